Background: an optimization exercise with open tools, aiming at small area, a short achievable clock period and few clock cycles. Do not read the settings as production practice.
The RTL was checked by simulation tests, not by an equivalence proof against the original design.
Order is by start time. A run may have started before the one above it ended, and the first run may already hold edits.
The series may have gaps, and a smaller design here may also do less where the tests do not look.
Power is estimated from default activity; no workload was simulated.

--- design/flow/design.v ---
/*verilator lint_off UNUSED*/
module alu(
in1, in2, control, out, zero, neg
);
input wire [31:0] in1;
input wire [31:0] in2;
input wire [3:0] control;  
output wire [31:0] out;
output wire zero;  
output wire neg;  
reg [31:0] acc;
reg reg_zero;
reg reg_neg;
always @*
begin
   if (control == 4'b0000) begin  
      acc = in1 + in2;
   end else if (control == 4'b1000) begin  
      acc = in1 - in2;
   end else if (control == 4'b1001) begin  
      acc = ($signed(in1) - $signed(in2));
   end else if (control == 4'b0001) begin  
      acc = in1 << in2[4:0];
   end else if (control == 4'b0010) begin  
      acc[0] = ($signed(in1) < $signed(in2));
      acc[31:1] = 31'h0;
   end else if (control == 4'b0011) begin  
      acc[0] = (in1 < in2);
      acc[31:1] = 31'h0;
   end else if (control == 4'b0100) begin  
      acc = in1 ^ in2;
   end else if (control == 4'b101) begin  
      acc = in1 >> in2[4:0];
   end else if (control == 4'b1101) begin  
      acc = $signed(in1) >>> in2[4:0];
   end else if (control == 4'b110) begin  
      acc = in1 | in2;
   end else if (control == 4'b111) begin  
      acc = in1 & in2;
   end else begin
      acc = 32'h0;
   end
   reg_neg = (acc[31] == 1'b1);
   reg_zero = (acc == 32'h0);
end
assign out  = acc;
assign neg  = reg_neg;
assign zero = reg_zero;
endmodule
/*verilator lint_off UNUSED*/
module register_file(
clk, reset, rd_1_en, rd_2_en, read_reg_1, read_reg_2, write_reg, write_data, write_en, data_out_1, data_out_2
);
input wire clk;
input wire reset;
input wire rd_1_en;
input wire rd_2_en;
input wire [4:0] read_reg_1;
input wire [4:0] read_reg_2;
input wire [4:0] write_reg;
input wire [31:0] write_data;
input wire write_en;
output reg [31:0] data_out_1;
output reg [31:0] data_out_2;
reg [31:0] registers_1 [0:31];
reg [31:0] registers_2 [0:31];
always @(posedge clk)
begin
   if(write_en == 1 && write_reg != 0) begin
      registers_1[write_reg] <= write_data;
      registers_2[write_reg] <= write_data;
   end
   if (rd_1_en == 1) begin
      data_out_1 <= (read_reg_1 == 5'd0) ? 32'h0 : registers_1[read_reg_1];
   end
   if (rd_2_en == 1) begin
      data_out_2 <= (read_reg_2 == 5'd0) ? 32'h0 : registers_2[read_reg_2];
   end
end
endmodule
/*verilator lint_off UNUSED*/
module simple_cpu(
clk, reset, read_req, read_addr, read_data, read_data_valid, write_req, write_addr, write_data, memory_mask, error_instruction, debug
);
input wire clk;
input wire reset;
output reg read_req;
output reg [31:0] read_addr;
input wire [31:0] read_data;
input wire read_data_valid;
output reg write_req;
output reg [31:0] write_addr;
output reg [31:0] write_data;
output reg [3:0] memory_mask;
output reg error_instruction;
output reg [31:0] debug;
reg read_1_en;
reg read_2_en;
reg [4:0] read_reg_1;
reg [4:0] read_reg_2;
reg [4:0] write_reg;
reg [31:0] reg_write_data;
reg write_en;
wire [31:0] data_out_1;
wire [31:0] data_out_2;
reg [31:0] pc;
reg misaligned_load;
register_file register_file_inst(
.clk(clk), .reset(reset), .rd_1_en(read_1_en), .rd_2_en(read_2_en), .read_reg_1(read_reg_1), .read_reg_2(read_reg_2), .write_reg(write_reg), .write_data(reg_write_data), .write_en(write_en), .data_out_1(data_out_1), .data_out_2(data_out_2)
);
reg [7:0] state;  
reg [7:0] future_state;  
reg [31:0] instruction_sav;
reg [31:0] jump_add_reg;
parameter IDLE = 0, IF_MEM = IDLE+1, ID = IF_MEM+1, ID_BUF = ID+1,
          EX_LD = ID_BUF+1, MEM_LD = EX_LD+1, WB_LD = MEM_LD+1,
          EX_R = WB_LD+1, MEM_R=EX_R+1, WB_R = MEM_R+1,
          EX_S=WB_R+1, MEM_S=EX_S+1, WB_S = MEM_S+1,
          EX_IR=WB_S+1, MEM_IR=EX_IR+1, WB_IR=MEM_IR+1,
          EX_J=WB_IR+1, MEM_J=EX_J+1, WB_J=MEM_J+1,
          EX_UPC=WB_J+1, MEM_UPC=EX_UPC+1, WB_UPC=MEM_UPC+1,
          EX_LUI=WB_UPC+1, MEM_LUI=EX_LUI+1, WB_LUI=MEM_LUI+1,
          EX_JALR=WB_LUI+1, MEM_JALR=EX_JALR+1, WB_JALR=MEM_JALR+1,
          EX_BR=WB_JALR+1, MEM_BR=EX_BR+1, WB_BR=MEM_BR+1,
          EX_SYS=WB_BR+1, MEM_SYS=EX_SYS+1, WB_SYS=MEM_SYS+1;
reg [31:0] alu_in1;
reg [31:0] alu_in2;
reg [3:0] alu_control;
wire [31:0] alu_out;
wire alu_zero;
wire alu_neg;
parameter mscratch = 0, mtvec = mscratch+1, mepc = mtvec+1, mcause = mepc+1, mtval = mcause+1;
reg [31:0] CSRegs [0:mtval];
alu alu_inst(
.in1(alu_in1), .in2(alu_in2), .control(alu_control), .out(alu_out), .zero(alu_zero), .neg(alu_neg)
);
always @(posedge clk)
begin : main
   reg[31:0] offset;
   reg[31:0] src;
   reg[31:0] csr_idx;
   if(reset == 1) begin
      read_req <= 1'b0;
      read_addr <= 32'b0;
      write_req <= 1'b0;
      write_addr <= 32'b0;
      write_data <= 32'b0;
      read_1_en <= 1'b0;
      read_2_en <= 1'b0;
      read_reg_1 <= 5'b0;
      read_reg_2 <= 5'b0;
      write_reg <= 5'b0;
      write_data <= 32'b0;
      write_en <= 1'b0;
      pc <= 32'b0;
      memory_mask <= 4'b0;
      error_instruction <= 1'b0;
      debug <= 32'b1;
      state <= IF_MEM;
   end else begin
      read_1_en <= 1'b0;
      read_2_en <= 1'b0;
      read_req <= 1'b0;
      write_req <= 1'b0;
      write_en <= 1'b0;
      read_addr <= pc[31:0];
      memory_mask <= 4'b1111;
      misaligned_load <= 1'b0;
      case (state)
      IF_MEM: begin
         if(pc[1:0] == 2'b00) begin
            pc <= pc+4;
            read_req <= 1'b1;
            state <= ID;
         end else begin  
            pc <= CSRegs[mtvec];
            CSRegs[mepc] <= pc;
            CSRegs[mtval] <= pc;
            state <= IF_MEM;
         end
      end
      ID: begin
         if( read_data_valid == 1'b1) begin
            instruction_sav <= read_data;
            state <= ID_BUF;
            if ( read_data[6:0] == 7'b0000011) begin  
               read_1_en <= 1'b1;
               read_reg_1 <= read_data[19:15];
               future_state <= EX_LD;
            end else if ( read_data[6:0] == 7'b0110011 ) begin  
               read_1_en <= 1'b1;
               read_2_en <= 1'b1;
               read_reg_1 <= read_data[19:15];
               read_reg_2 <= read_data[24:20];
               future_state <= EX_R;
            end else if ( read_data[6:0] == 7'b0100011 ) begin  
               read_1_en <= 1'b1;
               read_reg_1 <= read_data[19:15];
               future_state <= EX_S;
            end else if ( read_data[6:0] == 7'b0010011 ) begin  
               read_1_en <= 1'b1;
               read_reg_1 <= read_data[19:15];
               future_state <= EX_IR;
            end else if ( read_data[6:0] == 7'b1101111 ) begin  
               future_state <= EX_J;
            end else if ( read_data[6:0] == 7'b0010111 ) begin  
               future_state <= EX_UPC;
            end else if ( read_data[6:0] == 7'b0110111 ) begin  
               read_1_en <= 1'b1;
               read_reg_1 <= read_data[11:7];
               future_state <= EX_LUI;
            end else if ( read_data[6:0] == 7'b1100111 ) begin  
               read_1_en <= 1'b1;
               read_reg_1 <= read_data[19:15];
               future_state <= EX_JALR;
            end else if ( read_data[6:0] == 7'b1100011 ) begin  
               read_1_en <= 1'b1;
               read_2_en <= 1'b1;
               read_reg_1 <= read_data[19:15];
               read_reg_2 <= read_data[24:20];
               future_state <= EX_BR;
            end else if ( read_data[6:0] == 7'b1110011 ) begin  
               read_1_en <= 1'b1;
               read_reg_1 <= read_data[19:15];
               future_state <= EX_SYS;
            end else begin  
               error_instruction <= 1'b1;
               future_state <= IF_MEM;
            end
         end else begin
            read_req <= 1'b1;
            read_addr <= pc[31:0]-4;  
         end
      end
      ID_BUF: begin  
         state <= future_state;
         if(future_state == EX_S) begin
            read_1_en <= 1'b1;
            read_reg_1 <= instruction_sav[24:20];  
         end
      end
      EX_LD: begin
         alu_in1 <= data_out_1;
         alu_in2 <= {{20{instruction_sav[31]}}, instruction_sav[31:20]};
         alu_control <= 4'b0;  
         state <= MEM_LD;
      end
      MEM_LD: begin
         read_addr <= alu_out[31:0];
         if(instruction_sav[14:12] == 3'b000 || instruction_sav[14:12] == 3'b100) begin  
            memory_mask <= 4'b0001;
            read_req <= 1'b1;
         end else if (instruction_sav[14:12] == 3'b001 || instruction_sav[14:12] == 3'b101) begin  
            memory_mask <= 4'b0011;
            if (alu_out[0] == 1'b0) begin  
               read_req <= 1'b1;
            end else begin
               misaligned_load <= 1'b1;
               pc <= CSRegs[mtvec];
               CSRegs[mepc] <= pc-4;
               CSRegs[mtval] <= alu_out;
               CSRegs[mcause] <= 32'd4;  
            end
         end else if (instruction_sav[14:12] == 3'b010) begin  
            memory_mask <= 4'b1111;
            if (alu_out[1:0] == 2'b0) begin  
               read_req <= 1'b1;
            end else begin
               misaligned_load <= 1'b1;
               pc <= CSRegs[mtvec];
               CSRegs[mepc] <= pc-4;
               CSRegs[mtval] <= alu_out;
               CSRegs[mcause] <= 32'd4;  
            end
         end
         state <= WB_LD;
      end
      WB_LD: begin
         if( read_data_valid == 1'b1) begin
            if(instruction_sav[14:12] == 3'b000) begin  
               reg_write_data <= { {24{read_data[7]}}, read_data[7:0] };
            end else if (instruction_sav[14:12] == 3'b001) begin  
               reg_write_data <= { {16{read_data[15]}}, read_data[15:0] };
            end else if (instruction_sav[14:12] == 3'b010) begin  
               reg_write_data <= read_data[31:0];
            end else if (instruction_sav[14:12] == 3'b100) begin  
               reg_write_data <= {24'b0, read_data[7:0]};
            end else if (instruction_sav[14:12] == 3'b101) begin  
               reg_write_data <= {16'b0, read_data[15:0]};
            end
            write_reg <= instruction_sav[11:7];
            write_en <= 1'b1;
            state <= IF_MEM;
         end else if ( misaligned_load == 1'b1 ) begin  
            state <= IF_MEM;
         end else begin
            read_req <= 1'b1;
            read_addr <= read_addr;
         end
      end
      EX_R: begin
         alu_in1 <= data_out_1;
         alu_in2 <= data_out_2;
         alu_control <= {instruction_sav[30], instruction_sav[14:12]};
         state <= MEM_R;
      end
      MEM_R: begin  
         state <= WB_R;
      end
      WB_R: begin
         reg_write_data <= alu_out;
         write_reg <= instruction_sav[11:7];
         write_en <= 1'b1;
         state <= IF_MEM;
      end
      EX_S: begin
         alu_in1 <= data_out_1;
         alu_in2 <= { {20{instruction_sav[31]}}, instruction_sav[31:25], instruction_sav[11:7]};  
         alu_control <= 4'b0;  
         state <= MEM_S;
      end
      MEM_S: begin
         if(instruction_sav[14:12] == 3'b000) begin  
            memory_mask <= 4'b0001;
            write_req <= 1'b1;
         end else if (instruction_sav[14:12] == 3'b001) begin  
            memory_mask <= 4'b0011;
            if (alu_out[0] == 1'b0) begin  
               write_req <= 1'b1;
            end else begin
               pc <= CSRegs[mtvec];
               CSRegs[mepc] <= pc-4;
               CSRegs[mtval] <= alu_out;
               CSRegs[mcause] <= 32'd6;  
            end
         end else if (instruction_sav[14:12] == 3'b010) begin  
            memory_mask <= 4'b1111;
            if (alu_out[1:0] == 2'b00) begin  
               write_req <= 1'b1;
            end else begin
               pc <= CSRegs[mtvec];
               CSRegs[mepc] <= pc-4;
               CSRegs[mtval] <= alu_out;
               CSRegs[mcause] <= 32'd6;  
            end
         end
         write_addr <= alu_out[31:0];
         write_data <= data_out_1;
         state <= WB_S;
      end
      WB_S : begin
         state <= IF_MEM;
      end
      EX_IR: begin
         alu_control <= {1'b0, instruction_sav[14:12]};
         alu_in1 <= data_out_1;
         if(instruction_sav[14:12] == 3'b000 || instruction_sav[14:12] == 3'b100 || instruction_sav[14:12] == 3'b110|| instruction_sav[14:12] == 3'b111
         || instruction_sav[14:12] == 3'b010 || instruction_sav[14:12] == 3'b011) begin  
            alu_in2 <= { {20{instruction_sav[31]}}, instruction_sav[31:20]};
         end else if(instruction_sav[14:12] == 3'b001 || instruction_sav[14:12] == 3'b101) begin  
            alu_in2 <= {27'b0, instruction_sav[24:20]};
            alu_control <= {instruction_sav[30], instruction_sav[14:12]};
         end else begin
            alu_in2 <= {20'b0, instruction_sav[31:20]};
         end
         state <= MEM_IR;
      end
      MEM_IR: begin
         state <= WB_IR;
      end
      WB_IR: begin
         reg_write_data <= alu_out;
         write_reg <= instruction_sav[11:7];
         write_en <= 1'b1;
         state <= IF_MEM;
      end
      EX_J: begin
         jump_add_reg <= pc + {{11{instruction_sav[31]}}, instruction_sav[31], instruction_sav[19:12], instruction_sav[20], instruction_sav[30:21], 1'b0};
         state <= MEM_J;
      end
      MEM_J: begin
         state <= WB_J;
      end
      WB_J: begin  
         reg_write_data <= pc;  
         pc <= jump_add_reg-4;
         write_reg <= instruction_sav[11:7];
         write_en <= 1'b1;
         state <= IF_MEM;
      end
      EX_UPC: begin
         alu_in1 <= (pc-4);
         alu_in2 <= {instruction_sav[31:12], 12'b0};
         alu_control <= 4'b0;  
         state <= MEM_UPC;
      end
      MEM_UPC: begin
         state <= WB_UPC;
      end
      WB_UPC: begin
         reg_write_data <= alu_out;
         write_reg <= instruction_sav[11:7];
         write_en <= 1'b1;
         state <= IF_MEM;
      end
      EX_LUI: begin
         state <= MEM_LUI;
      end
      MEM_LUI: begin
         state <= WB_LUI;
      end
      WB_LUI: begin
         reg_write_data <= {instruction_sav[31:12], 12'b0};  
         write_reg <= instruction_sav[11:7];
         write_en <= 1'b1;
         state <= IF_MEM;
      end
      EX_JALR : begin
         alu_in1 <= data_out_1;
         alu_in2 <= {{20{instruction_sav[31]}}, instruction_sav[31:20]};
         alu_control <= 4'b0;  
         state <= MEM_JALR;
      end
      MEM_JALR : begin
         state <= WB_JALR;
      end
      WB_JALR : begin
         reg_write_data <= pc;
         pc <= {alu_out[31:1], 1'b0};
         write_reg <= instruction_sav[11:7];
         write_en <= 1'b1;
         state <= IF_MEM;
      end
      EX_BR : begin
         alu_in1 <= data_out_1;
         alu_in2 <= data_out_2;
         if(instruction_sav[14:12] == 3'b000 || instruction_sav[14:12] == 3'b001) begin  
            alu_control <= 4'b1000;  
         end else if(instruction_sav[14:12] == 3'b110 || instruction_sav[14:12] == 3'b111) begin  
            alu_control <= 4'b0011;  
         end else begin
            alu_control <= 4'b0010;  
         end
         state <= MEM_BR;
      end
      MEM_BR: begin
         state <= WB_BR;
      end
      WB_BR: begin
         offset = { {19{instruction_sav[31]}}, instruction_sav[31], instruction_sav[7], instruction_sav[30:25], instruction_sav[11:8], 1'b0};
         if(instruction_sav[14:12] == 3'b000 && alu_zero == 1'b1) begin  
            pc <= pc-4+offset;
         end else if (instruction_sav[14:12] == 3'b001 && alu_zero == 1'b0) begin  
            pc <= pc-4+offset;
         end else if (instruction_sav[14:12] == 3'b101 && alu_out == 32'b0 ) begin  
            pc <= pc-4+offset;
         end else if (instruction_sav[14:12] == 3'b111 && alu_out == 32'b0 ) begin  
            pc <= pc-4+offset;
         end else if (instruction_sav[14:12] == 3'b100 && alu_out == 32'b1 ) begin  
            pc <= pc-4+offset;
         end else if (instruction_sav[14:12] == 3'b110 && alu_out == 32'b1 ) begin  
            pc <= pc-4+offset;
         end
         state <= IF_MEM;
      end
      EX_SYS: begin
         state <= MEM_SYS;
      end
      MEM_SYS: begin
         state <= WB_SYS;
      end
      WB_SYS: begin
         if(instruction_sav[14] == 1'b0) begin
            src = data_out_1;
         end else begin
            src = {27'b0, instruction_sav[19:15]};
         end
         if(instruction_sav[31:20] == 12'h340) begin  
            csr_idx = mscratch;
         end else if (instruction_sav[31:20] == 12'h305) begin  
            csr_idx = mtvec;
         end else if (instruction_sav[31:20] == 12'h341) begin  
            csr_idx = mepc;
         end else if (instruction_sav[31:20] == 12'h342) begin  
            csr_idx = mcause;
         end else if (instruction_sav[31:20] == 12'h343) begin  
            csr_idx = mtval;
         end
         if(instruction_sav[14:12] == 3'b000) begin  
            if(instruction_sav[31:20] == 12'b000000000000) begin  
               pc <= CSRegs[mtvec];
               CSRegs[mepc] <= pc-4;
               CSRegs[mcause] <= 32'd11;  
            end else if(instruction_sav[31:20] == 12'b000000000001) begin  
               pc <= CSRegs[mtvec];
               CSRegs[mepc] <= pc-4;
               CSRegs[mcause] <= 32'd3;  
            end else if(instruction_sav[31:20] == 12'b001100000010) begin  
               pc <= CSRegs[mepc];
            end
         end else if(instruction_sav[13:12] == 2'b01) begin  
            CSRegs[csr_idx] <= src;
            reg_write_data <= CSRegs[csr_idx];
            write_reg <= instruction_sav[11:7];
            write_en <= 1'b1;
         end else if(instruction_sav[13:12] == 2'b10) begin  
            CSRegs[csr_idx] <= (CSRegs[csr_idx] | src);
            reg_write_data <= CSRegs[csr_idx];
            write_reg <= instruction_sav[11:7];
            write_en <= 1'b1;
         end else if(instruction_sav[13:12] == 2'b11) begin  
            CSRegs[csr_idx] <= (CSRegs[csr_idx] & ~src);
            reg_write_data <= CSRegs[csr_idx];
            write_reg <= instruction_sav[11:7];
            write_en <= 1'b1;
         end
         state <= IF_MEM;
      end
      default: begin
      end
      endcase
   end
end
endmodule
--- design/flow/run.sh ---
#!/bin/bash
# synth_recipe.tcl (not shown) runs the flow's synth.tcl, then flattens the netlist and writes it again
# the make line also repeats each setting of config.mk as NAME=value (left out here)
make -C /OpenROAD-flow-scripts/flow DESIGN_CONFIG=/design/flow/config.mk WORK_HOME=/design/flow/orfs CLKGATE_MAP_FILE= SYNTH_SCRIPT=/design/flow/synth_recipe.tcl finish
--- design/flow/config.mk ---
export PLATFORM = sky130hd
export DESIGN_NAME = simple_cpu
export DESIGN_NICKNAME = simple_cpu
export VERILOG_FILES = /design/flow/design.v
export SDC_FILE = /design/flow/constraint.sdc
export NUM_CORES = 4
export LEC_CHECK = 0
export CAP_MARGIN = 20
export CORE_MARGIN = 2
export CORE_UTILIZATION = 40
export SLEW_MARGIN = 20
--- design/flow/constraint.sdc ---
create_clock -name core_clock -period 8.0 [get_ports {clk}]
set_input_delay 1.6000 -clock core_clock [delete_from_list [all_inputs] [get_ports {clk}]]
set_output_delay 1.6000 -clock core_clock [all_outputs]
set_load 0.01 [all_outputs]
==> results.toml, run 1 <==
[grt]
antenna_found_initial = 38
grt_first_pass_wirelength_microns = 525000
global_route.usage.total_pct = 32.5
grt_start_max_net_pins = 151
first_global_vias = 65150
grt_remaining_overflow = 0

[clocking]
cts_root_buf = "sky130_fd_sc_hd__clkbuf_16"
cts_resized = 0
cts.hold.buffers_added = 0
cts.sinks = 1604
cts.htree.levels = 4
worst_setup_hold_path_clk_slew_ns = 0.07
worst_skew_pair.late_latency_ns = 0.87
post_cts.repair.setup_buffers = 0
cts-buffers-inserted = 172
tritoncts = "yes"
cts-root-to-sink-buffers = 3

[synthesis]
largest_family_of_logic_cells_by_synthesized_area = "multiplexers"
synth_compound_area_share_pct = 11.4
yosys.area.top_type = "sky130_fd_sc_hd__edfxtp_1"
asyncSetResetFlopFracSynth_pct = 0
synth.avg_cell_area_sq_um = 12.9
synth_top_area_share_pct = 48.2
yosys_most_used_dff = "sky130_fd_sc_hd__edfxtp_1"
ys_warn_count = 3
synth_enable_flop_cells = 1446
ys_seq_area_share_pct = 51.7
synthesis.area_sq_um = 90100
synthSimpleGateAreaFrac_pct = 9.11
synth-xor-area-share_pct = 1.57
synth.ff_latch_count = 1604
synth_cells = 6969
synth.mux.area_fraction_pct = 20.3
synth_fa_ha_area_share_pct = 2.39
ys_types = 103
synth_top_cells_by_area = "sky130_fd_sc_hd__edfxtp_1, sky130_fd_sc_hd__mux4_2, sky130_fd_sc_hd__dfxtp_1"

[worst_hold_path]
worst_hold_path_type = "reg -> reg"

[drt]
first_iter_violations = 10286
firstDrtPassIters = 9
drc = 0
detail-route-antenna-nets = 0
route.vias.total = 68096
drt-total-wl_microns = 381000
avgRoutedWirePerCell_microns = 37.4
via_per_inst = 6.69

[floorplan]
fp.dieW_microns = 479
starting_density_of_the_core_pct = 40.1
floorplan.die_area_sq_um = 229000
rows = 174
num_io_pins = 170
die_h_microns = 479
floorplan.core_area_sq_um = 224000

[critical_path]
worst-path-max-fanout = 14
critical_path_class = "reg -> reg"
worst_setup_path_end_kind = "flop"
critical_path_data_required_time_ns = 8.75
startpoint_type = "flop"
endpoint_arrival_time_on_the_critical_path_ns = 8.50

[timing]
worst_clock_skew_ns = 0.0832
maxSlewViolCount = 0
final.hold.worst_slack_ns = 0.451
tightestPinTransition_ns = 1.20
relSlewSlack_pct = 18.9
hold_violations = 0
final_setup_violation_count = 0
min_period_over_period_pct = 96.9
setup_repair_after_global_routing_missed_its_margin = "no"
fin_setup_tns_ns = 0
finalWorstPathRequiredPeriod_ns = 7.75
fmax_ghz = 0.129

[pwr]
report.power.total_mw = 27.3
power_per_cell_area_nw_per_um2 = 269
p_leak_nw = 32.7
peakVddDrop_mv = 0.236

[run_status]
outcome = "complete, no violations"

[layout]
top_register = "register_file_inst.registers_1"
final_cell_area_sq_um = 102000
filler_cell_count = 19949
max_reg_flops = 640
largestRegisters = "register_file_inst.registers_1 (640), register_file_inst.registers_2 (384), CSRegs (192)"
highest_count_cells_in_the_layout_ignoring_fill_and_taps = "sky130_fd_sc_hd__edfxtp_1, sky130_fd_sc_hd__mux4_2, sky130_fd_sc_hd__nand2_1"
layout_commonest_cell = "sky130_fd_sc_hd__edfxtp_1"
drive_above_1_share_pct = 20.2
syn2layout_area_growth_pct = 12.7
number_of_nets_at_the_end_of_the_flow = 7232
post_route_core_utilization_pct = 45.2

[placement]
numPortBuffers = 137
place_hpwl_microns = 261000
gp_congestion = 1.06
detailed_place.area_sq_um = 95700

[job]
drv_cap = 0
## final timing paths
check / startpoint / end / slack (ns) / cells after the start
worst max-delay path: pc[2] / pc[28] / 0.25 / 21
worst min-delay path: write_addr[0] / write_addr[0] / 0.45 / 2
worst max register to register: pc[2] / pc[28] / 0.25 / 21
worst min register to register: write_addr[0] / write_addr[0] / 0.45 / 2
## power breakdown
group / switching (mW) / internal [mW]
clock: 3.59 / 4.61
combinational: 6.26 / 2.84
sequential: 0.440 / 9.58
## cells in the mapped netlist, types with 96 or more instances
cell type,number
sky130_fd_sc_hd__mux4_2,698
sky130_fd_sc_hd__nand2_1,587
sky130_fd_sc_hd__a21oi_1,373
sky130_fd_sc_hd__dfxtp_1,158
sky130_fd_sc_hd__ha_1,166
sky130_fd_sc_hd__o21ai_0,343
sky130_fd_sc_hd__buf_1,96
sky130_fd_sc_hd__nor2_1,516
sky130_fd_sc_hd__mux2i_1,182
sky130_fd_sc_hd__inv_1,191
sky130_fd_sc_hd__edfxtp_1,1446
sky130_fd_sc_hd__xnor2_1,123
sky130_fd_sc_hd__nor3_1,141
sky130_fd_sc_hd__nand3_1,112
sky130_fd_sc_hd__clkbuf_1,415
## worst max-delay path, stage by stage, from the launching register on
cell and delay, ns:
sky130_fd_sc_hd__dfxtp_1 0.30, sky130_fd_sc_hd__buf_4 0.22, sky130_fd_sc_hd__inv_1 0.31, sky130_fd_sc_hd__ha_1 0.42, sky130_fd_sc_hd__nand4_1 0.39, sky130_fd_sc_hd__or4_1 0.71, sky130_fd_sc_hd__or3_1 0.52, sky130_fd_sc_hd__or3_1 0.48
sky130_fd_sc_hd__nor2_1 0.13, sky130_fd_sc_hd__nand4_1 0.54, sky130_fd_sc_hd__nor3_1 0.39, sky130_fd_sc_hd__xor2_1 0.40, sky130_fd_sc_hd__ha_1 0.37, sky130_fd_sc_hd__nand2b_1 0.12, sky130_fd_sc_hd__o21ai_0 0.18, sky130_fd_sc_hd__a222oi_1 0.35
sky130_fd_sc_hd__o221ai_1 0.37, sky130_fd_sc_hd__a21oi_1 0.54, sky130_fd_sc_hd__o221ai_1 0.27, sky130_fd_sc_hd__a21oi_1 0.32, sky130_fd_sc_hd__nor4_1 0.08, sky130_fd_sc_hd__a31o_1 0.21
## metal layers
metal  GRT usage [%]  share of wire (%)  vias up
met5               0              0.044        -
li1                -                  -    27609
met4            18.6                6.8       22
met2            49.8                 45     4585
met3            6.97                 10     1073
met1            42.9                 38    34807
## kinds of logic (layout without fill, tap and decap cells)
kind of cell / Yosys count / after routing
flops: 1604 / 1604
mux: 943 / 943
compound gates: 1521 / 1521
buf+inv: 788 / 928
other cells: 2 / 79
xor+xnor: 162 / 162
fa+ha+maj: 170 / 170
simple gates: 1779 / 1779
## final cells by class
type	instances	area, sq um	share of cell area, %
clock buffer	210	4510	4.44
clock inverter	108	1220	1.20
antenna	15	37.5	0.0370
multi-input combinational	4639	41000	40.4
tap	2992	3740	3.69
sequential	1604	46600	45.9
timing repair buffer	413	3640	3.59
inverter	197	739	0.728
## metrics by stage
step	instances	setup slack [ns]
floorplan	7031	1.39
global placement	9842	0.546
detailed placement	9843	0.653
CTS	10161	0.643
global route	10171	0.0991
finish	10178	0.251
Testbench counts, summed over its fixed seeds: cycles 192,018.
==> run 2: changes to the inputs <==
==> design/flow/design.v (replaced) <==
module alu(
in1, in2, sub, sel_add, sel_sll, sel_slt, sel_sltu, sel_xor, sel_sr, sel_or, sel_and, arith,
out, sum, lt, ltu, eq
);
input wire [31:0] in1;
input wire [31:0] in2;
input wire sub;
input wire sel_add, sel_sll, sel_slt, sel_sltu, sel_xor, sel_sr, sel_or, sel_and;
input wire arith;  
output wire [31:0] out;
output wire [31:0] sum;
output wire lt;
output wire ltu;
output wire eq;
wire [32:0] s = {1'b0, in1} + {1'b0, sub ? ~in2 : in2} + {32'b0, sub};
assign sum = s[31:0];
assign ltu = ~s[32];
assign lt = (in1[31] ^ in2[31]) ? in1[31] : s[31];
assign eq = (in1 == in2);
wire [31:0] sh_in;
wire [31:0] sh_out;
wire [31:0] sh_rev;
genvar k;
generate for (k = 0; k < 32; k = k + 1) begin : rev
   assign sh_in[k] = sel_sll ? in1[31-k] : in1[k];
   assign sh_rev[k] = sh_out[31-k];
end endgenerate
wire sh_fill = arith & in1[31];
assign sh_out = $signed({sh_fill, sh_in}) >>> in2[4:0];
assign out = ({32{sel_add}} & sum)
           | ({32{sel_sll}} & sh_rev)
           | ({32{sel_sr}} & sh_out)
           | {31'b0, (sel_slt & lt) | (sel_sltu & ltu)}
           | ({32{sel_xor}} & (in1 ^ in2))
           | ({32{sel_or}} & (in1 | in2))
           | ({32{sel_and}} & (in1 & in2));
endmodule
module register_file(
clk, read_reg_1, read_reg_2, write_reg, write_data, write_en, data_out_1, data_out_2
);
input wire clk;
input wire [4:0] read_reg_1;
input wire [4:0] read_reg_2;
input wire [4:0] write_reg;
input wire [31:0] write_data;
input wire write_en;
output wire [31:0] data_out_1;
output wire [31:0] data_out_2;
reg [31:0] registers [1:31];
integer i;
always @(posedge clk) begin
   for (i = 1; i < 32; i = i + 1)
      if (write_en && write_reg == i) registers[i] <= write_data;
end
reg [31:0] o1, o2;
always @* begin
   o1 = 32'h0;
   o2 = 32'h0;
   for (i = 1; i < 32; i = i + 1) begin
      o1 = o1 | ({32{read_reg_1 == i}} & registers[i]);
      o2 = o2 | ({32{read_reg_2 == i}} & registers[i]);
   end
end
assign data_out_1 = o1;
assign data_out_2 = o2;
endmodule
/*verilator lint_off UNUSED*/
module simple_cpu(
clk, reset, read_req, read_addr, read_data, read_data_valid, write_req, write_addr, write_data, memory_mask, error_instruction, debug
);
input wire clk;
input wire reset;
output reg read_req;
output wire [31:0] read_addr;
input wire [31:0] read_data;
input wire read_data_valid;
output wire write_req;
output wire [31:0] write_addr;
output reg [31:0] write_data;
output reg [3:0] memory_mask;
output reg error_instruction;
output wire [31:0] debug;
assign debug = 32'h00000001;
reg [31:0] pc_f;        
reg [31:0] baddr;       
reg        dph_ld;      
reg        dph_st;      
reg [2:0]  ld_f3;
reg [4:0]  ld_rd;
assign read_addr = baddr;
assign write_addr = baddr;
assign write_req = dph_st;
reg        v_e;
reg [31:0] op_a, op_b;
reg [31:0] x_e;         
reg [4:0]  rd_e, rs1_e, rs2_e;
reg [2:0]  f3_e;
reg        a_rs1_e, b_rs2_e;   
reg        wen_e;
reg        e_load, e_store, e_branch, e_jal, e_jalr, e_csr, e_ecall, e_ebreak, e_mret, e_illegal;
reg        e_sub, e_add, e_sll, e_slt, e_sltu, e_xor, e_sr, e_or, e_and, e_arith, e_link;
reg        c_scratch, c_tvec, c_epc, c_cause, c_tval;
reg [31:0] mscratch, mtvec, mepc, mcause, mtval;
wire dph = dph_ld | dph_st;
wire ex = v_e & ~dph;
wire [31:0] alu_out, alu_sum;
wire alu_lt, alu_ltu, alu_eq;
alu alu_inst(
.in1(op_a), .in2(op_b), .sub(e_sub), .sel_add(e_add), .sel_sll(e_sll), .sel_slt(e_slt), .sel_sltu(e_sltu),
.sel_xor(e_xor), .sel_sr(e_sr), .sel_or(e_or), .sel_and(e_and), .arith(e_arith),
.out(alu_out), .sum(alu_sum), .lt(alu_lt), .ltu(alu_ltu), .eq(alu_eq)
);
wire br_cond = f3_e[2] ? (f3_e[1] ? alu_ltu : alu_lt) : alu_eq;
wire taken = e_branch & (br_cond ^ f3_e[0]);
wire mis = (f3_e[1:0] == 2'b01 & alu_sum[0]) | (f3_e[1:0] == 2'b10 & alu_sum[1:0] != 2'b00);
wire trap_mem = ex & (e_load | e_store) & mis;
wire mem_go = ex & (e_load | e_store) & ~mis;
wire trap = ex & (e_ecall | e_ebreak) | trap_mem;
wire redirect = ex & (taken | e_jal | e_jalr | e_mret | e_ecall | e_ebreak) | trap_mem;
wire [31:0] csr_old = ({32{c_scratch}} & mscratch) | ({32{c_tvec}} & mtvec) | ({32{c_epc}} & mepc)
                    | ({32{c_cause}} & mcause) | ({32{c_tval}} & mtval);
wire [31:0] csr_new = (f3_e[1:0] == 2'b01) ? op_a : (f3_e[1:0] == 2'b10) ? (csr_old | op_a) : (csr_old & ~op_a);
wire [31:0] result_e = e_link ? pc_f : e_csr ? csr_old : alu_out;
wire [31:0] tgt_add = pc_f + x_e;
wire [31:0] iw = read_data;
wire [6:0] opc = iw[6:0];
wire [2:0] f3 = iw[14:12];
wire [4:0] rs1 = iw[19:15];
wire [4:0] rs2 = iw[24:20];
wire [4:0] rd = iw[11:7];
wire d_load   = (opc == 7'b0000011);
wire d_store  = (opc == 7'b0100011);
wire d_op     = (opc == 7'b0110011);
wire d_opimm  = (opc == 7'b0010011);
wire d_lui    = (opc == 7'b0110111);
wire d_auipc  = (opc == 7'b0010111);
wire d_jal    = (opc == 7'b1101111);
wire d_jalr   = (opc == 7'b1100111);
wire d_branch = (opc == 7'b1100011);
wire d_sys    = (opc == 7'b1110011);
wire d_illegal = ~(d_load | d_store | d_op | d_opimm | d_lui | d_auipc | d_jal | d_jalr | d_branch | d_sys);
wire d_csr    = d_sys & (f3[1:0] != 2'b00);
wire d_alu    = d_op | d_opimm;
wire [31:0] imm_i = {{20{iw[31]}}, iw[31:20]};
wire [31:0] imm_s = {{20{iw[31]}}, iw[31:25], iw[11:7]};
wire [31:0] imm_b = {{19{iw[31]}}, iw[31], iw[7], iw[30:25], iw[11:8], 1'b0};
wire [31:0] imm_u = {iw[31:12], 12'b0};
wire [31:0] imm_j = {{11{iw[31]}}, iw[31], iw[19:12], iw[20], iw[30:21], 1'b0};
wire [31:0] rf_1, rf_2;
wire [31:0] ld_val = (ld_f3[1:0] == 2'b00) ? {{24{~ld_f3[2] & read_data[7]}}, read_data[7:0]}
                   : (ld_f3[1:0] == 2'b01) ? {{16{~ld_f3[2] & read_data[15]}}, read_data[15:0]}
                   : read_data;
wire ld_done = dph_ld & read_data_valid;
wire [4:0]  rf_wreg = dph ? ld_rd : rd_e;
wire [31:0] rf_wdata = dph ? ld_val : result_e;
wire        rf_wen = dph ? ld_done : ex & wen_e;
register_file register_file_inst(
.clk(clk), .read_reg_1(rs1), .read_reg_2(rs2), .write_reg(rf_wreg), .write_data(rf_wdata), .write_en(rf_wen), .data_out_1(rf_1), .data_out_2(rf_2)
);
wire fw1 = ex & wen_e & (rd_e == rs1);
wire fw2 = ex & wen_e & (rd_e == rs2);
wire fix_a = ld_done & a_rs1_e & (rs1_e == ld_rd) & (ld_rd != 5'd0);
wire fix_b = ld_done & b_rs2_e & (rs2_e == ld_rd) & (ld_rd != 5'd0);
wire fix_x = ld_done & e_store & (rs2_e == ld_rd) & (ld_rd != 5'd0);
wire a_rs1 = ~(d_auipc | d_lui | (d_sys & f3[2]));
wire b_rs2 = d_op | d_branch;
wire ftrap = ~dph & ~v_e & (pc_f[1:0] != 2'b00);
wire fetch_ok = ~dph & read_req & read_data_valid;
wire jump = ex & (taken | e_jal);
reg [31:0] pc_s, pc_n, baddr_n;
always @* begin
   if (ex & e_jalr) pc_s = {alu_sum[31:1], 1'b0};
   else if (ex & e_mret) pc_s = mepc;
   else if (trap | ftrap) pc_s = mtvec;
   else if (fetch_ok) pc_s = pc_f + 32'd4;
   else pc_s = pc_f;
   pc_n = jump ? tgt_add : pc_s;
   baddr_n = jump ? tgt_add : mem_go ? alu_sum : pc_s;
end
always @(posedge clk) begin
   if (reset) begin
      pc_f <= 32'b0;
      baddr <= 32'b0;
      read_req <= 1'b1;
      v_e <= 1'b0;
      dph_ld <= 1'b0;
      dph_st <= 1'b0;
      error_instruction <= 1'b0;
   end else if (dph) begin
      if (dph_st | read_data_valid) begin
         dph_ld <= 1'b0;
         dph_st <= 1'b0;
         baddr <= pc_f;
         read_req <= (pc_f[1:0] == 2'b00);
      end
   end else begin
      if (ex & e_illegal) error_instruction <= 1'b1;
      pc_f <= pc_n;
      v_e <= fetch_ok & ~redirect & ~ftrap;
      baddr <= baddr_n;
      if (mem_go) begin
         dph_ld <= e_load;
         dph_st <= e_store;
         read_req <= e_load;
      end else begin
         read_req <= (pc_n[1:0] == 2'b00);
      end
   end
end
always @(posedge clk) begin
   if (mem_go) begin
      write_data <= x_e;
      memory_mask <= {f3_e[1], f3_e[1], f3_e[1] | f3_e[0], 1'b1};
      ld_f3 <= f3_e;
      ld_rd <= rd_e;
   end
end
always @(posedge clk) begin
   if (~dph | fix_a)
      op_a <= dph ? ld_val : (fw1 & a_rs1) ? result_e : d_auipc ? pc_f : d_lui ? 32'b0 : (d_sys & f3[2]) ? {27'b0, rs1} : rf_1;
   if (~dph | fix_b)
      op_b <= dph ? ld_val : (fw2 & b_rs2) ? result_e : (d_op | d_branch) ? rf_2 : d_store ? imm_s : (d_lui | d_auipc) ? imm_u : imm_i;
   if (~dph | fix_x)
      x_e <= dph ? ld_val : (fw2 & d_store) ? result_e : d_store ? rf_2 : (d_jal ? imm_j : imm_b) - 32'd4;
   if (~dph) begin
      rd_e <= rd;
      rs1_e <= rs1;
      rs2_e <= rs2;
      f3_e <= f3;
      a_rs1_e <= a_rs1;
      b_rs2_e <= b_rs2;
      wen_e <= (d_alu | d_lui | d_auipc | d_jal | d_jalr | d_csr) & (rd != 5'd0);
      e_load <= d_load;
      e_store <= d_store;
      e_branch <= d_branch;
      e_jal <= d_jal;
      e_jalr <= d_jalr;
      e_csr <= d_csr;
      e_ecall <= d_sys & (f3 == 3'b000) & (iw[31:20] == 12'h000);
      e_ebreak <= d_sys & (f3 == 3'b000) & (iw[31:20] == 12'h001);
      e_mret <= d_sys & (f3 == 3'b000) & (iw[31:20] == 12'h302);
      e_illegal <= d_illegal;
      e_sub <= d_branch | (d_op & iw[30] & f3 == 3'b000) | (d_alu & f3[2:1] == 2'b01);
      e_add <= (d_alu & f3 == 3'b000) | d_lui | d_auipc;
      e_sll <= d_alu & f3 == 3'b001;
      e_slt <= d_alu & f3 == 3'b010;
      e_sltu <= d_alu & f3 == 3'b011;
      e_xor <= d_alu & f3 == 3'b100;
      e_sr <= d_alu & f3 == 3'b101;
      e_or <= d_alu & f3 == 3'b110;
      e_and <= d_alu & f3 == 3'b111;
      e_arith <= iw[30];
      e_link <= d_jal | d_jalr;
      c_scratch <= iw[31:20] == 12'h340;
      c_tvec <= iw[31:20] == 12'h305;
      c_epc <= iw[31:20] == 12'h341;
      c_cause <= iw[31:20] == 12'h342;
      c_tval <= iw[31:20] == 12'h343;
   end
end
wire [31:0] pc_e = pc_f - 32'd4;
always @(posedge clk) begin
   if (~reset) begin
      if (ftrap) begin
         mepc <= pc_f;
         mtval <= pc_f;
      end else if (trap) begin
         mepc <= pc_e;
         if (e_ecall) mcause <= 32'd11;
         else if (e_ebreak) mcause <= 32'd3;
         else begin
            mcause <= e_load ? 32'd4 : 32'd6;
            mtval <= alu_sum;
         end
      end else if (ex & e_csr) begin
         if (c_scratch) mscratch <= csr_new;
         if (c_tvec) mtvec <= csr_new;
         if (c_epc) mepc <= csr_new;
         if (c_cause) mcause <= csr_new;
         if (c_tval) mtval <= csr_new;
      end
   end
end
endmodule
--- a/design/flow/config.mk
+++ b/design/flow/config.mk
@@ -7,2 +7,3 @@
 export LEC_CHECK = 0
+export ABC_CLOCK_PERIOD_IN_PS = 3500
 export CAP_MARGIN = 20
@@ -10,2 +11,3 @@
 export CORE_UTILIZATION = 40
+export SETUP_SLACK_MARGIN = 4.5
 export SLEW_MARGIN = 20
==> results.toml, run 2 <==
[synthesis]
synth_enable_flop_cells = 1336
synth_cells = 6191
ys_warn_count = 3
synthesis.area_sq_um = 72300
yosys.area.top_type = "sky130_fd_sc_hd__edfxtp_1"
synth.cells.most_frequent = "sky130_fd_sc_hd__edfxtp_1, sky130_fd_sc_hd__nand2_1, sky130_fd_sc_hd__a22oi_1, sky130_fd_sc_hd__clkbuf_1, sky130_fd_sc_hd__nor2_1"
asyncSetResetFlopFracSynth_pct = 0
synth_top_area_share_pct = 55.5
synth.avg_cell_area_sq_um = 11.7
synth.ff_latch_count = 1405
yosys_most_used_dff = "sky130_fd_sc_hd__edfxtp_1"
synth_top_cells_by_area = "sky130_fd_sc_hd__edfxtp_1, sky130_fd_sc_hd__a22oi_1, sky130_fd_sc_hd__a221oi_1"
ys_types = 95
yosysMostFrequentCell = "sky130_fd_sc_hd__edfxtp_1"
ys_seq_area_share_pct = 57.4

[drt]
drt-total-wl_microns = 434000
via_per_inst = 7.63
first_iter_violations = 18032
route.vias.total = 72358
firstDrtPassIters = 19
avgRoutedWirePerCell_microns = 45.8
drc = 0
detail-route-antenna-nets = 0

[floorplan]
fp.dieW_microns = 429
starting_density_of_the_core_pct = 40.1
floorplan.die_area_sq_um = 184000
rows = 156
num_io_pins = 170
die_h_microns = 429
floorplan.core_area_sq_um = 180000

[timing]
min_period_over_period_pct = 53.7
worst_clock_skew_ns = 0.0773
finalWorstPathRequiredPeriod_ns = 4.30
setup_repair_after_global_routing_missed_its_margin = "yes"
relSlewSlack_pct = 13.3
fmax_ghz = 0.233
tightestPinTransition_ns = 1.29
hold_violations = 0
final_setup_violation_count = 0
worst_slack_ns = 3.70
maxSlewViolCount = 0
fin_setup_tns_ns = 0

[critical_path]
worst-path-max-fanout = 13
cp_cell_sequence = "buf_12, buf_12, xor2_1, ha_1, nand4_1, o211ai_1, a21oi_2, buf_4, o31a_1, o2111ai_4, o2111a_2, o21a_4, buf_12, nand3_2, a311oi_1"
startpoint_type = "flop"
worst_setup_path_end_kind = "flop"
critical_path_buf_inv_count = 4
worstReg2RegStart = "e_sub"
endpoint_arrival_time_on_the_critical_path_ns = 5.05
critical_path_data_required_time_ns = 8.75
critical_path_class = "reg -> reg"
critical-path-top-delay-family = "compound AO/OA/AOI/OAI gates"
max_stage_delay_ns = 0.49
highest_delay_cell_along_the_critical_path = "sky130_fd_sc_hd__ha_1"
critPathMostFrequentCell = "sky130_fd_sc_hd__buf_12"
critPathLaunch = "e_sub"

[pwr]
peakVddDrop_mv = 0.193
p_leak_nw = 34.0
power_per_cell_area_nw_per_um2 = 204
report.power.total_mw = 19.8

[placement]
place_hpwl_microns = 253000
dp_worst_setup_slack_ns = 1.82
numPortBuffers = 136
gp_congestion = 1.03

[layout]
top_register = "register_file_inst.registers"
post_route_core_utilization_pct = 53.9
drive_above_1_share_pct = 30.1
layout_commonest_cell = "sky130_fd_sc_hd__edfxtp_1"
syn2layout_area_growth_pct = 34.3
max_reg_flops = 992
number_of_nets_at_the_end_of_the_flow = 7113
highest_count_cells_in_the_layout_ignoring_fill_and_taps = "sky130_fd_sc_hd__edfxtp_1, sky130_fd_sc_hd__buf_4, sky130_fd_sc_hd__a22oi_1"

[clocking]
tritoncts = "yes"
cts.htree.levels = 4
cts-root-to-sink-buffers = 3
cts_root_buf = "sky130_fd_sc_hd__clkbuf_16"
worst_setup_hold_path_clk_slew_ns = 0.06
cts.hold.buffers_added = 0
cts.sinks = 1405
cts-buffers-inserted = 154
worst_skew_pair.late_latency_ns = 0.88

[grt]
global_route.usage.total_pct = 45.4
antenna_found_initial = 37
first_global_vias = 65848
grt_remaining_overflow = 0
grt_first_pass_wirelength_microns = 571000
grt_start_max_net_pins = 114

[worst_hold_path]
worst_hold_startpoint = "baddr[3]"
worst_hold_path_type = "reg -> reg"

[job]
drv_cap = 0

[run_status]
outcome = "complete, no violations"
[run 2: cell types whose count changed after synthesis, sizes merged, moves of 51 or more]
cell and change:
a221oi +228, a222oi +68, a22o +234, a22oi +435
dfxtp -89, edfxtp -110, inv -51, mux2i -134
mux4 -653, nand2 -97, nand3 +73, nand4 +85
nor2 -116, o21ai -118
[run 2: worst register-to-register path: cells and delay by family (launching register included)]
kind,cells,cell delay (ns)
buf+inv,4,0.70
simple gates,2,0.44
fa+ha+maj,1,0.49
flops,1,0.42
compound gates,7,1.99
xor+xnor,1,0.19
[run 2: final cells by class]
cell class | count | area (sq um)
Antenna cell | 42 | 105
Clock buffer | 185 | 4040
Clock inverter | 96 | 1010
Fill cell | 14907 | 83100
Inverter | 145 | 592
Multi-Input combinational cell | 4159 | 34600
Sequential cell | 1405 | 41500
Tap cell | 2370 | 2970
Timing Repair Buffer | 1082 | 12200
[run 2: routing by layer]
metal / global-route usage [%] / share of wire (%) / wire length (microns) / vias up
met2: 61.7 / 39 / 169000 / 8282
met5: 6.32 / 0.41 / 1800 / -
met1: 49.6 / 31 / 134000 / 34637
met3: 25.0 / 17 / 74900 / 2947
li1: - / - / - / 26438
met4: 41.7 / 13 / 54500 / 54
[run 2: where the power goes]
part / internal, mW / total [mW] / switching, mW
clock: 4.04 / 7.30 / 3.26
combinational: 1.62 / 4.17 / 2.56
sequential: 8.15 / 8.35 / 0.207
total: 13.8 / 19.8 / 6.03
[run 2: cell families (layout without fill, tap and decap cells)]
kind of cell,after synthesis,in the layout,synth area share [%]
mux,125,125,2.58
other cells,2,75,0.0104
xor+xnor,168,168,2.04
buf+inv,701,1508,4.12
flops,1405,1405,57.4
compound gates,2138,2158,21.8
fa+ha+maj,131,131,2.29
simple gates,1521,1544,9.76
[run 2: per-stage QoR]
step	area, sq um	std cells	hold WS (ns)
5_1_grt	97000	9452	0.503
3_5_place_dp	79000	8472	0.480
6_report	97100	9484	0.483
4_1_cts	94500	9342	0.488
3_3_place_gp	78900	8469	0.467
2_1_floorplan	75100	6222	0.424
[run 2: path summary, 6_finish.rpt]
path | to | slack (ns) | depth (start not counted)
worst max-delay path | baddr[29] | 3.70 | 15
worst min register to register | baddr[3] | 0.48 | 2
worst max register to register | baddr[29] | 3.70 | 15
worst min-delay path | baddr[3] | 0.48 | 2
[run 2: timing repair]
| action | 4_1_cts | 5_1_grt |
|---|---|---|
| buffers inserted | 523 | 88 |
| resized for setup | 938 | 304 |
| setup endpoints to repair | 2502 | 1815 |
| cloned | 66 | 11 |
| pin swaps | 312 | 174 |
Testbench counts for the RTL of run 2, summed over its fixed seeds: cycles 44,586.
==> run 3: changes to the inputs <==
--- a/design/flow/config.mk
+++ b/design/flow/config.mk
@@ -11,3 +11,2 @@
 export CORE_UTILIZATION = 40
-export SETUP_SLACK_MARGIN = 4.5
 export SLEW_MARGIN = 20
==> results.toml, run 3 <==
[critical_path]
worstReg2RegStart = "e_sub"
worst-path-max-fanout = 41
r2r_setup_slack_ns = 1.86
worst_setup_path_end_kind = "flop"
worst_r2r_path_depth = 14
critical_path_data_required_time_ns = 8.73
critical_path_class = "reg -> reg"
worstReg2RegEnd = "pc_f[19]"
startpoint_type = "flop"
endpoint_arrival_time_on_the_critical_path_ns = 6.87

[timing]
min_period_over_period_pct = 76.8
fin_setup_tns_ns = 0
final_setup_violation_count = 0
relSlewSlack_pct = 13.0
fmax_ghz = 0.163
maxSlewViolCount = 0
setup_repair_after_global_routing_missed_its_margin = "no"
tightestPinTransition_ns = 1.30
worst_clock_skew_ns = 0.0734
worst_slack_ns = 1.86
hold_violations = 0
finalWorstPathRequiredPeriod_ns = 6.14

[floorplan]
die_h_microns = 429
starting_density_of_the_core_pct = 40.1
fp.dieW_microns = 429
floorplan.die_area_sq_um = 184000
num_io_pins = 170
floorplan.core_area_sq_um = 180000
rows = 156

[grt]
grt_remaining_overflow = 0
global_route.usage.total_pct = 39.9
grt_start_max_net_pins = 103
antenna_found_initial = 26
first_global_vias = 60044
grt_first_pass_wirelength_microns = 509000

[pwr]
p_leak_nw = 28.2
power_per_cell_area_nw_per_um2 = 223
peakVddDrop_mv = 0.198

[layout]
drive_above_1_share_pct = 12.1
number_of_nets_at_the_end_of_the_flow = 6422
syn2layout_area_growth_pct = 14.6
layout_commonest_cell = "sky130_fd_sc_hd__edfxtp_1"
top_register = "register_file_inst.registers"
filler_cell_count = 16271
highest_count_cells_in_the_layout_ignoring_fill_and_taps = "sky130_fd_sc_hd__edfxtp_1, sky130_fd_sc_hd__nand2_1, sky130_fd_sc_hd__a22oi_1"
max_reg_flops = 992

[worst_hold_path]
min_to = "baddr[2]"
worst_hold_path_type = "reg -> reg"
worst_hold_startpoint = "baddr[2]"
whs_path_depth = 2

[clocking]
cts_resized = 0
tritoncts = "yes"
cts-buffers-inserted = 151
cts.hold.buffers_added = 0
post_cts.repair.setup_buffers = 0
worst_setup_hold_path_clk_slew_ns = 0.07
worst_skew_pair.late_latency_ns = 0.86
cts_root_buf = "sky130_fd_sc_hd__clkbuf_16"
cts-root-to-sink-buffers = 3
cts.htree.levels = 4
cts.sinks = 1405

[placement]
place_hpwl_microns = 247000
gp_congestion = 1.06
dp_worst_setup_slack_ns = 1.68
numPortBuffers = 136

[drt]
firstDrtPassIters = 10
first_iter_violations = 15941
via_per_inst = 7.48
avgRoutedWirePerCell_microns = 43.3
drt-total-wl_microns = 380000
route.vias.total = 65621
detail-route-antenna-nets = 0
drc = 0

[synthesis]
synth_cells = 6191
yosys_most_used_dff = "sky130_fd_sc_hd__edfxtp_1"
ys_types = 95
asyncSetResetFlopFracSynth_pct = 0
synth_enable_flop_cells = 1336
synth_top_area_share_pct = 55.5
synth.avg_cell_area_sq_um = 11.7
yosysMostFrequentCell = "sky130_fd_sc_hd__edfxtp_1"
synth_top_cells_by_area = "sky130_fd_sc_hd__edfxtp_1, sky130_fd_sc_hd__a22oi_1, sky130_fd_sc_hd__a221oi_1"
synth.ff_latch_count = 1405
yosys.area.top_type = "sky130_fd_sc_hd__edfxtp_1"
ys_seq_area_share_pct = 57.4
ys_warn_count = 3
synth.cells.most_frequent = "sky130_fd_sc_hd__edfxtp_1, sky130_fd_sc_hd__nand2_1, sky130_fd_sc_hd__a22oi_1, sky130_fd_sc_hd__clkbuf_1, sky130_fd_sc_hd__nor2_1"
synthesis.area_sq_um = 72300

[run_status]
outcome = "complete, no violations"

[job]
drv_cap = 0
[run 3: report_power, final]
part / internal (mW) / switching (mW)
sequential: 8.15 / 0.259
clock: 4.04 / 3.13
combinational: 0.889 / 1.98
[run 3: area by class of cell]
class | count | area (sq um) | area share [%]
diodes | 18 | 45.0 | 0.0544
flip-flops and latches | 1405 | 41500 | 50.1
repair buffers | 437 | 3900 | 4.71
multi-input cells | 4116 | 28900 | 34.8
inverters | 145 | 547 | 0.660
well taps | 2370 | 2970 | 3.58
clock buffers | 190 | 4000 | 4.83
clock inverters | 87 | 1010 | 1.21
[run 3: per-stage QoR]
step	utilization, %	std cells	area, sq um	power [mW]	hold slack, ns
floorplan	-	6222	72400	9.93	0.424
global placement	43.0	8462	77400	11.2	0.466
detailed placement	43.1	8471	77700	11.2	0.470
CTS	45.9	8748	82700	18.2	0.482
global route	46.0	8756	82800	18.8	0.503
finish	46.0	8768	82800	18.4	0.481
[run 3: worst max-delay path, cell delays in order (launching register included)]
cell and delay [ns]:
sky130_fd_sc_hd__edfxtp_1 1.03, sky130_fd_sc_hd__buf_4 0.28, sky130_fd_sc_hd__xor2_1 0.20, sky130_fd_sc_hd__ha_1 0.36, sky130_fd_sc_hd__a21oi_1 0.29, sky130_fd_sc_hd__o21ai_0 0.18
sky130_fd_sc_hd__or3_1 0.39, sky130_fd_sc_hd__a211oi_2 0.28, sky130_fd_sc_hd__mux2i_1 0.28, sky130_fd_sc_hd__o2111ai_2 0.32, sky130_fd_sc_hd__o31ai_1 0.77, sky130_fd_sc_hd__o21a_2 0.78
sky130_fd_sc_hd__nor2_1 0.25, sky130_fd_sc_hd__o21a_1 0.26, sky130_fd_sc_hd__a2111oi_2 0.31
[run 3: metal layers]
metal  vias to the layer above  wire length (microns)  GRT usage, %
met5                         -                    187             0
met4                        22                  39500          31.8
met3                      2115                  58800          15.8
met2                      7008                 156000          57.1
met1                     31616                 125000          47.4
li1                      24860                      -             -
[run 3: cell families (layout without fill, tap and decap cells)]
family / count (synthesis) / in the layout / synth area share [%]
multiplexers: 125 / 125 / 2.58
AND/OR/NAND/NOR: 1521 / 1521 / 9.76
other: 2 / 51 / 0.0104
AO/OA/AOI/OAI: 2138 / 2138 / 21.8
flip-flops: 1405 / 1405 / 57.4
XOR/XNOR: 168 / 168 / 2.04
buffers and inverters: 701 / 859 / 4.12
adder cells (fa/ha/maj): 131 / 131 / 2.29
[run 3: worst max path at each step]
stage | start | to | slack (ns) | cells after the start
3_3_place_gp | read_data[5] | x_e[23] | 1.77 | 14
3_5_place_dp | read_data[5] | x_e[23] | 1.68 | 14
2_1_floorplan | op_b[1] | mcause[0] | 2.58 | 12
4_1_cts | e_sub | pc_f[19] | 2.00 | 14
5_1_grt | e_sub | pc_f[19] | 1.62 | 14
6_report | e_sub | pc_f[19] | 1.86 | 14
==> run 4: changes to the inputs <==
--- a/design/flow/design.v
+++ b/design/flow/design.v
@@ -16,4 +16,4 @@
 assign sum = s[31:0];
-assign ltu = ~s[32];
-assign lt = (in1[31] ^ in2[31]) ? in1[31] : s[31];
+assign ltu = in1 < in2;
+assign lt = (in1[31] ^ in2[31]) ? in1[31] : ltu;
 assign eq = (in1 == in2);
@@ -99,2 +99,3 @@
 reg        wen_e;
+reg        b_eq_e, b_lt_e, b_ltu_e;
 reg        e_load, e_store, e_branch, e_jal, e_jalr, e_csr, e_ecall, e_ebreak, e_mret, e_illegal;
@@ -112,4 +113,5 @@
 );
-wire br_cond = f3_e[2] ? (f3_e[1] ? alu_ltu : alu_lt) : alu_eq;
-wire taken = e_branch & (br_cond ^ f3_e[0]);
+wire cond_p = (b_eq_e & alu_eq) | (b_lt_e & alu_lt) | (b_ltu_e & alu_ltu);
+wire cond_n = (b_eq_e & ~alu_eq) | (b_lt_e & ~alu_lt) | (b_ltu_e & ~alu_ltu);
+wire taken = f3_e[0] ? cond_n : cond_p;
 wire mis = (f3_e[1:0] == 2'b01 & alu_sum[0]) | (f3_e[1:0] == 2'b10 & alu_sum[1:0] != 2'b00);
@@ -235,2 +237,5 @@
       e_branch <= d_branch;
+      b_eq_e <= d_branch & ~f3[2];
+      b_lt_e <= d_branch & f3[2] & ~f3[1];
+      b_ltu_e <= d_branch & f3[2] & f3[1];
       e_jal <= d_jal;
@@ -242,3 +247,3 @@
       e_illegal <= d_illegal;
-      e_sub <= d_branch | (d_op & iw[30] & f3 == 3'b000) | (d_alu & f3[2:1] == 2'b01);
+      e_sub <= d_op & iw[30] & f3 == 3'b000;
       e_add <= (d_alu & f3 == 3'b000) | d_lui | d_auipc;
--- a/design/flow/config.mk
+++ b/design/flow/config.mk
@@ -10,3 +10,6 @@
 export CORE_MARGIN = 2
-export CORE_UTILIZATION = 40
+export CORE_UTILIZATION = 35
+export CTS_CLUSTER_DIAMETER = 80
+export CTS_CLUSTER_SIZE = 20
+export SETUP_SLACK_MARGIN = 4.0
 export SLEW_MARGIN = 20
==> results.toml, run 4 <==
[critical_path]
worst-path-max-fanout = 12
startpoint_type = "input pin"
r2r_setup_slack_ns = 3.83
worst_setup_path_end_kind = "flop"
critical_path_class = "in -> reg"
endpoint_arrival_time_on_the_critical_path_ns = 4.81
worst_r2r_path_depth = 17
critical_path_data_required_time_ns = 8.60

[timing]
maxSlewViolCount = 0
min_period_over_period_pct = 52.7
fmax_ghz = 0.237
setup_repair_after_global_routing_missed_its_margin = "yes"
worst_clock_skew_ns = 0.0644
hold_violations = 0
final_setup_violation_count = 0
fin_setup_tns_ns = 0
finalWorstPathRequiredPeriod_ns = 4.21
tightestPinTransition_ns = 1.21
relSlewSlack_pct = 19.6
worst_slack_ns = 3.79

[floorplan]
floorplan.core_area_sq_um = 209000
fp.dieW_microns = 463
rows = 168
num_io_pins = 170
starting_density_of_the_core_pct = 35.1
die_h_microns = 463
floorplan.die_area_sq_um = 214000

[drt]
via_per_inst = 7.17
firstDrtPassIters = 13
first_iter_violations = 16945
route.vias.total = 70111
drc = 0
detail-route-antenna-nets = 0
drt-total-wl_microns = 405000
avgRoutedWirePerCell_microns = 41.4

[synthesis]
ys_warn_count = 3
ys_seq_area_share_pct = 56.5
ys_types = 113
synth.avg_cell_area_sq_um = 11.4
synth_top_cells_by_area = "sky130_fd_sc_hd__edfxtp_1, sky130_fd_sc_hd__a22oi_1, sky130_fd_sc_hd__nand2_1"
synth.ff_latch_count = 1407
yosysMostFrequentCell = "sky130_fd_sc_hd__edfxtp_1"
synth_cells = 6466
yosys.area.top_type = "sky130_fd_sc_hd__edfxtp_1"
synth_top_area_share_pct = 54.6
synth_enable_flop_cells = 1338
asyncSetResetFlopFracSynth_pct = 0
yosys_most_used_dff = "sky130_fd_sc_hd__edfxtp_1"
synthesis.area_sq_um = 73600
synth.cells.most_frequent = "sky130_fd_sc_hd__edfxtp_1, sky130_fd_sc_hd__a22oi_1, sky130_fd_sc_hd__nand2_1, sky130_fd_sc_hd__nor2_1, sky130_fd_sc_hd__clkbuf_1"

[job]
drv_cap = 0

[run_status]
outcome = "complete, no violations"

[pwr]
peakVddDrop_mv = 0.199
p_leak_nw = 31.5
power_per_cell_area_nw_per_um2 = 188

[grt]
first_global_vias = 63998
global_route.usage.total_pct = 35.8
grt_start_max_net_pins = 104
grt_first_pass_wirelength_microns = 536000
antenna_found_initial = 26
grt_remaining_overflow = 0

[layout]
syn2layout_area_growth_pct = 21.6
highest_count_cells_in_the_layout_ignoring_fill_and_taps = "sky130_fd_sc_hd__edfxtp_1, sky130_fd_sc_hd__a22oi_1, sky130_fd_sc_hd__nand2_1"
drive_above_1_share_pct = 20.8
number_of_nets_at_the_end_of_the_flow = 7112
top_register = "register_file_inst.registers"
layout_commonest_cell = "sky130_fd_sc_hd__edfxtp_1"
max_reg_flops = 992
final_cell_area_sq_um = 89500

[clocking]
cts-buffers-inserted = 92
tritoncts = "yes"
cts.htree.levels = 3
cts_root_buf = "sky130_fd_sc_hd__clkbuf_16"
worst_setup_hold_path_clk_slew_ns = 0.09
cts.hold.buffers_added = 0
cts.sinks = 1407
worst_skew_pair.late_latency_ns = 0.81
cts-root-to-sink-buffers = 3

[worst_hold_path]
worst_hold_path_type = "reg -> reg"
whs_path_depth = 0

[placement]
place_hpwl_microns = 246000
dp_worst_setup_slack_ns = 1.85
numPortBuffers = 136
gp_congestion = 1.02
detailed_place.area_sq_um = 79300
-- run 4: cell count changes after synthesis, moves of 29 or more --
cell	delta
sky130_fd_sc_hd__ha_1	+31
sky130_fd_sc_hd__a22oi_1	+459
sky130_fd_sc_hd__nand3_1	-81
sky130_fd_sc_hd__nand2_1	+251
sky130_fd_sc_hd__a221oi_1	-223
sky130_fd_sc_hd__o31ai_1	-30
sky130_fd_sc_hd__nand4_1	-36
sky130_fd_sc_hd__buf_2	+29
sky130_fd_sc_hd__nor4_1	+55
sky130_fd_sc_hd__a22o_1	-203
-- run 4: cells by family (layout without fill, tap and decap cells) --
kind of cell             count (synthesis)  after routing  share of synthesized area [%]
AO/OA/AOI/OAI                         2198           2215                           21.4
XOR/XNOR                               181            181                           2.15
adder cells (fa/ha/maj)                162            162                           2.77
buffers and inverters                  709           1144                           4.26
flip-flops                            1407           1407                           56.5
multiplexers                           108            108                           2.26
other                                    2             50                         0.0102
AND/OR/NAND/NOR                       1699           1705                           10.7
-- run 4: metrics by stage --
| step | utilization (%) | cells | hold slack (ns) | total power [mW] |
|---|---|---|---|---|
| floorplan | - | 6497 | 0.400 | 9.92 |
| global placement | 37.8 | 9156 | 0.404 | 11.1 |
| detailed placement | 37.9 | 9162 | 0.417 | 11.1 |
| CTS | 41.6 | 9644 | 0.401 | 16.4 |
| global route | 42.7 | 9762 | 0.441 | 17.1 |
| finish | 42.8 | 9777 | 0.409 | 16.9 |
-- run 4: path summary, 6_finish.rpt --
path	start	to
setup reg to reg	e_sub	register_file_inst.registers[16][20]
hold reg to reg	f3_e[2]	ld_f3[2]
hold / removal	f3_e[2]	ld_f3[2]
setup / recovery	read_data[16]	op_a[19]
-- run 4: timing repair --
action / CTS / global route
pin swaps: 133 / 76
endpoints found under the setup margin: 2346 / 1637
resized for setup: 366 / 253
gates cloned: 26 / 14
buffers inserted: 322 / 102
-- run 4: worst max-delay path, stage by stage --
cell,delay [ns]
sky130_fd_sc_hd__clkdlybuf4s15_2,0.36
sky130_fd_sc_hd__buf_4,0.30
sky130_fd_sc_hd__or3_4,0.44
sky130_fd_sc_hd__nor2_4,0.52
sky130_fd_sc_hd__buf_6,0.33
sky130_fd_sc_hd__a22oi_1,0.13
sky130_fd_sc_hd__nand2_1,0.10
sky130_fd_sc_hd__nor4_1,0.06
sky130_fd_sc_hd__nand3_1,0.45
sky130_fd_sc_hd__a22oi_1,0.15
sky130_fd_sc_hd__o31ai_1,0.31
-- run 4: layer usage --
layer / global-route usage [%] / vias to the layer above / wire length, microns
li1: - / 26295 / -
met1: 41.5 / 33459 / 129000
met2: 50.6 / 7873 / 160000
met4: 28.4 / 34 / 44400
met3: 16.7 / 2450 / 69800
met5: 2.05 / - / 918
-- run 4: final cells by class --
class                           instances  area, sq um
Fill cell                           19382       120000
Sequential cell                      1407        41600
Multi-Input combinational cell       4404        32500
Timing Repair Buffer                  860         8470
Tap cell                             2805         3510
Clock buffer                           98         2370
Inverter                              149          594
Clock inverter                         36          457
Antenna cell                           17         42.5
Timing Repair inverter                  1         7.51
-- run 4: where the power goes --
group / internal [mW] / switching [mW]
clock: 2.26 / 2.78
sequential: 8.14 / 0.155
combinational: 1.25 / 2.26
Testbench counts for the RTL of run 4, summed over its fixed seeds: cycles 44,586.
==> run 5: changes to the inputs <==
--- a/design/flow/design.v
+++ b/design/flow/design.v
@@ -14,4 +14,5 @@
 output wire eq;
-wire [32:0] s = {1'b0, in1} + {1'b0, sub ? ~in2 : in2} + {32'b0, sub};
-assign sum = s[31:0];
+wire [31:0] s_add = in1 + in2;
+wire [31:0] s_sub = in1 - in2;
+assign sum = sub ? s_sub : s_add;
 assign ltu = in1 < in2;
--- a/design/flow/config.mk
+++ b/design/flow/config.mk
@@ -13,2 +13,3 @@
 export CTS_CLUSTER_SIZE = 20
+export PLACE_DENSITY = 0.5
 export SETUP_SLACK_MARGIN = 4.0
==> results.toml, run 5 <==
[run_status]
outcome = "complete, no violations"

[critical_path]
highest_delay_cell_along_the_critical_path = "sky130_fd_sc_hd__edfxtp_1"
worst_setup_path_end_kind = "flop"
cp_cell_sequence = "inv_2, ha_4, inv_1, a21oi_1, a31oi_4, a211oi_4, buf_12, buf_6, o21ai_2, a22oi_2, xnor2_2, buf_6, o221ai_4, a221oi_4, a31oi_4, buf_12, buf_12"
critPathMostFrequentCell = "sky130_fd_sc_hd__buf_12"
critical_path_class = "reg -> reg"
worst-path-max-fanout = 9
r2r_setup_slack_ns = 3.76
critical_path_data_required_time_ns = 8.56
endpoint_arrival_time_on_the_critical_path_ns = 4.80
max_stage_delay_ns = 0.57
startpoint_type = "flop"

[layout]
highest_count_cells_in_the_layout_ignoring_fill_and_taps = "sky130_fd_sc_hd__edfxtp_1, sky130_fd_sc_hd__a22oi_1, sky130_fd_sc_hd__nand2_1"
finish.cell_count_without_fillers = 10071
syn2layout_area_growth_pct = 24.2
drive_above_1_share_pct = 21.3
number_of_nets_at_the_end_of_the_flow = 7348
layout_commonest_cell = "sky130_fd_sc_hd__edfxtp_1"
top_register = "register_file_inst.registers"
max_reg_flops = 992
final_cell_area_sq_um = 91800

[floorplan]
rows = 168
starting_density_of_the_core_pct = 35.2
num_io_pins = 170
floorplan.die_area_sq_um = 215000
die_h_microns = 463
floorplan.core_area_sq_um = 210000
fp.dieW_microns = 463

[grt]
global_route.usage.total_pct = 39.4
first_global_vias = 65204
antenna_found_initial = 34
grt_remaining_overflow = 0
grt_start_max_net_pins = 79
grt_first_pass_wirelength_microns = 582000

[synthesis]
yosys.area.top_type = "sky130_fd_sc_hd__edfxtp_1"
ys_types = 98
synth.ff_latch_count = 1407
synth.cells.most_frequent = "sky130_fd_sc_hd__edfxtp_1, sky130_fd_sc_hd__a22oi_1, sky130_fd_sc_hd__nand2_1, sky130_fd_sc_hd__clkbuf_1, sky130_fd_sc_hd__nor2_1"
asyncSetResetFlopFracSynth_pct = 0
synth_top_area_share_pct = 54.4
synth_cells = 6670
yosysMostFrequentCell = "sky130_fd_sc_hd__edfxtp_1"
synth_top_cells_by_area = "sky130_fd_sc_hd__edfxtp_1, sky130_fd_sc_hd__a22oi_1, sky130_fd_sc_hd__nand2_1"
synth_enable_flop_cells = 1338
synthesis.area_sq_um = 73900
yosys_most_used_dff = "sky130_fd_sc_hd__edfxtp_1"
ys_warn_count = 3
ys_seq_area_share_pct = 56.3
synth.avg_cell_area_sq_um = 11.1

[placement]
dp_worst_setup_slack_ns = 1.84
place_hpwl_microns = 279000
gp_congestion = 1.02
numPlacedInstances = 9382
detailed_place.area_sq_um = 80200
numPortBuffers = 136

[timing]
final_setup_violation_count = 0
maxSlewViolCount = 0
fin_setup_tns_ns = 0
fmax_ghz = 0.236
finalWorstPathRequiredPeriod_ns = 4.24
tightestPinTransition_ns = 1.28
worst_slack_ns = 3.76
setup_repair_after_global_routing_missed_its_margin = "yes"
worst_clock_skew_ns = 0.113
relSlewSlack_pct = 14.8
min_period_over_period_pct = 53.0
hold_violations = 0

[drt]
detailroute.wirelength.met2_microns = 181000
avgRoutedWirePerCell_microns = 44.1
via_per_inst = 7.16
first_iter_violations = 14540
drc = 0
wl_met1_microns = 150000
route.vias.total = 72097
firstDrtPassIters = 15
detail-route-antenna-nets = 0
maxUsedRoutingLayer = "met5"
dr_wl_met3_microns = 63400
drt-total-wl_microns = 444000

[pwr]
p_leak_nw = 32.5
share_clk_of_total_power_pct = 30.2
power.switching_mw = 5.98
power_switching_share_pct = 32.7
pwr-share-comb_pct = 23.9
share_seq_of_total_power_pct = 46.0
internal_power_mw = 12.3
peakVddDrop_mv = 0.196
power_per_cell_area_nw_per_um2 = 199

[clocking]
cts-root-to-sink-buffers = 3
cts_root_buf = "sky130_fd_sc_hd__clkbuf_16"
cts.sinks = 1407
cts.hold.buffers_added = 0
tritoncts = "yes"
cts.htree.levels = 3
cts-buffers-inserted = 99
worst_setup_hold_path_clk_slew_ns = 0.08
worst_skew_pair.late_latency_ns = 0.86

[worst_hold_path]
worst_hold_path_type = "reg -> reg"

[job]
drv_cap = 0
-- run 5: cell types whose count changed in the layout (fill, tap and decap cells not counted), moves of 24 or more --
cell / previous run / this run
sky130_fd_sc_hd__xnor2_1: 98 / 67
sky130_fd_sc_hd__a21oi_1: 305 / 361
sky130_fd_sc_hd__o211ai_1: 60 / 97
sky130_fd_sc_hd__buf_12: 92 / 121
sky130_fd_sc_hd__ha_1: 125 / 101
sky130_fd_sc_hd__buf_4: 558 / 596
sky130_fd_sc_hd__nand2_1: 724 / 752
sky130_fd_sc_hd__nand3_1: 91 / 116
-- run 5: critical path: cells and delay by family, from the launching register on --
kind,cells,cell delay (ns)
fa+ha+maj,1,0.38
flops,1,0.57
compound gates,8,1.73
buf+inv,7,1.07
xor+xnor,1,0.15
-- run 5: logic make-up after synthesis --
| group | Yosys count | synth area share [%] |
|---|---|---|
| compound gates | 2339 | 22.4 |
| xor+xnor | 125 | 1.48 |
| fa+ha+maj | 133 | 2.28 |
| buf+inv | 752 | 4.29 |
| flops | 1407 | 56.3 |
| mux | 99 | 1.97 |
| other cells | 2 | 0.0102 |
| simple gates | 1813 | 11.3 |
-- run 5: power by group through the flow --
| stage | clock, mW | combinational [mW] | sequential [mW] |
|---|---|---|---|
| 3_5_place_dp | 0 | 3.28 | 8.67 |
| 3_3_place_gp | 0 | 3.27 | 8.67 |
| 6_report | 5.52 | 4.37 | 8.41 |
| 5_1_grt | 5.78 | 4.46 | 8.41 |
| 4_1_cts | 5.53 | 3.89 | 8.40 |
| 2_1_floorplan | 0 | 1.89 | 8.46 |
-- run 5: path summary, 6_finish.rpt --
kind                            depth (start not counted)  startpoint                                   end
worst min-delay path                                    0     f3_e[2]                              ld_f3[2]
worst min register to register                          0     f3_e[2]                              ld_f3[2]
worst max register to register                         17     op_a[7]  register_file_inst.registers[14][28]
worst max-delay path                                   17     op_a[7]  register_file_inst.registers[14][28]
-- run 5: area by class of cell --
| cell class | count | area (sq um) |
|---|---|---|
| Tap cell | 2805 | 3510 |
| Inverter | 161 | 658 |
| Sequential cell | 1407 | 41600 |
| Clock inverter | 56 | 694 |
| Multi-Input combinational cell | 4555 | 32800 |
| Clock buffer | 107 | 2560 |
| Antenna cell | 24 | 60.1 |
| Fill cell | 19653 | 118000 |
| Timing Repair Buffer | 956 | 9890 |
-- run 5: routing by layer --
layer / GRT usage (%) / vias up
met5: 0 / -
met4: 32.9 / 22
met3: 14.4 / 2212
met2: 56.5 / 7432
met1: 46.8 / 35171
li1: - / 27260
-- run 5: repair_timing --
| action | in CTS | in global routing |
|---|---|---|
| setup endpoints to repair | 1917 | 1447 |
| gates cloned | 22 | 21 |
| pin swaps | 136 | 103 |
| resized for setup | 412 | 291 |
| buffers inserted | 356 | 103 |
-- run 5: through the flow --
stage	util [%]	hold slack, ns	power, mW
floorplan	-	0.400	10.4
global placement	38.1	0.406	11.9
detailed placement	38.2	0.414	11.9
CTS	42.5	0.484	17.8
global route	43.7	0.484	18.6
finish	43.7	0.483	18.3
Testbench counts for the RTL of run 5, summed over its fixed seeds: cycles 44,586.
==> run 6: changes to the inputs <==
--- a/design/flow/config.mk
+++ b/design/flow/config.mk
@@ -11,5 +11,4 @@
 export CORE_UTILIZATION = 35
-export CTS_CLUSTER_DIAMETER = 80
-export CTS_CLUSTER_SIZE = 20
-export PLACE_DENSITY = 0.5
+export CTS_CLUSTER_DIAMETER = 100
+export CTS_CLUSTER_SIZE = 25
 export SETUP_SLACK_MARGIN = 4.0
==> results.toml, run 6 <==
[synthesis]
synth.ff_latch_count = 1407
synth_fa_ha_area_share_pct = 2.28
synth_cells = 6670
synth.avg_cell_area_sq_um = 11.1
synthSimpleGateAreaFrac_pct = 11.3
synth-xor-area-share_pct = 1.48
synth_compound_area_share_pct = 22.4
asyncSetResetFlopFracSynth_pct = 0
ys_warn_count = 3
ys_types = 98
synth_top_area_share_pct = 54.4
synthesis.area_sq_um = 73900
synth.cells.most_frequent = "sky130_fd_sc_hd__edfxtp_1, sky130_fd_sc_hd__a22oi_1, sky130_fd_sc_hd__nand2_1, sky130_fd_sc_hd__clkbuf_1, sky130_fd_sc_hd__nor2_1"
yosys_most_used_dff = "sky130_fd_sc_hd__edfxtp_1"
yosysMostFrequentCell = "sky130_fd_sc_hd__edfxtp_1"
synth.mux.area_fraction_pct = 1.97
ys_seq_area_share_pct = 56.3
largest_family_of_logic_cells_by_synthesized_area = "compound AO/OA/AOI/OAI gates"
synth_top_cells_by_area = "sky130_fd_sc_hd__edfxtp_1, sky130_fd_sc_hd__a22oi_1, sky130_fd_sc_hd__nand2_1"
yosys.area.top_type = "sky130_fd_sc_hd__edfxtp_1"
synth_enable_flop_cells = 1338

[layout]
final_cell_area_sq_um = 89700
filler_cell_count = 19565
max_reg_flops = 992
number_of_nets_at_the_end_of_the_flow = 7236
syn2layout_area_growth_pct = 21.5
top_register = "register_file_inst.registers"
drive_above_1_share_pct = 20.1
highest_count_cells_in_the_layout_ignoring_fill_and_taps = "sky130_fd_sc_hd__edfxtp_1, sky130_fd_sc_hd__a22oi_1, sky130_fd_sc_hd__nand2_1"
layout_commonest_cell = "sky130_fd_sc_hd__edfxtp_1"

[pwr]
peakVddDrop_mv = 0.250
p_leak_nw = 31.4
power_per_cell_area_nw_per_um2 = 190

[timing]
finalWorstPathRequiredPeriod_ns = 4.29
tightestPinTransition_ns = 1.21
relSlewSlack_pct = 19.3
fin_setup_tns_ns = 0
fmax_ghz = 0.233
min_period_over_period_pct = 53.6
maxSlewViolCount = 0
final_setup_violation_count = 0
hold_violations = 0
worst_clock_skew_ns = 0.0630
setup_repair_after_global_routing_missed_its_margin = "yes"

[drt]
avgRoutedWirePerCell_microns = 42.8
route.vias.total = 71918
first_iter_violations = 15904
drt-total-wl_microns = 424000
firstDrtPassIters = 12
via_per_inst = 7.25
detail-route-antenna-nets = 0
drc = 0

[run_status]
outcome = "complete, no violations"

[critical_path]
worst-path-max-fanout = 31
r2r_setup_slack_ns = 3.71
critical_path_class = "reg -> reg"
worst_r2r_path_depth = 11
worstReg2RegEnd = "register_file_inst.registers[14][5]"
worstReg2RegStart = "op_b[0]"
worst_setup_path_end_kind = "flop"
critical_path_data_required_time_ns = 8.51
endpoint_arrival_time_on_the_critical_path_ns = 4.80
startpoint_type = "flop"

[floorplan]
rows = 168
die_h_microns = 463
starting_density_of_the_core_pct = 35.2
floorplan.die_area_sq_um = 215000
fp.dieW_microns = 463
floorplan.core_area_sq_um = 210000
num_io_pins = 170

[grt]
grt_remaining_overflow = 0
grt_first_pass_wirelength_microns = 557000
antenna_found_initial = 36
first_global_vias = 64745
grt_start_max_net_pins = 89
global_route.usage.total_pct = 37.4

[worst_hold_path]
worst_hold_path_type = "reg -> reg"
worst_hold_startpoint = "f3_e[2]"
min_to = "ld_f3[2]"
whs_path_depth = 0

[clocking]
cts.hold.buffers_added = 0
cts-root-to-sink-buffers = 3
cts.sinks = 1407
worst_skew_pair.late_latency_ns = 0.80
tritoncts = "yes"
cts.htree.levels = 3
cts_root_buf = "sky130_fd_sc_hd__clkbuf_16"
worst_setup_hold_path_clk_slew_ns = 0.11
cts-buffers-inserted = 69

[placement]
detailed_place.area_sq_um = 79700
place_hpwl_microns = 263000
gp_congestion = 1.06
numPortBuffers = 136

[job]
drv_cap = 0
[run 6: cell count changes in the layout (fill, tap and decap cells not counted), sizes merged, moves of 3 or more]
cell and change:
clkbuf -34, diode -4, inv -17, clkdlybuf4s15 +3, clkinv -9, buf -88, bufinv -4, clkinvlp -9
[run 6: cells by family after synthesis]
group | after synthesis
buf+inv | 752
mux | 99
simple gates | 1813
xor+xnor | 125
flops | 1407
compound gates | 2339
other cells | 2
fa+ha+maj | 133
[run 6: what timing repair did]
action	in CTS	in global routing
endpoints found under the setup margin	1812	1456
pin swaps	137	112
setup buffers	326	86
gates resized for setup	466	306
gates cloned	23	19
[run 6: how the worst max path moves through the flow]
stage,startpoint,endpoint,slack (ns),cells past startpoint
2_1_floorplan,read_data[4],x_e[16],3.76,14
3_3_place_gp,read_data[22],op_b[9],1.89,11
3_5_place_dp,read_data[22],op_b[9],1.93,11
4_1_cts,op_b[0],register_file_inst.registers[6][28],3.85,20
5_1_grt,op_b[0],register_file_inst.registers[30][28],3.71,20
6_report,op_b[0],register_file_inst.registers[14][5],3.71,11
[run 6: where the power goes]
part	total, mW	switching (mW)	internal [mW]	leakage (nW)
Clock	4.26	2.53	1.73	1.00
Combinational	4.34	2.83	1.51	17.2
Sequential	8.43	0.244	8.18	13.2
[run 6: area by class of cell]
class,instances,area [sq um],area share (%)
timing repair inverter,1,8.76,0.00976
antenna,20,50.0,0.0558
clock buffer,79,1810,2.01
sequential,1407,41600,46.3
multi-input combinational,4561,33000,36.8
clock inverter,16,265,0.296
tap,2805,3510,3.91
inverter,161,636,0.708
timing repair buffer,867,8920,9.94
[run 6: per-stage QoR]
| step | setup WS, ns | util [%] | hold WS, ns | total power, mW | instances |
|---|---|---|---|---|---|
| after global routing | 3.71 | 42.8 | 0.448 | 17.3 | 9902 |
| after global placement | 1.89 | 37.9 | 0.404 | 12.0 | 9343 |
| final | 3.71 | 42.8 | 0.434 | 17.0 | 9917 |
| after CTS | 3.85 | 41.6 | 0.435 | 16.6 | 9791 |
| after floorplan | 3.76 | - | 0.400 | 10.4 | 6701 |
| after detailed placement | 1.93 | 38.0 | 0.414 | 12.0 | 9347 |
[run 6: critical path, stage by stage, from the launching register on]
cell                       delay [ns]
sky130_fd_sc_hd__edfxtp_1        0.49
sky130_fd_sc_hd__buf_6           0.17
sky130_fd_sc_hd__buf_6           0.11
sky130_fd_sc_hd__buf_4           0.13
sky130_fd_sc_hd__xor2_1          0.25
sky130_fd_sc_hd__mux2i_2         0.51
sky130_fd_sc_hd__mux4_2          0.41
sky130_fd_sc_hd__a211oi_1        0.09
sky130_fd_sc_hd__a211oi_1        0.68
sky130_fd_sc_hd__o221ai_1        0.52
sky130_fd_sc_hd__o21ai_2         0.27
sky130_fd_sc_hd__buf_4           0.36
[run 6: layer usage]
metal  vias up  track usage (%)  wire (microns)
met2      7796             52.7          169000
met4        18             31.2           47300
met5         -            0.245             122
met1     34837             44.8          140000
met3      2302             14.4           67400
li1      26965                -               -
==> run 7: changes to the inputs <==
--- a/design/flow/design.v
+++ b/design/flow/design.v
@@ -14,5 +14,4 @@
 output wire eq;
-wire [31:0] s_add = in1 + in2;
-wire [31:0] s_sub = in1 - in2;
-assign sum = sub ? s_sub : s_add;
+wire [32:0] s = {1'b0, in1} + {1'b0, sub ? ~in2 : in2} + {32'b0, sub};
+assign sum = s[31:0];
 assign ltu = in1 < in2;
@@ -125,3 +124,3 @@
 wire [31:0] csr_new = (f3_e[1:0] == 2'b01) ? op_a : (f3_e[1:0] == 2'b10) ? (csr_old | op_a) : (csr_old & ~op_a);
-wire [31:0] result_e = e_link ? pc_f : e_csr ? csr_old : alu_out;
+wire [31:0] result_e = ({32{e_link}} & pc_f) | ({32{e_csr}} & csr_old) | alu_out;
 wire [31:0] tgt_add = pc_f + x_e;
@@ -213,5 +212,5 @@
 always @(posedge clk) begin
+   write_data <= x_e;
+   memory_mask <= {f3_e[1], f3_e[1], f3_e[1] | f3_e[0], 1'b1};
    if (mem_go) begin
-      write_data <= x_e;
-      memory_mask <= {f3_e[1], f3_e[1], f3_e[1] | f3_e[0], 1'b1};
       ld_f3 <= f3_e;
@@ -222,7 +221,7 @@
    if (~dph | fix_a)
-      op_a <= dph ? ld_val : (fw1 & a_rs1) ? result_e : d_auipc ? pc_f : d_lui ? 32'b0 : (d_sys & f3[2]) ? {27'b0, rs1} : rf_1;
+      op_a <= (~dph & fw1 & a_rs1) ? result_e : dph ? ld_val : d_auipc ? pc_f : d_lui ? 32'b0 : (d_sys & f3[2]) ? {27'b0, rs1} : rf_1;
    if (~dph | fix_b)
-      op_b <= dph ? ld_val : (fw2 & b_rs2) ? result_e : (d_op | d_branch) ? rf_2 : d_store ? imm_s : (d_lui | d_auipc) ? imm_u : imm_i;
+      op_b <= (~dph & fw2 & b_rs2) ? result_e : dph ? ld_val : (d_op | d_branch) ? rf_2 : d_store ? imm_s : (d_lui | d_auipc) ? imm_u : imm_i;
    if (~dph | fix_x)
-      x_e <= dph ? ld_val : (fw2 & d_store) ? result_e : d_store ? rf_2 : (d_jal ? imm_j : imm_b) - 32'd4;
+      x_e <= (~dph & fw2 & d_store) ? result_e : dph ? ld_val : d_store ? rf_2 : (d_jal ? imm_j : imm_b) - 32'd4;
    if (~dph) begin
--- a/design/flow/config.mk
+++ b/design/flow/config.mk
@@ -11,4 +11,4 @@
 export CORE_UTILIZATION = 35
-export CTS_CLUSTER_DIAMETER = 100
-export CTS_CLUSTER_SIZE = 25
+export CTS_CLUSTER_DIAMETER = 80
+export CTS_CLUSTER_SIZE = 20
 export SETUP_SLACK_MARGIN = 4.0
==> results.toml, run 7 <==
[run_status]
outcome = "complete, no violations"

[timing]
final.hold.worst_slack_ns = 0.408
fmax_ghz = 0.243
min_period_over_period_pct = 51.5
relSlewSlack_pct = 18.9
worst_clock_skew_ns = 0.0947
fin_setup_tns_ns = 0
hold_violations = 0
final_setup_violation_count = 0
finalWorstPathRequiredPeriod_ns = 4.12
tightestPinTransition_ns = 1.22
setup_repair_after_global_routing_missed_its_margin = "yes"
maxSlewViolCount = 0

[layout]
post_route_core_utilization_pct = 42.7
max_reg_flops = 992
drive_above_1_share_pct = 20.0
highest_count_cells_in_the_layout_ignoring_fill_and_taps = "sky130_fd_sc_hd__edfxtp_1, sky130_fd_sc_hd__a22oi_1, sky130_fd_sc_hd__nand2_1"
top_register = "register_file_inst.registers"
number_of_nets_at_the_end_of_the_flow = 7206
syn2layout_area_growth_pct = 21.2
layout_commonest_cell = "sky130_fd_sc_hd__edfxtp_1"

[synthesis]
yosys.area.top_type = "sky130_fd_sc_hd__edfxtp_1"
ys_seq_area_share_pct = 55.8
yosysMostFrequentCell = "sky130_fd_sc_hd__edfxtp_1"
synth_top_area_share_pct = 53.0
ys_types = 100
yosys_most_used_dff = "sky130_fd_sc_hd__edfxtp_1"
synth.cells.most_frequent = "sky130_fd_sc_hd__edfxtp_1, sky130_fd_sc_hd__a22oi_1, sky130_fd_sc_hd__nand2_1, sky130_fd_sc_hd__clkbuf_1, sky130_fd_sc_hd__nor2_1"
synth_top_cells_by_area = "sky130_fd_sc_hd__edfxtp_1, sky130_fd_sc_hd__a22oi_1, sky130_fd_sc_hd__nand2_1"
synth.avg_cell_area_sq_um = 11.2
asyncSetResetFlopFracSynth_pct = 0
synth_enable_flop_cells = 1305
synth_cells = 6592
synthesis.area_sq_um = 74000
synth.ff_latch_count = 1408
ys_warn_count = 3

[placement]
gp_congestion = 1.03
numPortBuffers = 136
place_hpwl_microns = 264000

[pwr]
peakVddDrop_mv = 0.202
power_per_cell_area_nw_per_um2 = 196
p_leak_nw = 32.6

[critical_path]
cp_cell_sequence = "buf_4, mux4_2, mux2i_1, mux2_2, mux2i_1, nor2_1, a31o_2, o211ai_1, nor2_1, nor2_4"
endpoint_arrival_time_on_the_critical_path_ns = 4.63
critical_path_buf_inv_count = 1
highest_delay_cell_along_the_critical_path = "sky130_fd_sc_hd__nor2_4"
worst-path-max-fanout = 31
critical-path-top-delay-family = "multiplexers"
worst_r2r_path_depth = 10
max_stage_delay_ns = 0.67
r2r_setup_slack_ns = 3.88
worst_setup_path_end_kind = "flop"
startpoint_type = "flop"
worstReg2RegStart = "e_sll"
critical_path_class = "reg -> reg"
timing.critical_path.depth = 10
worstReg2RegEnd = "register_file_inst.registers[11][0]"
critical_path_data_required_time_ns = 8.51

[floorplan]
starting_density_of_the_core_pct = 35.3
fp.dieW_microns = 464
rows = 168
floorplan.die_area_sq_um = 215000
floorplan.core_area_sq_um = 210000
num_io_pins = 170
die_h_microns = 464

[clocking]
cts_root_buf = "sky130_fd_sc_hd__clkbuf_16"
cts-root-to-sink-buffers = 3
worst_setup_hold_path_clk_slew_ns = 0.09
tritoncts = "yes"
cts-buffers-inserted = 96
cts.hold.buffers_added = 0
cts.htree.levels = 3
cts.sinks = 1408
worst_skew_pair.late_latency_ns = 0.84

[grt]
first_global_vias = 65233
grt_first_pass_wirelength_microns = 560000
antenna_found_initial = 45
grt_start_max_net_pins = 110
global_route.usage.total_pct = 37.6
grt_remaining_overflow = 0

[drt]
first_iter_violations = 14858
route.vias.total = 70460
via_per_inst = 7.11
avgRoutedWirePerCell_microns = 42.7
detail-route-antenna-nets = 0
drt-total-wl_microns = 423000
drc = 0
firstDrtPassIters = 15

[worst_hold_path]
worst_hold_path_type = "reg -> reg"
worst_hold_startpoint = "f3_e[1]"
min_to = "memory_mask[2]"
whs_path_depth = 0

[job]
drv_cap = 0
==> run 7: final cells by class <==
type | instances | area (sq um)
sequential | 1408 | 41300
tap | 2805 | 3510
antenna | 32 | 80.1
clock inverter | 53 | 687
timing repair buffer | 850 | 8290
clock buffer | 104 | 2450
multi-input combinational | 4518 | 32800
inverter | 135 | 539
fill | 19588 | 120000
==> run 7: layer usage <==
layer,GRT usage [%],wire length (microns),vias to the layer above
met2,54.8,175000,7237
met5,0.512,367,-
met4,29.7,44000,22
met1,43.1,139000,34140
li1,-,-,26790
met3,16.1,64000,2271
==> run 7: power by group <==
part           internal [mW]  switching, mW  total [mW]
clock network           2.46           2.91        5.37
logic                   1.38           2.45        3.82
registers               8.17          0.251        8.42
==> run 7: kinds of logic (layout without fill, tap and decap cells) <==
| logic type | Yosys count | after routing | share of synthesized area, % |
|---|---|---|---|
| AND/OR/NAND/NOR | 1912 | 1928 | 12.8 |
| adder cells (fa/ha/maj) | 162 | 162 | 2.76 |
| multiplexers | 123 | 123 | 2.34 |
| XOR/XNOR | 178 | 178 | 2.11 |
| buffers and inverters | 728 | 1142 | 4.20 |
| other | 2 | 65 | 0.0102 |
| flip-flops | 1408 | 1408 | 55.8 |
| AO/OA/AOI/OAI | 2079 | 2094 | 20.1 |
==> run 7: stage by stage <==
step	cells	setup WS, ns	power, mW	area (sq um)
after global placement	9281	1.76	11.7	79500
after CTS	9768	3.63	17.2	87600
final	9905	3.88	17.6	89600
after floorplan	6623	3.69	10.3	74400
after global routing	9878	3.90	18.0	89600
after detailed placement	9284	1.75	11.8	79600
==> run 7: how the worst max path moves through the flow <==
stage                                                end          start  slack, ns
CTS                 register_file_inst.registers[31][28]          e_sub       3.63
global placement                                op_a[27]  read_data[16]       1.76
global route                                    op_b[23]  read_data[24]       3.90
detailed placement                              op_a[27]  read_data[15]       1.75
floorplan           register_file_inst.registers[10][18]        op_b[4]       3.69
finish               register_file_inst.registers[11][0]          e_sll       3.88
==> run 7: timing repair <==
| action | CTS | global route |
|---|---|---|
| resized for setup | 468 | 230 |
| gates cloned | 26 | 8 |
| setup endpoints to repair | 1775 | 1239 |
| setup buffers | 301 | 97 |
| pin swaps | 109 | 77 |
==> run 7: worst register-to-register path, delay by kind of cell (launching register included) <==
family	cells	cell delay [ns]
buf+inv	1	0.30
mux	4	1.35
simple gates	3	0.92
flops	1	0.52
compound gates	2	0.75
Testbench counts for the RTL of run 7, summed over its fixed seeds: cycles 44,586.
==> run 8: changes to the inputs <==
--- a/design/flow/config.mk
+++ b/design/flow/config.mk
@@ -10,3 +10,3 @@
 export CORE_MARGIN = 2
-export CORE_UTILIZATION = 35
+export CORE_UTILIZATION = 40
 export CTS_CLUSTER_DIAMETER = 80
==> results.toml, run 8 <==
[run_status]
outcome = "complete, no violations"

[placement]
place_hpwl_microns = 246000
numPortBuffers = 136
numPlacedInstances = 8903
detailed_place.area_sq_um = 78700
gp_congestion = 1.08
dp_worst_setup_slack_ns = 1.62

[floorplan]
floorplan.core_area_sq_um = 183000
fp.dieW_microns = 434
num_io_pins = 170
floorplan.die_area_sq_um = 188000
starting_density_of_the_core_pct = 40.3
die_h_microns = 434
rows = 157

[drt]
via_per_inst = 7.38
drc = 0
first_iter_violations = 15229
avgRoutedWirePerCell_microns = 42.4
drt-total-wl_microns = 399000
detail-route-antenna-nets = 0
firstDrtPassIters = 17
route.vias.total = 69467

[grt]
globalRouteMet2Util_pct = 59.5
first_global_vias = 63813
grt_use_met3_pct = 18.4
global_route.peak_usage_layer = "met2"
antenna_found_initial = 28
grt_start_max_net_pins = 65
global_route.usage.total_pct = 41.1
grt_first_pass_wirelength_microns = 533000
grt_remaining_overflow = 0
globalRouteMet1Util_pct = 46.5

[synthesis]
synth_cells = 6592
yosys_most_used_dff = "sky130_fd_sc_hd__edfxtp_1"
ys_types = 100
yosysMostFrequentCell = "sky130_fd_sc_hd__edfxtp_1"
asyncSetResetFlopFracSynth_pct = 0
synthesis.area_sq_um = 74000
yosys.area.top_type = "sky130_fd_sc_hd__edfxtp_1"
ys_seq_area_share_pct = 55.8
synth.avg_cell_area_sq_um = 11.2
synth_enable_flop_cells = 1305
synth_top_cells_by_area = "sky130_fd_sc_hd__edfxtp_1, sky130_fd_sc_hd__a22oi_1, sky130_fd_sc_hd__nand2_1"
synth_top_area_share_pct = 53.0
synth.cells.most_frequent = "sky130_fd_sc_hd__edfxtp_1, sky130_fd_sc_hd__a22oi_1, sky130_fd_sc_hd__nand2_1, sky130_fd_sc_hd__clkbuf_1, sky130_fd_sc_hd__nor2_1"
ys_warn_count = 3
synth.ff_latch_count = 1408

[pwr]
share_seq_of_total_power_pct = 49.0
p_leak_nw = 31.8
peakVddDrop_mv = 0.197
internal_power_mw = 11.7
share_clk_of_total_power_pct = 29.1
power_switching_share_pct = 31.5
power_per_cell_area_nw_per_um2 = 196
power.switching_mw = 5.41
pwr-share-comb_pct = 21.9
report.power.total_mw = 17.2

[timing]
worst_clock_skew_ns = 0.0593
final.hold.worst_slack_ns = 0.439
setup_repair_after_global_routing_missed_its_margin = "yes"
final_setup_violation_count = 0
hold_violations = 0
min_period_over_period_pct = 52.5
finalWorstPathRequiredPeriod_ns = 4.20
relSlewSlack_pct = 21.3
maxSlewViolCount = 0
tightestPinTransition_ns = 1.18
fin_setup_tns_ns = 0
worst_slack_ns = 3.80
fmax_ghz = 0.238

[critical_path]
critical_path_data_required_time_ns = 8.63
worst_setup_path_end_kind = "flop"
startpoint_type = "input pin"
r2r_setup_slack_ns = 3.91
endpoint_arrival_time_on_the_critical_path_ns = 4.84
worst-path-max-fanout = 21
critical_path_class = "in -> reg"

[clocking]
cts.sinks = 1408
worst_setup_hold_path_clk_slew_ns = 0.09
cts-root-to-sink-buffers = 3
tritoncts = "yes"
cts.htree.levels = 3
cts.hold.buffers_added = 0
cts_root_buf = "sky130_fd_sc_hd__clkbuf_16"
cts-buffers-inserted = 93
worst_skew_pair.late_latency_ns = 0.81

[layout]
highest_count_cells_in_the_layout_ignoring_fill_and_taps = "sky130_fd_sc_hd__edfxtp_1, sky130_fd_sc_hd__a22oi_1, sky130_fd_sc_hd__nand2_1"
finish.cell_count_without_fillers = 9419
number_of_nets_at_the_end_of_the_flow = 7087
final_cell_area_sq_um = 87300
drive_above_1_share_pct = 18.3
top_register = "register_file_inst.registers"
syn2layout_area_growth_pct = 18.0
layout_commonest_cell = "sky130_fd_sc_hd__edfxtp_1"
max_reg_flops = 992
post_route_core_utilization_pct = 47.6

[job]
drv_cap = 0

[worst_hold_path]
worst_hold_path_type = "reg -> reg"
## run 8: worst max-delay path, cell delays in order
cell and delay, ns:
sky130_fd_sc_hd__clkbuf_4 0.23, sky130_fd_sc_hd__nor2_4 0.37, sky130_fd_sc_hd__buf_4 0.33, sky130_fd_sc_hd__and2_4 0.37, sky130_fd_sc_hd__buf_6 0.44, sky130_fd_sc_hd__a22oi_1 0.17, sky130_fd_sc_hd__nand4_1 0.14, sky130_fd_sc_hd__nor3_1 0.06
sky130_fd_sc_hd__a31oi_1 0.53, sky130_fd_sc_hd__a211oi_1 0.15, sky130_fd_sc_hd__or3_1 0.32, sky130_fd_sc_hd__o21ai_0 0.07
## run 8: per-layer routing
layer | wire (microns) | vias to the layer above
met1 | 127000 | 33208
met5 | 409 | -
met4 | 45400 | 36
li1 | - | 26455
met2 | 163000 | 7326
met3 | 63200 | 2442
## run 8: logic make-up (layout without fill, tap and decap cells)
group           after synthesis  after routing  share of synthesized area, %
simple gates               1912           1923                          12.8
xor+xnor                    178            178                          2.11
fa+ha+maj                   162            162                          2.76
buf+inv                     728           1018                          4.20
mux                         123            123                          2.34
flops                      1408           1408                          55.8
other cells                   2             53                        0.0102
compound gates             2079           2090                          20.1
## run 8: layout make-up
class                      instances  area [sq um]
antenna                           20          50.0
clock buffer                     102          2400
clock inverter                    38           440
fill                           16639         96200
inverter                         135           544
multi-input combinational       4509         32400
sequential                      1408         41300
tap                             2464          3080
timing repair buffer             743          7100
## run 8: final timing paths
check           startpoint   endpoint  depth (start not counted)
max          read_data[19]    op_a[4]                         12
min                f3_e[2]   ld_f3[2]                          0
max reg2reg        op_a[8]  baddr[15]                         10
min reg2reg        f3_e[2]   ld_f3[2]                          0
## run 8: power by group through the flow
stage / Combinational [mW] / Clock, mW / Sequential (mW)
final: 3.76 / 5.00 / 8.40
after CTS: 3.40 / 4.97 / 8.40
after detailed placement: 3.06 / 0 / 8.63
after global routing: 3.89 / 5.21 / 8.40
after floorplan: 1.86 / 0 / 8.47
after global placement: 3.03 / 0 / 8.63
## run 8: what timing repair did
action	4_1_cts	5_1_grt
buffers inserted	247	80
setup endpoints to repair	1896	1236
pin swaps	82	77
gates resized for setup	419	248
cloned	25	4
==> run 9: changes to the inputs <==
--- a/design/flow/config.mk
+++ b/design/flow/config.mk
@@ -10,6 +10,6 @@
 export CORE_MARGIN = 2
-export CORE_UTILIZATION = 40
+export CORE_UTILIZATION = 35
 export CTS_CLUSTER_DIAMETER = 80
 export CTS_CLUSTER_SIZE = 20
-export SETUP_SLACK_MARGIN = 4.0
+export SETUP_SLACK_MARGIN = 3.8
 export SLEW_MARGIN = 20
==> results.toml, run 9 <==
[synthesis]
synth.cells.most_frequent = "sky130_fd_sc_hd__edfxtp_1, sky130_fd_sc_hd__a22oi_1, sky130_fd_sc_hd__nand2_1, sky130_fd_sc_hd__clkbuf_1, sky130_fd_sc_hd__nor2_1"
yosysMostFrequentCell = "sky130_fd_sc_hd__edfxtp_1"
synthesis.area_sq_um = 74000
ys_types = 100
yosys.area.top_type = "sky130_fd_sc_hd__edfxtp_1"
ys_warn_count = 3
ys_seq_area_share_pct = 55.8
synth_top_cells_by_area = "sky130_fd_sc_hd__edfxtp_1, sky130_fd_sc_hd__a22oi_1, sky130_fd_sc_hd__nand2_1"
synth_top_area_share_pct = 53.0
synth_enable_flop_cells = 1305
yosys_most_used_dff = "sky130_fd_sc_hd__edfxtp_1"
synth_cells = 6592
synth.avg_cell_area_sq_um = 11.2
synth.ff_latch_count = 1408
asyncSetResetFlopFracSynth_pct = 0

[drt]
via_per_inst = 7.15
avgRoutedWirePerCell_microns = 41.0
detail-route-antenna-nets = 0
firstDrtPassIters = 14
drt-total-wl_microns = 395000
route.vias.total = 68975
first_iter_violations = 16378
drc = 0

[worst_hold_path]
worst_hold_path_type = "reg -> reg"

[critical_path]
cp_cell_sequence = "buf_6, and3b_1, buf_4, and2_4, buf_4, a2111oi_1, nand3_1, or4_1, a221oi_1, o21ai_0, nor2_1, a21oi_1"
critical_path_data_required_time_ns = 8.52
worst_setup_path_end_kind = "flop"
highest_delay_cell_along_the_critical_path = "sky130_fd_sc_hd__a2111oi_1"
max_stage_delay_ns = 0.67
worst-path-max-fanout = 23
critPathMostFrequentCell = "sky130_fd_sc_hd__buf_4"
endpoint_arrival_time_on_the_critical_path_ns = 4.90
startpoint_type = "input pin"
critical_path_class = "in -> reg"

[timing]
worst_clock_skew_ns = 0.0589
fin_setup_tns_ns = 0
final_setup_violation_count = 0
finalWorstPathRequiredPeriod_ns = 4.39
fmax_ghz = 0.228
tightestPinTransition_ns = 1.21
hold_violations = 0
setup_repair_after_global_routing_missed_its_margin = "yes"
min_period_over_period_pct = 54.9
maxSlewViolCount = 0
relSlewSlack_pct = 18.8

[placement]
gp_congestion = 1.02
numPortBuffers = 136
detailed_place.area_sq_um = 79100
place_hpwl_microns = 244000

[grt]
first_global_vias = 62307
grt_first_pass_wirelength_microns = 524000
grt_remaining_overflow = 0
grt_start_max_net_pins = 67
antenna_found_initial = 38
global_route.usage.total_pct = 34.8

[layout]
layout_commonest_cell = "sky130_fd_sc_hd__edfxtp_1"
max_reg_flops = 992
number_of_nets_at_the_end_of_the_flow = 6975
top_register = "register_file_inst.registers"
drive_above_1_share_pct = 15.6
syn2layout_area_growth_pct = 16.2
final_cell_area_sq_um = 85900
highest_count_cells_in_the_layout_ignoring_fill_and_taps = "sky130_fd_sc_hd__edfxtp_1, sky130_fd_sc_hd__a22oi_1, sky130_fd_sc_hd__nand2_1"

[job]
drv_cap = 0

[pwr]
p_leak_nw = 31.0
peakVddDrop_mv = 0.181
power_per_cell_area_nw_per_um2 = 197

[floorplan]
floorplan.core_area_sq_um = 210000
fp.dieW_microns = 464
starting_density_of_the_core_pct = 35.3
num_io_pins = 170
rows = 168
die_h_microns = 464
floorplan.die_area_sq_um = 215000

[clocking]
cts-root-to-sink-buffers = 3
cts.sinks = 1408
worst_skew_pair.late_latency_ns = 0.81
cts_root_buf = "sky130_fd_sc_hd__clkbuf_16"
cts.htree.levels = 3
tritoncts = "yes"
cts-buffers-inserted = 91
worst_setup_hold_path_clk_slew_ns = 0.09

[run_status]
outcome = "complete, no violations"
==> run 9: final cells by class <==
type	instances	area (sq um)
flip-flops and latches	1408	41300
clock inverters	31	447
diodes	23	57.6
multi-input cells	4509	31800
fillers	20030	124000
inverters	135	531
well taps	2805	3510
repair buffers	633	5920
clock buffers	103	2370
==> run 9: cells by family after synthesis <==
family	share of synthesized area, %
compound gates	20.1
simple gates	12.8
flops	55.8
buf+inv	4.20
xor+xnor	2.11
fa+ha+maj	2.76
mux	2.34
other cells	0.0102
==> run 9: stage by stage <==
step / hold slack [ns] / worst slack, ns / utilization (%) / std cells / power (mW)
after global routing: 0.474 / 3.60 / 40.9 / 9628 / 17.3
after global placement: 0.409 / 1.69 / 37.7 / 9241 / 11.6
after floorplan: 0.352 / 3.72 / - / 6623 / 10.3
after CTS: 0.449 / 3.72 / 40.3 / 9551 / 16.7
final: 0.450 / 3.61 / 41.0 / 9647 / 17.0
after detailed placement: 0.417 / 1.76 / 37.7 / 9241 / 11.6
==> run 9: final timing paths <==
check	start	end	slack, ns	cells after the start
worst max register to register	e_sub	register_file_inst.registers[23][24]	3.72	16
worst min-delay path	f3_e[2]	ld_f3[2]	0.45	0
worst min register to register	f3_e[2]	ld_f3[2]	0.45	0
worst max-delay path	read_data[24]	op_b[23]	3.61	12
==> run 9: worst max-delay path: cells and delay by family <==
kind	cells	cell delay, ns
buf+inv	3	0.75
compound gates	4	1.10
simple gates	5	1.40
==> run 9: repair_timing <==
item | 4_1_cts | 5_1_grt
gates resized for setup | 303 | 168
pin swaps | 53 | 37
setup endpoints to repair | 2176 | 953
gates cloned | 18 | 6
hold buffers | 0 | 0
setup buffers | 158 | 66
==> run 9: where the power goes <==
group / switching (mW) / internal, mW / total, mW
combinational: 2.28 / 1.22 / 3.51
sequential: 0.262 / 8.17 / 8.43
clock: 2.76 / 2.26 / 5.02
==> run 9: metal layers <==
metal,track usage (%),vias to the layer above,share of wire (%)
met1,40.9,33044,33
li1,-,26231,-
met3,15.0,2330,16
met5,0.847,-,0.15
met4,26.4,36,10
met2,49.9,7334,40
==> run 10: changes to the inputs <==
--- a/design/flow/config.mk
+++ b/design/flow/config.mk
@@ -10,6 +10,6 @@
 export CORE_MARGIN = 2
-export CORE_UTILIZATION = 35
+export CORE_UTILIZATION = 45
 export CTS_CLUSTER_DIAMETER = 80
 export CTS_CLUSTER_SIZE = 20
-export SETUP_SLACK_MARGIN = 3.8
+export SETUP_SLACK_MARGIN = 4.0
 export SLEW_MARGIN = 20
==> results.toml, run 10 <==
[run_status]
outcome = "complete, no violations"

[synthesis]
synthesis.area_sq_um = 74000
asyncSetResetFlopFracSynth_pct = 0
synth_top_cells_by_area = "sky130_fd_sc_hd__edfxtp_1, sky130_fd_sc_hd__a22oi_1, sky130_fd_sc_hd__nand2_1"
ys_types = 100
synth_cells = 6592
yosysMostFrequentCell = "sky130_fd_sc_hd__edfxtp_1"
ys_warn_count = 3
synth_top_area_share_pct = 53.0
synth_enable_flop_cells = 1305
yosys.area.top_type = "sky130_fd_sc_hd__edfxtp_1"
ys_seq_area_share_pct = 55.8
synth.cells.most_frequent = "sky130_fd_sc_hd__edfxtp_1, sky130_fd_sc_hd__a22oi_1, sky130_fd_sc_hd__nand2_1, sky130_fd_sc_hd__clkbuf_1, sky130_fd_sc_hd__nor2_1"
synth.ff_latch_count = 1408
synth.avg_cell_area_sq_um = 11.2
yosys_most_used_dff = "sky130_fd_sc_hd__edfxtp_1"

[timing]
maxSlewViolCount = 0
fmax_ghz = 0.240
relSlewSlack_pct = 10.5
min_period_over_period_pct = 52.1
final.hold.worst_slack_ns = 0.405
final_setup_violation_count = 0
setup_repair_after_global_routing_missed_its_margin = "yes"
finalWorstPathRequiredPeriod_ns = 4.16
fin_setup_tns_ns = 0
tightestPinTransition_ns = 1.34
worst_clock_skew_ns = 0.0653
hold_violations = 0
worst_slack_ns = 3.84

[critical_path]
cp-endpoint = "op_a[4]"
worstReg2RegStart = "op_a[6]"
critical_path_class = "in -> reg"
worst_setup_path_end_kind = "flop"
startpoint_type = "input pin"
worst_r2r_path_depth = 9
endpoint_arrival_time_on_the_critical_path_ns = 4.77
worstReg2RegEnd = "register_file_inst.registers[31][7]"
worst-path-max-fanout = 25
r2r_setup_slack_ns = 3.87
critical_path_data_required_time_ns = 8.61
critPathLaunch = "read_data[18]"

[clocking]
worst_setup_hold_path_clk_slew_ns = 0.09
cts.htree.levels = 3
worst_skew_pair.late_latency_ns = 0.80
cts-root-to-sink-buffers = 3
cts-buffers-inserted = 94
cts_root_buf = "sky130_fd_sc_hd__clkbuf_16"
cts.hold.buffers_added = 0
tritoncts = "yes"
cts.sinks = 1408

[drt]
avgRoutedWirePerCell_microns = 44.5
via_per_inst = 7.74
route.vias.total = 71277
drc = 0
drt-total-wl_microns = 410000
firstDrtPassIters = 19
detail-route-antenna-nets = 0
first_iter_violations = 18604

[floorplan]
die_h_microns = 409
floorplan.core_area_sq_um = 163000
rows = 148
fp.dieW_microns = 409
num_io_pins = 170
starting_density_of_the_core_pct = 45.4
floorplan.die_area_sq_um = 168000

[grt]
grt_start_max_net_pins = 100
global_route.usage.total_pct = 46.9
grt_remaining_overflow = 0
antenna_found_initial = 40
grt_first_pass_wirelength_microns = 542000
first_global_vias = 64458

[layout]
post_route_core_utilization_pct = 54.0
top_register = "register_file_inst.registers"
highest_count_cells_in_the_layout_ignoring_fill_and_taps = "sky130_fd_sc_hd__edfxtp_1, sky130_fd_sc_hd__a22oi_1, sky130_fd_sc_hd__nand2_1"
finish.cell_count_without_fillers = 9213
number_of_nets_at_the_end_of_the_flow = 7145
final_cell_area_sq_um = 88000
layout_commonest_cell = "sky130_fd_sc_hd__edfxtp_1"
syn2layout_area_growth_pct = 19.0
max_reg_flops = 992
drive_above_1_share_pct = 19.3

[placement]
dp_worst_setup_slack_ns = 1.62
detailed_place.area_sq_um = 78600
gp_congestion = 1.09
numPlacedInstances = 8625
place_hpwl_microns = 252000
numPortBuffers = 136

[worst_hold_path]
worst_hold_path_type = "reg -> reg"

[pwr]
peakVddDrop_mv = 0.192
report.power.total_mw = 17.5
power_per_cell_area_nw_per_um2 = 199
p_leak_nw = 32.3

[job]
drv_cap = 0
==> run 10: cell counts after synthesis <==
Identical to the previous run, type by type.
==> run 10: cells by family (layout without fill, tap and decap cells) <==
group                      count (synthesis)  count (layout)  synth area share [%]
AOI/OAI and AO/OA                       2079            2090                  20.1
xor gates and xnor gates                 178             178                  2.11
adders and majority gates                162             162                  2.76
buffers and inverters                    728            1075                  4.20
DFF                                     1408            1408                  55.8
muxes                                    123             123                  2.34
other                                      2              70                0.0102
and+or+nand+nor                         1912            1932                  12.8
==> run 10: worst max-delay path: stages <==
cell and delay [ns]:
sky130_fd_sc_hd__buf_2 0.37, sky130_fd_sc_hd__nor2b_4 0.41, sky130_fd_sc_hd__buf_6 0.28, sky130_fd_sc_hd__and2_2 0.67
sky130_fd_sc_hd__a22oi_1 0.21, sky130_fd_sc_hd__nand4_1 0.13, sky130_fd_sc_hd__nor2_1 0.09, sky130_fd_sc_hd__a31oi_2 0.44
sky130_fd_sc_hd__a211oi_1 0.14, sky130_fd_sc_hd__or3_1 0.32, sky130_fd_sc_hd__o21ai_0 0.07
==> run 10: layout make-up <==
class / instances / area, sq um
Fill cell: 13906 / 74900
Sequential cell: 1408 / 41300
Multi-Input combinational cell: 4518 / 32700
Timing Repair Buffer: 791 / 7630
Tap cell: 2175 / 2720
Clock buffer: 106 / 2430
Clock inverter: 43 / 622
Inverter: 135 / 539
Antenna cell: 37 / 92.6
==> run 10: how the worst min path moves through the flow <==
stage | from | end | slack, ns | cells after the start
after global placement | f3_e[2] | ld_f3[2] | 0.41 | 0
after CTS | f3_e[1] | memory_mask[2] | 0.42 | 0
after floorplan | x_e[10] | write_data[10] | 0.35 | 0
after global routing | f3_e[1] | memory_mask[2] | 0.43 | 0
after detailed placement | f3_e[1] | memory_mask[2] | 0.40 | 0
final | f3_e[1] | memory_mask[2] | 0.41 | 0
==> run 10: power breakdown <==
part	switching, mW	leakage, nW	internal [mW]
Clock	2.81	1.47	2.42
Sequential	0.292	13.2	8.17
Combinational	2.43	17.6	1.36
==> run 10: per-layer routing <==
metal | wire length, microns | share of wire, % | vias to the layer above | GRT usage (%)
li1 | - | - | 26615 | -
met1 | 127000 | 31 | 33854 | 52.5
met2 | 165000 | 40 | 7901 | 66.9
met3 | 64700 | 16 | 2871 | 20.9
met4 | 52200 | 13 | 36 | 41.7
met5 | 746 | 0.18 | - | 2.53
==> run 10: repair_timing <==
item / 4_1_cts / 5_1_grt
buffers inserted: 278 / 85
cloned: 29 / 10
gates resized for setup: 521 / 233
pin swaps: 75 / 54
setup endpoints to repair: 1841 / 1195

-- what the ideal ports hide --
How much do the figures lean on ideal ports? The routed layouts below were timed once more, with nothing changed but the port constraints.
Step 1 (the two cells are an assumption about what drives the block):
set clk [get_ports {clk}]
set_driving_cell -lib_cell sky130_fd_sc_hd__clkbuf_16 $clk
set_driving_cell -lib_cell sky130_fd_sc_hd__buf_2 [delete_from_list [all_inputs] $clk]
Step 2, shift: input delay + t, output delay - t, t = (earliest + latest rising clock arrival at the registers) / 2. This alone moves slack from input paths to output paths.
Three values: ideal, step 1, step 2; two values: the first two.
run | t (ns) | setup slack, ns | worst setup path at the end | cell pins on the clock port's net
run 1 | 0.921 | 0.251 / 0.251 / 0.251 | register to register | 1
run 2 | 0.943 | 3.702 / 3.702 / 3.059 | input to register | 1
run 3 | 0.907 | 1.857 / 1.857 / 1.454 | input to register | 1
run 4 | 0.869 | 3.786 / 3.829 / 2.989 | input to register | 1
run 5 | 0.890 | 3.763 / 3.763 / 2.962 | input to register | 1
run 6 | 0.849 | 3.709 / 3.709 / 3.076 | input to register | 1
run 7 | 0.887 | 3.880 / 3.880 / 3.067 | input to register | 1
run 8 | 0.859 | 3.797 / 3.860 / 3.001 | input to register | 1
run 9 | 0.867 | 3.611 / 3.661 / 2.795 | input to register | 1
run 10 | 0.865 | 3.836 / 3.873 / 3.018 | input to register | 1
After both steps setup and hold are still met in every run listed. The setup slack of run 10, which loses most, moves by +0.037 ns with the drivers and by -0.818 ns with both steps.
